From an optimization exercise on the open Yosys and OpenROAD flow, aimed at small area, a short achievable clock period and few clock cycles; shortcuts taken in it are not production practice.
At most, simulation tests tie the RTL to the original design; equivalence was not proved.
Order is by start time. A run may have started before the one above it ended, and the first run may already hold edits.
Some runs may be left out. An edit can pass the tests and still lose a function that they never use.
Function not checked in run 1: the RTL went through the layout flow alone.

==> flow/design.v <==
`default_nettype none
module div #(parameter WIDTH=32) (   
    input                  i_rst,    
    input                  i_clk,    
    input                  i_start,  
    output reg             o_busy,   
    output reg             o_done,   
    output reg             o_valid,  
    output reg             o_dbz,    
    input      [WIDTH-1:0] i_a,      
    input      [WIDTH-1:0] i_b,      
    output reg [WIDTH-1:0] o_val,    
    output reg [WIDTH-1:0] o_rem     
);
    reg [WIDTH-1:0] b1;              
    reg [WIDTH-1:0] quo, quo_next;   
    reg [WIDTH:0] acc, acc_next;     
    reg [$clog2(WIDTH)-1:0] i;       
    always @(*) begin
        if (acc >= {1'b0, b1}) begin
            acc_next = acc - b1;
            {acc_next, quo_next} = {acc_next[WIDTH-1:0], quo, 1'b1};
        end else begin
            {acc_next, quo_next} = {acc, quo} << 1;
        end
    end
    always @(posedge i_clk) begin
        o_done <= 0;
        if (i_start) begin
            o_valid <= 0;
            i <= 0;
            if (i_b == 0) begin   
                o_busy <= 0;
                o_done <= 1;
                o_dbz <= 1;
            end else begin
                o_busy <= 1;
                o_dbz <= 0;
                b1 <= i_b;
                {acc, quo} <= {{WIDTH{1'b0}}, i_a, 1'b0};   
            end
        end else if (o_busy) begin
            if (i == {$clog2(WIDTH){1'b1}}) begin   
                o_busy <= 0;
                o_done <= 1;
                o_valid <= 1;
                o_val <= quo_next;
                o_rem <= acc_next[WIDTH:1];   
            end else begin   
                i <= i + 1;
                acc <= acc_next;
                quo <= quo_next;
            end
        end
        if (i_rst) begin
            o_busy <= 0;
            o_done <= 0;
            o_valid <= 0;
            o_dbz <= 0;
            o_val <= 0;
            o_rem <= 0;
        end
    end
endmodule
`default_nettype none
module or32(
    input               i_rst,
    input               i_clk,
    output reg [31:0]   o_addr,
    output reg [31:0]   o_dat_w,
    output reg [3:0]    o_we,
    input      [31:0]   i_dat_r,
	output reg          o_stb,
	input               i_ack
);
    localparam FETCH      = 4'd0;
    localparam FETCH_WAIT = 4'd1;
    localparam EXECUTE    = 4'd2;
    localparam LOAD       = 4'd3;
    localparam LOAD_WAIT  = 4'd4;
    localparam STORE      = 4'd5;
    localparam STORE_WAIT = 4'd6;
    localparam DIV_WAIT   = 4'd7;
    reg [31:0] regs[16];
    reg [3:0] state;
    reg [31:0] instr;
    wire [7:0] opcode = instr[7:0];
    wire [7:0] arg1 = instr[15:8];
    wire [7:0] arg2 = instr[23:16];
    wire [7:0] arg3 = instr[31:24];
    wire [31:0] arg1_val = (arg1[7:4] == 4'h8) ? regs[arg1[3:0]] : (arg1[7:4] < 4'h8) ? {24'h0, arg1} : {24'hFFFFFF, arg1}; 
    wire [31:0] arg2_val = (arg2[7:4] == 4'h8) ? regs[arg2[3:0]] : (arg2[7:4] < 4'h8) ? {24'h0, arg2} : {24'hFFFFFF, arg2}; 
    wire [31:0] arg3_val = (arg3[7:4] == 4'h8) ? regs[arg3[3:0]] : (arg3[7:4] < 4'h8) ? {24'h0, arg3} : {24'hFFFFFF, arg3}; 
    wire [31:0] next_ip = regs[4'hF] + 32'h4;
    wire [31:0] addr = arg2_val + arg3_val;
    reg div_start;
    wire div_done;
    reg [31:0] div_a, div_b;
    wire [31:0] div_val;
    div div(
        .i_rst(i_rst),
        .i_clk(i_clk),
        .i_start(div_start),
        .o_busy(),
        .o_done(div_done),
        .o_valid(),
        .o_dbz(),
        .i_a(div_a),
        .i_b(div_b),
        .o_val(div_val),
        .o_rem()
    );
    always @(posedge i_clk) begin
        if (i_rst) begin
            state <= FETCH;
            o_we <= 4'h0;
            o_stb <= 1'b0;
            regs[4'hE] <= 32'h00000000;
            regs[4'hF] <= 32'h00000000;
            div_start <= 1'b0;
        end else begin
            case (state)
                FETCH: begin
                    o_addr <= regs[4'hF];
                    regs[4'hF] <= next_ip;
                    o_stb <= 1'b1;
                    state <= FETCH_WAIT;
                end
                FETCH_WAIT: begin
                    o_stb <= 1'b0;
                    if (i_ack) begin
                        instr <= i_dat_r;
                        state <= EXECUTE;
                    end
                end
                EXECUTE: begin
                    state <= FETCH;
                    if (opcode[7:4] == 4'h7) begin
                        case (opcode[3:0])
                            4'h0:
                                regs[arg1[3:0]] <= arg2_val + arg3_val;
                            4'h1:
                                regs[arg1[3:0]] <= arg2_val - arg3_val;
                            4'h2:
                                regs[arg1[3:0]] <= arg2_val * arg3_val;
                            4'h3: begin
                                div_a <= arg2_val;
                                div_b <= arg3_val;
                                div_start <= 1'b1;
                                state <= DIV_WAIT;
                            end
                            4'h4:
                                regs[arg1[3:0]] <= arg2_val & arg3_val;
                            4'h5:
                                regs[arg1[3:0]] <= arg2_val | arg3_val;
                            4'h6:
                                regs[arg1[3:0]] <= arg2_val << arg3_val;
                            4'h7:
                                regs[arg1[3:0]] <= arg2_val >> arg3_val;
                            4'h8:
                                state <= LOAD;
                            4'hA:
                                state <= LOAD;
                            4'h9:
                                state <= STORE;
                            4'hB:
                                state <= STORE;
                            4'hC:
                                regs[arg1[3:0]] <= {regs[arg1[3:0]][15:0], arg3, arg2}; 
                            4'hD:
                                regs[arg1[3:0]] <= arg2_val < arg3_val ? 32'd1 : 32'd0;
                            4'hE:
                                if (arg1_val == 32'd0)
                                    regs[4'hF] <= regs[4'hF] + {{{14{arg3[7]}}, arg3, arg2}, 2'b00};
                            4'hF: begin
                            end
                        endcase
                    end
                end
                LOAD: begin
                    o_addr <= {addr[31:2], 2'b0};
                    o_stb <= 1'b1;
                    state <= LOAD_WAIT;
                end
                LOAD_WAIT: begin
                    o_stb <= 1'b0;
                    if (i_ack) begin
                        if (opcode[3:0] == 4'hA) begin
                            case (addr[1:0])
                                2'b00: regs[arg1[3:0]] <= {24'd0, i_dat_r[7:0]};
                                2'b01: regs[arg1[3:0]] <= {24'd0, i_dat_r[15:8]};
                                2'b10: regs[arg1[3:0]] <= {24'd0, i_dat_r[23:16]};
                                2'b11: regs[arg1[3:0]] <= {24'd0, i_dat_r[31:24]};
                            endcase
                        end else begin
                            regs[arg1[3:0]] <= i_dat_r;
                        end
                        state <= FETCH;
                    end
                end
                STORE: begin
                    o_addr <= {addr[31:2], 2'b0};
                    if (opcode[3:0] == 4'hB) begin
                        case (addr[1:0])
                            2'b00: begin
                                o_dat_w <= {24'd0, arg1_val[7:0]};
                                o_we <= 4'b0001;
                            end
                            2'b01: begin
                                o_dat_w <= {16'd0, arg1_val[7:0], 8'd0};
                                o_we <= 4'b0010;
                            end
                            2'b10: begin
                                o_dat_w <= {8'd0, arg1_val[7:0], 16'd0};
                                o_we <= 4'b0100;
                            end
                            2'b11: begin
                                o_dat_w <= {arg1_val[7:0], 24'd0};
                                o_we <= 4'b1000;
                            end
                        endcase
                    end else begin
                        o_dat_w <= arg1_val;
                        o_we <= 4'b1111;
                    end
                    o_stb <= 1'b1;
                    state <= STORE_WAIT;
                end
                STORE_WAIT: begin
                    o_stb <= 1'b0;
                    if (i_ack) begin
                        o_we <= 4'h0;
                        state <= FETCH;
                    end
                end
                DIV_WAIT: begin
                    div_start <= 1'b0;
                    if (div_done) begin
                        regs[arg1[3:0]] <= div_val;
                        state <= FETCH;
                    end
                end
                default: begin
                    state <= FETCH;
                end
            endcase
        end
    end
endmodule
==> flow/run.sh <==
#!/bin/bash
# synth_recipe.tcl (not shown) runs the flow's synth.tcl, then flattens the netlist and writes it again
# the make line also repeats each setting of config.mk as NAME=value (left out here)
make -C /OpenROAD-flow-scripts/flow DESIGN_CONFIG=/design/flow/config.mk WORK_HOME=/design/flow/orfs CLKGATE_MAP_FILE= SYNTH_SCRIPT=/design/flow/synth_recipe.tcl finish
==> flow/config.mk <==
export PLATFORM = sky130hd
export DESIGN_NAME = or32
export DESIGN_NICKNAME = or32
export VERILOG_FILES = /design/flow/design.v
export SDC_FILE = /design/flow/constraint.sdc
export NUM_CORES = 4
export LEC_CHECK = 0
export CAP_MARGIN = 20
export CORE_MARGIN = 2
export CORE_UTILIZATION = 40
export SLEW_MARGIN = 20
==> flow/constraint.sdc <==
create_clock -name core_clock -period 13.0 [get_ports {i_clk}]
set_input_delay 2.6000 -clock core_clock [delete_from_list [all_inputs] [get_ports {i_clk}]]
set_output_delay 2.6000 -clock core_clock [all_outputs]
set_load 0.01 [all_outputs]
==> metrics.yaml, run 1 <==
cts_hold_buf: 0
hold_viol: 0
final_common_cell: "edfxtp_1"
min_path_type: "reg2reg"
cts_tree: "done"
avgSynthCellArea_sq_um: 10.9
whs_endpoint: "div.b1[30]$_DFFE_PP_"
startpoint_type: "flop"
post-route-period-util_pct: 92.6
multi_input_area_sq_um: 41400
synth_fa_ha_area_share_pct: 16.9
start_util_pct: 40.2
outcome: "finished clean"
syn_inst: 6423
reg2regPathDepth: 32
critPathKind: "reg2reg"
finClkSkew_ns: 0.0598
synthSimpleGateAreaFrac_pct: 11.4
fillers: 16300
synth_xor_area_share_pct: 2.69
required_ns: 13.52
rsz0062_at_grt: "no"
syn_area_sq_um: 69700
worstHoldStart: "div_b[30]$_DFFE_PP_"
numCtsBuffers: 93
cts_resized: 0
grt_pass1_vias: 56900
finalSetupViolCount: 0
dp_hpwl_um: 239000
track_usage_pct: 35.6
drc: 0
ys_seq_area_share_pct: 34.8
cts_max_level: 3
rrSetupSlack_ns: 0.96
syn_to_final_growth_pct: 10.9
antenna_found_initial: 37
dieArea_sq_um: 178000
vias_per_cell: 6.56
clkLatencyLatePin_ns: 0.79
timing.max_cap.violations: 0
grt.overflow.total: 0
ys_types: 117
crit_slowest_cell: "dfxtp_4"
clock-root-buffer: "clkbuf_16"
ant_nets: 0
whs_ns: 0.441
gp_congestion: 1.11
endpoint_kind: "flop"
async_flop_share_pct: 0
relSlewSlack_pct: 13.5
syn_nets: 7153
die_width_um: 421
worstHoldPathCells: 0
layout.nets: 7196
cts_buffer_depth: 3
port_buffers: 103
grt_max_degree: 91
arrival_ns: 12.56
min_period_ns: 12.04
synth_compound_area_share_pct: 11.4
synth_edf_count: 769
coreArea_sq_um: 173000
cp_common_cell: "fa_1"
maxSlewViolCount: 0
wl_um: 321000
max_freq_mhz: 83.0
cts_num_sinks: 829
rr_endpoint: "regs[15][23]$_DFFE_PP_"
synth_top_family_by_area: "adder cells"
drt_iter0_drc: 8801
post-cts-setup-buffer-count: 0
cp_max_fo: 37
setup_tns_ns: 0
synth-main-ff-cell: "edfxtp_1"
wl_per_cell_um: 36.1
io_pins: 104
rows: 153
clkTransAtPathRegs_ns: 0.06
num_vias: 58400
drtPass1Iterations: 7
worst_path_largest_cell_delay_ns: 0.72
worstMarginPinSlew_ns: 1.29
fin_area_sq_um: 77300
synth_warnings: 2
synth_mux_area_share_pct: 16.6
die_h_um: 421
regArea_sq_um: 24300
dpl_cell_area_sq_um: 74000
drive_gt1_share_pct: 15.2
layout_common_cells: "769 x edfxtp_1, 671 x nand2_1, 616 x inv_1, 598 x nor2_1, 412 x fa_1"
synth-seq-cells: 829
grt_pass1_wl_um: 445000
sequential cells by signal, indices dropped and copies added (netlist names), 3 cells and up, named ones only:
register   count
o_addr        32
o_dat_w       32
regs         512
div.quo       32
o_we           4
div_b         32
div.i          5
state          3
div_a         32
instr         32
div.o_val     32
div.acc       33
div.b1        32
cells by family after synthesis:
logic type	Yosys count
buffers and inverters	1052
adder cells (fa/ha/maj)	695
XOR/XNOR	206
flip-flops	829
AND/OR/NAND/NOR	1801
AO/OA/AOI/OAI	1205
multiplexers	635
metal layers:
metal	routed length [um]	track usage, %	share of wire, %
met5	165	0	0.051
met2	138000	52.6	43
met1	112000	43.1	35
met3	42100	12.8	13
met4	28400	25.5	8.9
area by class of cell:
| class | instances | area share [%] |
|---|---|---|
| diodes | 28 | 0.0907 |
| inverters | 650 | 3.17 |
| flip-flops and latches | 829 | 31.5 |
| well taps | 2325 | 3.76 |
| multi-input cells | 4542 | 53.5 |
| clock buffers | 114 | 3.22 |
| clock inverters | 61 | 0.950 |
| repair buffers | 350 | 3.80 |
how the worst max path moves through the flow:
stage | slack, ns | to | cells after the start | startpoint
4_1_cts | 1.40 | regs[15][23]$_DFFE_PP_ | 34 | flop
3_5_place_dp | 1.40 | regs[15][23]$_DFFE_PP_ | 34 | flop
3_3_place_gp | 1.16 | regs[15][22]$_DFFE_PP_ | 31 | flop
2_1_floorplan | 2.40 | regs[15][30]$_DFFE_PP_ | 41 | flop
6_report | 0.96 | regs[15][23]$_DFFE_PP_ | 32 | flop
5_1_grt | 0.96 | regs[2][29]$_DFFE_PP_ | 36 | flop
per-stage QoR:
step / std cells / util (%) / worst slack, ns
final: 8899 / 44.6 / 0.959
after global routing: 8872 / 44.5 / 0.957
after CTS: 8871 / 44.5 / 1.40
after detailed placement: 8696 / 42.7 / 1.40
after global placement: 8695 / 42.7 / 1.16
after floorplan: 6423 / - / 2.40
critical path: cells and delay by family (launching register included):
kind,cells,cell delay [ns]
AO/OA/AOI/OAI,13,3.88
flip-flops,1,0.72
buffers and inverters,8,1.89
adder cells (fa/ha/maj),9,4.42
XOR/XNOR,1,0.34
multiplexers,1,0.40
cell usage after synthesis, types with 39 or more instances:
master / n / share of area [%]
fa_1: 412 / 12
dfxtp_1: 60 / 1.7
a31oi_1: 47 / 0.42
buf_2: 61 / 0.44
nand3_1: 99 / 0.71
clkbuf_1: 224 / 1.2
a22oi_1: 39 / 0.42
buf_1: 71 / 0.38
nor2b_1: 39 / 0.35
a21o_1: 64 / 0.69
nor3_1: 106 / 0.76
o211ai_1: 53 / 0.57
inv_1: 619 / 3.3
and3_1: 44 / 0.39
xor2_1: 51 / 0.64
a211oi_1: 67 / 0.72
o22ai_1: 50 / 0.45
a21oi_1: 325 / 2.3
ha_1: 283 / 5.1
xnor2_1: 150 / 1.9
mux2i_1: 165 / 2.4
mux4_2: 406 / 13
o21ai_0: 236 / 1.7
edfxtp_1: 769 / 33
nand2_1: 674 / 3.6
mux2_2: 60 / 0.97
nor2_1: 619 / 3.3
Power of run 1 is not shown: the default activity estimate is doubtful for this run.
==> run 2: changes to the inputs <==
==> flow/design.v (replaced) <==
`default_nettype none
module or32_lzc (
    input  wire [31:0] i_v,
    output wire [5:0]  o_n     
);
    wire        z16 = ~|i_v[31:16];
    wire [15:0] v16 = z16 ? i_v[15:0] : i_v[31:16];
    wire        z8  = ~|v16[15:8];
    wire [7:0]  v8  = z8 ? v16[7:0] : v16[15:8];
    wire        z4  = ~|v8[7:4];
    wire [3:0]  v4  = z4 ? v8[3:0] : v8[7:4];
    wire        z2  = ~|v4[3:2];
    wire [1:0]  v2  = z2 ? v4[1:0] : v4[3:2];
    wire        z1  = ~v2[1];
    wire        zz  = ~|i_v;
    assign o_n = zz ? 6'd32 : {1'b0, z16, z8, z4, z2, z1};
endmodule
`default_nettype none
module or32(
    input               i_rst,
    input               i_clk,
    output reg [31:0]   o_addr,
    output reg [31:0]   o_dat_w,
    output reg [3:0]    o_we,
    input      [31:0]   i_dat_r,
    output reg          o_stb,
    input               i_ack
);
    reg         rst;                 
    reg [31:0]  r [0:14];            
    reg [31:0]  fpc;                 
    reg         bus_wait;            
    reg [1:0]   bk;                  
    reg         fkill;               
    reg         mem_pend;            
    reg         mem_ld;              
    reg         st_chk;              
    localparam BK_F = 2'd0, BK_L = 2'd1, BK_S = 2'd2;
    reg [31:0]  ir, fb;
    reg         ir_v, fb_v;
    reg [3:0]   q_r1a;               
    reg         q_p1r;               
    reg         q_use1, q_use2;      
    reg         q_wr;                
    reg         q_x;                 
    reg         q_jz, q_ims, q_shift, q_mul, q_div, q_ld, q_st;
    reg         q_stdat;             
    reg [11:0]  q_xo;                
    reg         q_inv;
    reg         x_v;
    reg [11:0]  xo;
    reg         x_inv;               
    reg         x_lb;                
    reg         x_w15;               
    reg         x_fin;               
    reg [3:0]   x_d;
    reg [7:0]   x_a1;
    reg [31:0]  x_a, x_b;
    reg [31:0]  acc;                 
    reg [31:0]  q;                   
    reg [4:0]   cnt;
    reg [1:0]   dph;                 
    reg         pb;                  
    reg         mfirst;              
    localparam XO_SUM = 0, XO_MUL = 1, XO_DIV = 2, XO_AND = 3, XO_OR = 4, XO_SHL = 5,
               XO_SHR = 6, XO_LD = 7, XO_ST = 8, XO_IMS = 9, XO_LTU = 10, XO_JZ = 11;
    reg         ld_pend;             
    reg         ld_wb;               
    reg [3:0]   ld_d;
    reg         ld_15;
    reg         ld_b;
    reg [1:0]   ld_sel;
    reg [31:0]  ld_data;
    wire [31:0] ir_in = fb_v ? fb : i_dat_r;
    wire [7:0]  n_op = ir_in[7:0];
    wire [7:0]  n_a1 = ir_in[15:8];
    wire [7:0]  n_a2 = ir_in[23:16];
    wire [7:0]  n_a3 = ir_in[31:24];
    wire        n_is7 = (n_op[7:4] == 4'h7);
    wire [3:0]  n_opc = n_op[3:0];
    wire [15:0] n_oh = n_is7 ? (16'd1 << n_opc) : 16'd0;
    wire n_alu  = n_oh[0] | n_oh[1] | n_oh[4] | n_oh[5] | n_oh[6] | n_oh[7] | n_oh[13];
    wire n_mul  = n_oh[2];
    wire n_div  = n_oh[3];
    wire n_ld   = n_oh[8] | n_oh[10];
    wire n_st   = n_oh[9] | n_oh[11];
    wire n_ims  = n_oh[12];
    wire n_jz   = n_oh[14];
    wire n_a1r  = (n_a1[7:4] == 4'h8);
    wire n_a2r  = (n_a2[7:4] == 4'h8);
    wire n_a3r  = (n_a3[7:4] == 4'h8);
    wire n_two  = n_alu | n_mul | n_div | n_ld | n_st;
    wire [7:0] a1 = ir[15:8];
    wire [7:0] a2 = ir[23:16];
    wire [7:0] a3 = ir[31:24];
    wire [3:0] dd = a1[3:0];
    wire [31:0] rv [0:15];
    genvar gi;
    generate
        for (gi = 0; gi < 15; gi = gi + 1) begin : g_rv
            assign rv[gi] = r[gi];
        end
    endgenerate
    assign rv[15] = fpc;
    wire        x_st = xo[XO_ST];
    wire        x_sthold = x_v & x_st;
    wire [3:0]  p1a = x_sthold ? x_a1[3:0] : q_r1a;
    wire [31:0] p1 = rv[p1a];
    wire [31:0] p2 = rv[a3[3:0]];
    wire [7:0]  pimm = q_jz ? a1 : a2;
    wire [31:0] Ap1 = q_p1r ? p1 : {{24{pimm[7]}}, pimm};
    wire [31:0] A3  = (a3[7:4] == 4'h8) ? p2 : {{24{a3[7]}}, a3};
    wire [31:0] ims_v = {p1[15:0], a3, a2};
    wire [31:0] jz_tgt = fpc + {{14{a3[7]}}, a3, a2, 2'b00};
    wire [31:0] xa_in = q_ims ? ims_v : (q_shift ? A3 : Ap1);
    wire [31:0] xb_in = q_jz ? jz_tgt : (q_shift ? Ap1 : A3);
    wire        x_mul = xo[XO_MUL];
    wire        x_div = xo[XO_DIV];
    wire        x_ld  = xo[XO_LD];
    wire        x_jz  = xo[XO_JZ];
    wire        x_wr  = ~x_ld & ~x_st & ~x_jz;
    wire [32:0] sum33 = {1'b0, x_a} + {1'b0, x_inv ? ~x_b : x_b} + {32'd0, x_inv};
    wire [31:0] sum = sum33[31:0];
    wire        cout = sum33[32];
    wire [4:0]  sh_amt = x_div ? cnt : x_a[4:0];
    wire        sh_big = ~x_div & (|x_a[31:5]);
    wire [31:0] shl_r = sh_big ? 32'd0 : (x_b << sh_amt);
    wire [31:0] shr_r = sh_big ? 32'd0 : (x_b >> sh_amt);
    wire [2:0] bd0 = {x_b[1], x_b[0], pb};
    wire [2:0] bd1 = {x_b[3], x_b[2], x_b[1]};
    wire b0_one = bd0[0] ^ bd0[1];
    wire b0_two = (bd0 == 3'b011) | (bd0 == 3'b100);
    wire b0_neg = bd0[2] & ~(bd0[1] & bd0[0]);
    wire b1_one = bd1[0] ^ bd1[1];
    wire b1_two = (bd1 == 3'b011) | (bd1 == 3'b100);
    wire b1_neg = bd1[2] & ~(bd1[1] & bd1[0]);
    wire [31:0] m0 = b0_one ? x_a : (b0_two ? {x_a[30:0], 1'b0} : 32'd0);
    wire [31:0] m1 = b1_one ? {x_a[29:0], 2'b0} : (b1_two ? {x_a[28:0], 3'b0} : 32'd0);
    wire [31:0] row0 = b0_neg ? ~m0 : m0;
    wire [31:0] row1 = b1_neg ? ~m1 : m1;
    wire [31:0] cs_s = acc ^ row0 ^ row1;
    wire [31:0] cs_c = {(acc[30:0] & row0[30:0]) | (acc[30:0] & row1[30:0]) |
                        (row0[30:0] & row1[30:0]), b0_neg};
    wire [32:0] acc_n33 = {cs_s, 1'b1} + {cs_c, b1_neg};
    wire [31:0] acc_n = acc_n33[32:1];
    wire        m_last = (&x_b[31:3]) | ~(|x_b[31:3]);
    wire        sm_a = (&x_a[31:7]) | ~(|x_a[31:7]);
    wire        sm_b = (&x_b[31:7]) | ~(|x_b[31:7]);
    wire        m_swap = mfirst & ~sm_b & sm_a;
    wire [5:0] lz_a, lz_b;
    or32_lzc u_lza (.i_v(x_a), .o_n(lz_a));
    or32_lzc u_lzb (.i_v(x_b), .o_n(lz_b));
    wire       dv_dz  = lz_b[5];
    wire       dv_neg = (lz_a > lz_b);
    wire [4:0] dv_s   = lz_b[4:0] - lz_a[4:0];
    wire [31:0] q_n   = {q[30:0], cout};
    wire x_done = x_v & x_fin & ~(x_ld ? (mem_pend | ld_pend) :
                                  x_st ? mem_pend :
                                  x_jz ? 1'b0 : ld_wb);
    wire [31:0] x_res = ({32{xo[XO_SUM]}} & sum) |
                        ({32{xo[XO_MUL]}} & acc) |
                        ({32{xo[XO_DIV]}} & (dph[0] ? q : q_n)) |
                        ({32{xo[XO_AND]}} & (x_a & x_b)) |
                        ({32{xo[XO_OR]}}  & (x_a | x_b)) |
                        ({32{xo[XO_SHL]}} & shl_r) |
                        ({32{xo[XO_SHR]}} & shr_r) |
                        ({32{xo[XO_IMS]}} & x_a) |
                        {31'd0, xo[XO_LTU] & ~cout};
    wire [31:0] maddr = {sum[31:2], 2'b00};
    wire        x_a1r = (x_a1[7:4] == 4'h8);
    wire [31:0] fpcm4 = {fpc[31:2] - 30'd1, fpc[1:0]};
    wire [31:0] st_rip = ir_v ? fpcm4 : fpc;
    wire [31:0] st_d  = ~x_a1r ? {{24{x_a1[7]}}, x_a1} :
                        (x_a1[3:0] == 4'hF) ? st_rip : p1;
    reg  [3:0]  st_we;
    always @(*) begin
        case (sum[1:0])
            2'd0: st_we = 4'b0001;
            2'd1: st_we = 4'b0010;
            2'd2: st_we = 4'b0100;
            default: st_we = 4'b1000;
        endcase
        if (~x_lb) st_we = 4'b1111;
    end
    wire [31:0] st_dw = x_lb ? {4{st_d[7:0]}} : st_d;
    wire hz_x  = x_v & (x_wr | x_ld) & ((q_use1 & (q_r1a == x_d)) | (q_use2 & (a3[3:0] == x_d)) |
                                        (x_ld & q_wr & (dd == x_d)) |
                                        (x_ld & q_stdat & (dd == x_d)));
    wire hz_ld = ld_pend & ((q_use1 & (q_r1a == ld_d)) | (q_use2 & (a3[3:0] == ld_d)) |
                            ((q_wr | q_stdat) & (dd == ld_d)));
    wire x_blk   = x_v & (x_st | x_jz | x_w15);      
    wire r_stall = hz_x | hz_ld | x_blk | st_chk;
    wire x_free  = ~x_v | x_done;
    wire r_go    = ir_v & ~r_stall & (~q_x | x_free);
    wire r_free  = ~ir_v | r_go;
    wire jzt      = x_v & x_jz & ~(|x_a);
    wire hold     = (x_v & x_w15) | (ld_pend & ld_15);
    wire smc      = st_chk & ((ir_v & (o_addr[31:2] == fpcm4[31:2])) |
                              (o_addr[31:2] == fpc[31:2]));
    wire flush    = jzt | hold | smc;
    wire mem_go   = x_done & (x_ld | x_st);
    wire xj       = x_done & x_w15 & x_wr;
    wire [31:0] ld_val = ~ld_b ? ld_data :
                         {24'd0, (ld_sel == 2'd0) ? ld_data[7:0] :
                                 (ld_sel == 2'd1) ? ld_data[15:8] :
                                 (ld_sel == 2'd2) ? ld_data[23:16] : ld_data[31:24]};
    wire lj       = ld_wb & ld_15;
    wire arr      = i_ack & bus_wait & (bk == BK_F) & ~fkill;
    wire ir_load  = ~flush & r_free & (fb_v | arr);
    wire ir_v_nx  = ~flush & (r_free ? (fb_v | arr) : ir_v);
    wire fb_v_nx  = ~flush & ~r_free & (fb_v | arr);
    wire [31:0] fpc_base = jzt ? x_b : ((smc & ir_v) ? fpcm4 : fpc);
    wire [31:0] fpc_seq  = ir_load ? fpc + 32'd4 : fpc_base;
    wire can_issue = ~o_stb & (~bus_wait | i_ack);
    wire f_go = can_issue & ~mem_go & ~mem_pend & ~hold & ~fb_v & ~(ir_v & arr);
    wire        rf_we = (ld_wb & ~ld_15) | (x_done & x_wr & ~x_w15);
    wire [3:0]  rf_wa = ld_wb ? ld_d : x_d;
    wire [31:0] rf_wd = ld_wb ? ld_val : x_res;
    integer k;
    always @(posedge i_clk) begin
        rst <= i_rst;
        for (k = 0; k < 15; k = k + 1)
            if (rf_we && rf_wa == k) r[k] <= rf_wd;
        if (xj)
            fpc <= x_res;
        else if (lj)
            fpc <= ld_val;
        else
            fpc <= fpc_seq;
        if (r_free) begin
            ir      <= ir_in;
            q_r1a   <= (n_ims | n_jz) ? n_a1[3:0] : n_a2[3:0];
            q_p1r   <= n_jz ? n_a1r : n_a2r;
            q_use1  <= (n_two & n_a2r) | n_ims | (n_jz & n_a1r);
            q_use2  <= n_two & n_a3r;
            q_wr    <= n_alu | n_ims | n_mul | n_div | n_ld;
            q_x     <= n_two | n_ims | n_jz;
            q_jz    <= n_jz;
            q_ims   <= n_ims;
            q_shift <= n_oh[6] | n_oh[7];
            q_mul   <= n_mul;
            q_div   <= n_div;
            q_ld    <= n_ld;
            q_st    <= n_st;
            q_stdat <= n_st & n_a1r;
            q_xo    <= 12'd0;
            q_xo[XO_SUM] <= n_oh[0] | n_oh[1];
            q_xo[XO_MUL] <= n_mul;
            q_xo[XO_DIV] <= n_div;
            q_xo[XO_AND] <= n_oh[4];
            q_xo[XO_OR]  <= n_oh[5];
            q_xo[XO_SHL] <= n_oh[6];
            q_xo[XO_SHR] <= n_oh[7];
            q_xo[XO_LD]  <= n_ld;
            q_xo[XO_ST]  <= n_st;
            q_xo[XO_IMS] <= n_ims;
            q_xo[XO_LTU] <= n_oh[13];
            q_xo[XO_JZ]  <= n_jz;
            q_inv   <= n_oh[1] | n_oh[3] | n_oh[13];
        end
        if (~r_free & ~fb_v) fb <= i_dat_r;
        ir_v <= ir_v_nx;
        fb_v <= fb_v_nx;
        o_stb <= ~i_rst & can_issue & (mem_go | mem_pend | f_go);
        bus_wait <= o_stb | (bus_wait & ~i_ack);
        if (can_issue)
            bk <= (mem_go | mem_pend) ? ((mem_go ? x_ld : mem_ld) ? BK_L : BK_S) : BK_F;
        mem_pend <= (mem_go | mem_pend) & ~can_issue;
        if (mem_go) mem_ld <= x_ld;
        st_chk <= mem_go & x_st;
        if (can_issue & f_go) fkill <= 1'b0;
        else if (flush) fkill <= 1'b1;
        if (mem_go) begin
            o_addr  <= maddr;
            o_we    <= x_st ? st_we : 4'b0000;
            o_dat_w <= st_dw;
        end else if (~mem_pend) begin
            o_addr  <= fpc_seq;
            o_we    <= 4'b0000;
        end
        if (r_go & q_x) begin
            xo     <= q_xo;
            x_inv  <= q_inv;
            x_lb   <= ir[1];
            x_w15  <= q_wr & (dd == 4'hF);
            x_d    <= dd;
            x_a1   <= a1;
            x_a    <= xa_in;
            x_b    <= xb_in;
            acc    <= 32'd0;
            pb     <= 1'b0;
            dph    <= 2'd0;
            mfirst <= 1'b1;
            x_fin  <= ~(q_mul | q_div);
        end else if (x_v & x_mul & ~x_fin) begin
            mfirst <= 1'b0;
            if (m_swap) begin
                x_a   <= x_b;
                x_b   <= x_a;
            end else begin
                x_a   <= {x_a[27:0], 4'd0};
                x_b   <= {{4{x_b[31]}}, x_b[31:4]};
                pb    <= x_b[3];
                acc   <= acc_n;
                x_fin <= m_last;      
            end
        end else if (x_v & x_div) begin
            case (dph)
                2'd0: begin
                    if (dv_dz | dv_neg) begin
                        dph   <= 2'd3;       
                        x_fin <= 1'b1;
                    end else begin
                        cnt <= dv_s;
                        dph <= 2'd1;
                    end
                end
                2'd1: begin
                    x_b   <= shl_r;
                    dph   <= 2'd2;
                    x_fin <= (cnt == 5'd0);
                end
                2'd2: begin
                    if (~(x_fin & ld_wb)) begin
                        if (cout) x_a <= sum;
                        x_b   <= {1'b0, x_b[31:1]};
                        cnt   <= cnt - 5'd1;
                        x_fin <= (cnt == 5'd1);
                    end
                end
                default: ;
            endcase
        end
        if (x_v & x_div) begin
            if (dph == 2'd0) begin
                if (~dv_dz) q <= 32'd0;
            end else if (dph == 2'd2) begin
                if (~(x_fin & ld_wb)) q <= q_n;
            end
        end
        x_v <= (r_go & q_x) | (x_v & ~x_done);
        if (bus_wait & (bk == BK_L)) ld_data <= i_dat_r;
        ld_wb <= i_ack & bus_wait & (bk == BK_L);
        if (mem_go & x_ld) begin
            ld_pend <= 1'b1;
            ld_d    <= x_d;
            ld_15   <= x_w15;
            ld_b    <= x_lb;
            ld_sel  <= sum[1:0];
        end else if (ld_wb)
            ld_pend <= 1'b0;
        if (rst) begin
            o_stb      <= ~i_rst;        
            o_addr     <= 32'd0;
            o_we       <= 4'b0000;
            bk         <= BK_F;
            bus_wait   <= 1'b0;
            fkill      <= 1'b0;
            mem_pend   <= 1'b0;
            st_chk     <= 1'b0;
            fpc        <= 32'd0;
            r[14]      <= 32'd0;
            ir_v       <= 1'b0;
            fb_v       <= 1'b0;
            x_v        <= 1'b0;
            q          <= 32'd0;
            ld_pend    <= 1'b0;
            ld_wb      <= 1'b0;
        end
    end
endmodule
==> flow/flow/run.sh (new file) <==
#!/bin/bash
set -euo pipefail
bash standard.sh SETUP_SLACK_MARGIN=9 finish > standard.log 2>&1
==> flow/standard.sh (new file) <==
#!/bin/bash
# synth_recipe.tcl (not shown) runs the flow's synth.tcl, then flattens the netlist and writes it again
# the make line also repeats each setting of config.mk as NAME=value (left out here)
make -C /OpenROAD-flow-scripts/flow DESIGN_CONFIG=/design/flow/config.mk WORK_HOME=/design/flow/orfs CLKGATE_MAP_FILE= SYNTH_SCRIPT=/design/flow/synth_recipe.tcl "${@:-finish}"
--- a/flow/config.mk
+++ b/flow/config.mk
@@ -5,7 +5,9 @@
 export SDC_FILE = /design/flow/constraint.sdc
 export NUM_CORES = 4
 export LEC_CHECK = 0
+export ABC_CLOCK_PERIOD_IN_PS = 4000
 export CAP_MARGIN = 20
 export CORE_MARGIN = 2
 export CORE_UTILIZATION = 40
 export SLEW_MARGIN = 20
+export TNS_END_PERCENT = 5
removed: flow/run.sh
==> metrics.yaml, run 2 <==
outcome: "finished clean"
syn_area_sq_um: 56100  # -20%
gp_congestion: 1.07  # -3.3%
synth_edf_count: 694  # -9.8%
dpl_cell_area_sq_um: 59900  # -19%
clkLatencyLatePin_ns: 0.74  # -0.05 ns
coreArea_sq_um: 139000  # -20%
clock-root-buffer: "clkbuf_16"
dp.cells: 7432  # -15%
synth_top_area_share_pct: 37.1  # +4.0 points
min_path_type: "reg2reg"
max_freq_mhz: 208  # +150%
grt_pass1_wl_um: 394000  # -11%
numCtsBuffers: 97  # +4.3%
num_vias: 55900  # -4.3%
critical_path_buf_inv_count: 2  # -6
arrival_ns: 5.39  # -7.17 ns
start_util_pct: 40.3  # +0.068 points
critical-path-top-delay-family: "compound AO/OA/AOI/OAI gates"
rr_endpoint: "x_b[15]$_DFFE_PP_"
endpoint_kind: "flop"
hold_viol: 0  # unchanged
synth-main-ff-cell: "edfxtp_1"
synth_warnings: 2  # unchanged
startpoint_type: "flop"
rrSetupSlack_ns: 8.19  # +7.23 ns
async_flop_share_pct: 0  # unchanged
critPathLaunch: "x_a1[3]$_DFFE_PP_"
cp_cell_sequence: "nand2_1 -> mux2_2 -> nor2_2 -> buf_4 -> a222oi_1 -> and3_1 -> a31oi_1 -> buf_4 -> a21oi_1 -> a211oi_1 -> a21oi_1 -> a21oi_1"
drc: 0  # unchanged
cts_hold_buf: 0  # unchanged
syn_nets: 5898  # -18%
yosys-top-cells-count: "694 x edfxtp_1, 473 x a22oi_1, 462 x nor2_1, 415 x clkbuf_1, 414 x nand2_1"
finClkSkew_ns: 0.0422  # -0.0176 ns
io_pins: 104  # unchanged
worst_path_largest_cell_delay_ns: 0.77  # +0.05 ns
post-route-period-util_pct: 37.0  # -56 points
drive_gt1_share_pct: 17.4  # +2.2 points
cts_num_sinks: 876  # +5.7%
synth-seq-cells: 876  # +5.7%
relSlewSlack_pct: 22.0  # +8.5 points
grt_pass1_vias: 50800  # -11%
maxSlewViolCount: 0  # unchanged
fin_area_sq_um: 66700  # -14%
syn_to_final_growth_pct: 18.8
syn_inst: 5715  # -11%
cts_tree: "done"
cp_common_cell: "a21oi_1"
ant_nets: 0  # unchanged
regMostFlops: "r"
cts_buffer_depth: 3  # unchanged
timing.max_cap.violations: 0  # unchanged
whs_ns: 0.402  # -0.0390 ns
reg2regPathDepth: 12  # -63%
track_usage_pct: 38.8  # +3.3 points
die_width_um: 379  # -10%
drt_iter0_drc: 11100  # +26%
grt_max_degree: 60  # -34%
setup_tns_ns: 0  # unchanged
rows: 137  # -10%
port_buffers: 103  # unchanged
synth_area_leaders: "edfxtp_1 37%, dfxtp_1 6.5%, a22oi_1 6.3%"
whs_endpoint: "xo[4]$_DFFE_PP_"
vias_per_cell: 7.16  # +9.0%
grt.overflow.total: 0  # unchanged
cp_max_fo: 16  # -57%
die_h_um: 379  # -10%
worstHoldStart: "q_xo[4]$_DFFE_PN_"
final_cell_count_no_fill: 7810  # -12%
final_common_cell: "edfxtp_1"
avgSynthCellArea_sq_um: 9.82  # -9.5%
ys_types: 93  # -21%
synth.most_common_cell: "edfxtp_1"
rsz0062_at_grt: "yes"
wl_per_cell_um: 36.8  # +2.1%
r2r_start: "x_a1[3]$_DFFE_PP_"
crit_slowest_cell: "a211oi_1"
cts_max_level: 3  # unchanged
dp_hpwl_um: 189000  # -21%
finalSetupViolCount: 0  # unchanged
min_period_ns: 4.81  # -7.23 ns
worstMarginPinSlew_ns: 1.16  # -0.132 ns
clkTransAtPathRegs_ns: 0.08  # +0.02 ns
largest_reg_flops: 480  # -6.3%
worstHoldPathCells: 0  # unchanged
synth_top_cell_by_area: "edfxtp_1"
critical_path_depth: 12  # -63%
critPathKind: "reg2reg"
wl_um: 287000  # -10%
drtPass1Iterations: 10  # +3
layout_common_cells: "694 x edfxtp_1, 454 x a22oi_1, 407 x nand2_1, 405 x nor2_1, 346 x buf_4"
required_ns: 13.58  # +0.06 ns
ys_seq_area_share_pct: 43.6  # +8.8 points
layout.nets: 6029  # -16%
antenna_found_initial: 28  # -24%
dieArea_sq_um: 143000  # -19%
[run 2: cells by family (layout without fill, tap and decap cells)]
| family | after synthesis | count (layout) | synth area share [%] |
|---|---|---|---|
| compound gates | 1887 | 1887 | 23.6 |
| xor+xnor | 304 | 304 | 4.74 |
| fa+ha+maj | 148 | 148 | 3.75 |
| buf+inv | 591 | 799 | 4.02 |
| flops | 876 | 876 | 43.6 |
| mux | 358 | 358 | 7.07 |
| other cells | 0 | 7 | 0 |
| simple gates | 1551 | 1555 | 13.2 |
[run 2: repair_timing]
action                                  4_1_cts  5_1_grt
setup buffers                               128       52
endpoints found under the hold margin         0        0
pin swaps                                    77       63
gates cloned                                  8        3
resized for setup                           291       96
endpoints found under the setup margin      837      816
[run 2: per-stage QoR]
step | setup slack [ns] | util [%]
after floorplan | 8.53 | -
after global placement | 6.97 | 43.0
after detailed placement | 6.90 | 43.0
after CTS | 8.47 | 47.1
after global routing | 8.30 | 47.8
final | 8.19 | 47.9
[run 2: worst max-delay path by stage]
stage                                 to  slack (ns)
floorplan             fpc[28]$_SDFF_PP0_        8.53
global placement    acc[30]$_SDFFE_PP0P_        6.97
detailed placement  acc[30]$_SDFFE_PP0P_        6.90
CTS                   r[3][29]$_DFFE_PP_        8.47
global route        acc[30]$_SDFFE_PP0P_        8.30
finish                 x_b[15]$_DFFE_PP_        8.19
[run 2: routing by layer]
layer | part of all wire (%) | global-route usage (%)
met1 | 36 | 51.0
met2 | 40 | 53.3
met3 | 16 | 14.4
met4 | 8.3 | 24.9
met5 | 0.072 | 0
[run 2: area by class of cell]
class	instances	area (sq um)
Antenna cell	7	17.5
Clock buffer	127	2650
Clock inverter	53	627
Fill cell	12700	72700
Inverter	101	418
Multi-Input combinational cell	4252	31300
Sequential cell	876	24500
Tap cell	1876	2350
Timing Repair Buffer	517	4790
Timing Repair inverter	1	7.51
Testbench counts for the RTL of run 2, summed over its fixed seeds: cycles 176,329.
Power of run 2 is not shown: the default activity estimate is doubtful for this run.
==> run 3: changes to the inputs <==
--- a/flow/design.v
+++ b/flow/design.v
@@ -39,17 +39,21 @@
     reg [31:0]  ir, fb;
     reg         ir_v, fb_v;
     reg [3:0]   q_r1a;               
-    reg         q_p1r;               
+    reg [3:0]   q_r2a;               
+    reg         q_p2r;               
     reg         q_use1, q_use2;      
     reg         q_wr;                
     reg         q_x;                 
     reg         q_jz, q_ims, q_shift, q_mul, q_div, q_ld, q_st;
+    reg         q_rj;                
     reg         q_stdat;             
     reg [11:0]  q_xo;                
     reg         q_inv;
+    reg [15:0]  sel1, sel2;          
     reg         x_v;
     reg [11:0]  xo;
     reg         x_inv;               
+    reg         x_as;                
     reg         x_lb;                
     reg         x_w15;               
     reg         x_fin;               
@@ -60,17 +64,22 @@
     reg [31:0]  q;                   
     reg [4:0]   cnt;
     reg [1:0]   dph;                 
-    reg         pb;                  
     reg         mfirst;              
+    reg         dvz, dneg;           
+    reg [2:0]   bc0, bc1;            
     localparam XO_SUM = 0, XO_MUL = 1, XO_DIV = 2, XO_AND = 3, XO_OR = 4, XO_SHL = 5,
                XO_SHR = 6, XO_LD = 7, XO_ST = 8, XO_IMS = 9, XO_LTU = 10, XO_JZ = 11;
     reg         ld_pend;             
-    reg         ld_wb;               
+    reg         ld_rdy;              
     reg [3:0]   ld_d;
     reg         ld_15;
     reg         ld_b;
     reg [1:0]   ld_sel;
     reg [31:0]  ld_data;
+    reg         w_v;
+    reg [3:0]   w_d;
+    reg         w_15;
+    reg [31:0]  w_data;
     wire [31:0] ir_in = fb_v ? fb : i_dat_r;
     wire [7:0]  n_op = ir_in[7:0];
     wire [7:0]  n_a1 = ir_in[15:8];
@@ -90,6 +99,14 @@
     wire n_a2r  = (n_a2[7:4] == 4'h8);
     wire n_a3r  = (n_a3[7:4] == 4'h8);
     wire n_two  = n_alu | n_mul | n_div | n_ld | n_st;
+    wire n_jz0   = n_jz & (n_a1 == 8'h00);
+    wire n_addpc = n_oh[0] & (n_a1[3:0] == 4'hF) & (n_a2 == 8'h8F) & ~n_a3r;
+    wire n_rj    = n_jz0 | n_addpc;
+    wire [7:0] d_a1 = i_dat_r[15:8];
+    wire [7:0] d_a2 = i_dat_r[23:16];
+    wire       d_rj = (i_dat_r[7:0] == 8'h7E & d_a1 == 8'h00) |
+                      (i_dat_r[7:0] == 8'h70 & d_a1[3:0] == 4'hF & d_a2 == 8'h8F &
+                       i_dat_r[31:28] != 4'h8);
     wire [7:0] a1 = ir[15:8];
     wire [7:0] a2 = ir[23:16];
     wire [7:0] a3 = ir[31:24];
@@ -105,35 +122,46 @@
     wire        x_st = xo[XO_ST];
     wire        x_sthold = x_v & x_st;
     wire [3:0]  p1a = x_sthold ? x_a1[3:0] : q_r1a;
-    wire [31:0] p1 = rv[p1a];
-    wire [31:0] p2 = rv[a3[3:0]];
-    wire [7:0]  pimm = q_jz ? a1 : a2;
-    wire [31:0] Ap1 = q_p1r ? p1 : {{24{pimm[7]}}, pimm};
-    wire [31:0] A3  = (a3[7:4] == 4'h8) ? p2 : {{24{a3[7]}}, a3};
-    wire [31:0] ims_v = {p1[15:0], a3, a2};
-    wire [31:0] jz_tgt = fpc + {{14{a3[7]}}, a3, a2, 2'b00};
-    wire [31:0] xa_in = q_ims ? ims_v : (q_shift ? A3 : Ap1);
-    wire [31:0] xb_in = q_jz ? jz_tgt : (q_shift ? Ap1 : A3);
+    reg  [31:0] p1r, p2r;
+    integer j;
+    always @(*) begin
+        p1r = 32'd0;
+        p2r = 32'd0;
+        for (j = 0; j < 16; j = j + 1) begin
+            p1r = p1r | ({32{sel1[j]}} & rv[j]);
+            p2r = p2r | ({32{sel2[j]}} & rv[j]);
+        end
+    end
+    wire [31:0] p1 = (w_v & ~w_15 & (w_d == p1a)) ? w_data : p1r;
+    wire [31:0] p2 = (w_v & ~w_15 & (w_d == q_r2a)) ? w_data : p2r;
+    wire [7:0]  pimm = q_jz ? a1 : a3;
+    wire [31:0] A2  = (a2[7:4] == 4'h8) ? p1 : {{24{a2[7]}}, a2};
+    wire [31:0] B2  = q_p2r ? p2 : {{24{pimm[7]}}, pimm};      
+    wire [31:0] ims_v = {p2[15:0], a3, a2};
+    wire [31:0] jz_tgt = fpc + (q_jz ? {{14{a3[7]}}, a3, a2, 2'b00} : {{24{a3[7]}}, a3});
+    wire [31:0] xa_in = q_ims ? ims_v : ((q_jz | q_shift) ? B2 : A2);
+    wire [31:0] xb_in = q_jz ? jz_tgt : (q_shift ? A2 : B2);
+    function [2:0] booth(input [2:0] b);     
+        booth = {b[2] & ~(b[1] & b[0]), (b == 3'b011) | (b == 3'b100), b[1] ^ b[0]};
+    endfunction
     wire        x_mul = xo[XO_MUL];
     wire        x_div = xo[XO_DIV];
     wire        x_ld  = xo[XO_LD];
     wire        x_jz  = xo[XO_JZ];
     wire        x_wr  = ~x_ld & ~x_st & ~x_jz;
-    wire [32:0] sum33 = {1'b0, x_a} + {1'b0, x_inv ? ~x_b : x_b} + {32'd0, x_inv};
+    wire        inv = x_div ? ~x_as : x_inv;
+    wire [32:0] sum33 = {x_as, x_a} + (inv ? ~{1'b0, x_b} : {1'b0, x_b}) + {32'd0, inv};
     wire [31:0] sum = sum33[31:0];
-    wire        cout = sum33[32];
     wire [4:0]  sh_amt = x_div ? cnt : x_a[4:0];
     wire        sh_big = ~x_div & (|x_a[31:5]);
     wire [31:0] shl_r = sh_big ? 32'd0 : (x_b << sh_amt);
     wire [31:0] shr_r = sh_big ? 32'd0 : (x_b >> sh_amt);
-    wire [2:0] bd0 = {x_b[1], x_b[0], pb};
-    wire [2:0] bd1 = {x_b[3], x_b[2], x_b[1]};
-    wire b0_one = bd0[0] ^ bd0[1];
-    wire b0_two = (bd0 == 3'b011) | (bd0 == 3'b100);
-    wire b0_neg = bd0[2] & ~(bd0[1] & bd0[0]);
-    wire b1_one = bd1[0] ^ bd1[1];
-    wire b1_two = (bd1 == 3'b011) | (bd1 == 3'b100);
-    wire b1_neg = bd1[2] & ~(bd1[1] & bd1[0]);
+    wire b0_one = bc0[0];
+    wire b0_two = bc0[1];
+    wire b0_neg = bc0[2];
+    wire b1_one = bc1[0];
+    wire b1_two = bc1[1];
+    wire b1_neg = bc1[2];
     wire [31:0] m0 = b0_one ? x_a : (b0_two ? {x_a[30:0], 1'b0} : 32'd0);
     wire [31:0] m1 = b1_one ? {x_a[29:0], 2'b0} : (b1_two ? {x_a[28:0], 3'b0} : 32'd0);
     wire [31:0] row0 = b0_neg ? ~m0 : m0;
@@ -150,13 +178,9 @@
     wire [5:0] lz_a, lz_b;
     or32_lzc u_lza (.i_v(x_a), .o_n(lz_a));
     or32_lzc u_lzb (.i_v(x_b), .o_n(lz_b));
-    wire       dv_dz  = lz_b[5];
-    wire       dv_neg = (lz_a > lz_b);
-    wire [4:0] dv_s   = lz_b[4:0] - lz_a[4:0];
-    wire [31:0] q_n   = {q[30:0], cout};
+    wire [31:0] q_n   = {q[30:0], ~sum33[32]};
     wire x_done = x_v & x_fin & ~(x_ld ? (mem_pend | ld_pend) :
-                                  x_st ? mem_pend :
-                                  x_jz ? 1'b0 : ld_wb);
+                                  x_st & mem_pend);
     wire [31:0] x_res = ({32{xo[XO_SUM]}} & sum) |
                         ({32{xo[XO_MUL]}} & acc) |
                         ({32{xo[XO_DIV]}} & (dph[0] ? q : q_n)) |
@@ -165,7 +189,7 @@
                         ({32{xo[XO_SHL]}} & shl_r) |
                         ({32{xo[XO_SHR]}} & shr_r) |
                         ({32{xo[XO_IMS]}} & x_a) |
-                        {31'd0, xo[XO_LTU] & ~cout};
+                        {31'd0, xo[XO_LTU] & sum33[32]};    
     wire [31:0] maddr = {sum[31:2], 2'b00};
     wire        x_a1r = (x_a1[7:4] == 4'h8);
     wire [31:0] fpcm4 = {fpc[31:2] - 30'd1, fpc[1:0]};
@@ -183,10 +207,10 @@
         if (~x_lb) st_we = 4'b1111;
     end
     wire [31:0] st_dw = x_lb ? {4{st_d[7:0]}} : st_d;
-    wire hz_x  = x_v & (x_wr | x_ld) & ((q_use1 & (q_r1a == x_d)) | (q_use2 & (a3[3:0] == x_d)) |
+    wire hz_x  = x_v & (x_wr | x_ld) & ((q_use1 & (q_r1a == x_d)) | (q_use2 & (q_r2a == x_d)) |
                                         (x_ld & q_wr & (dd == x_d)) |
                                         (x_ld & q_stdat & (dd == x_d)));
-    wire hz_ld = ld_pend & ((q_use1 & (q_r1a == ld_d)) | (q_use2 & (a3[3:0] == ld_d)) |
+    wire hz_ld = ld_pend & ((q_use1 & (q_r1a == ld_d)) | (q_use2 & (q_r2a == ld_d)) |
                             ((q_wr | q_stdat) & (dd == ld_d)));
     wire x_blk   = x_v & (x_st | x_jz | x_w15);      
     wire r_stall = hz_x | hz_ld | x_blk | st_chk;
@@ -194,47 +218,49 @@
     wire r_go    = ir_v & ~r_stall & (~q_x | x_free);
     wire r_free  = ~ir_v | r_go;
     wire jzt      = x_v & x_jz & ~(|x_a);
-    wire hold     = (x_v & x_w15) | (ld_pend & ld_15);
+    wire hold     = (x_v & x_w15) | (w_v & w_15) | (ld_pend & ld_15);
     wire smc      = st_chk & ((ir_v & (o_addr[31:2] == fpcm4[31:2])) |
                               (o_addr[31:2] == fpc[31:2]));
-    wire flush    = jzt | hold | smc;
+    wire rj       = r_go & q_rj;
+    wire flush    = jzt | hold | smc | rj;
     wire mem_go   = x_done & (x_ld | x_st);
-    wire xj       = x_done & x_w15 & x_wr;
     wire [31:0] ld_val = ~ld_b ? ld_data :
                          {24'd0, (ld_sel == 2'd0) ? ld_data[7:0] :
                                  (ld_sel == 2'd1) ? ld_data[15:8] :
                                  (ld_sel == 2'd2) ? ld_data[23:16] : ld_data[31:24]};
-    wire lj       = ld_wb & ld_15;
+    wire ld_wr    = ld_rdy & ~w_v;         
     wire arr      = i_ack & bus_wait & (bk == BK_F) & ~fkill;
     wire ir_load  = ~flush & r_free & (fb_v | arr);
     wire ir_v_nx  = ~flush & (r_free ? (fb_v | arr) : ir_v);
     wire fb_v_nx  = ~flush & ~r_free & (fb_v | arr);
-    wire [31:0] fpc_base = jzt ? x_b : ((smc & ir_v) ? fpcm4 : fpc);
+    wire [31:0] fpc_base = rj ? jz_tgt : jzt ? x_b : ((smc & ir_v) ? fpcm4 : fpc);
     wire [31:0] fpc_seq  = ir_load ? fpc + 32'd4 : fpc_base;
     wire can_issue = ~o_stb & (~bus_wait | i_ack);
-    wire f_go = can_issue & ~mem_go & ~mem_pend & ~hold & ~fb_v & ~(ir_v & arr);
-    wire        rf_we = (ld_wb & ~ld_15) | (x_done & x_wr & ~x_w15);
-    wire [3:0]  rf_wa = ld_wb ? ld_d : x_d;
-    wire [31:0] rf_wd = ld_wb ? ld_val : x_res;
+    wire f_go = can_issue & ~mem_go & ~mem_pend & ~hold & ~fb_v & ~(ir_v & arr) & ~(arr & d_rj);
+    wire        rf_we = w_v ? ~w_15 : (ld_wr & ~ld_15);
+    wire [3:0]  rf_wa = w_v ? w_d : ld_d;
+    wire [31:0] rf_wd = w_v ? w_data : ld_val;
     integer k;
     always @(posedge i_clk) begin
         rst <= i_rst;
         for (k = 0; k < 15; k = k + 1)
             if (rf_we && rf_wa == k) r[k] <= rf_wd;
-        if (xj)
-            fpc <= x_res;
-        else if (lj)
+        if (w_v & w_15)
+            fpc <= w_data;
+        else if (ld_wr & ld_15)
             fpc <= ld_val;
         else
             fpc <= fpc_seq;
         if (r_free) begin
             ir      <= ir_in;
-            q_r1a   <= (n_ims | n_jz) ? n_a1[3:0] : n_a2[3:0];
-            q_p1r   <= n_jz ? n_a1r : n_a2r;
-            q_use1  <= (n_two & n_a2r) | n_ims | (n_jz & n_a1r);
-            q_use2  <= n_two & n_a3r;
-            q_wr    <= n_alu | n_ims | n_mul | n_div | n_ld;
-            q_x     <= n_two | n_ims | n_jz;
+            q_r1a   <= n_a2[3:0];
+            q_r2a   <= (n_ims | n_jz) ? n_a1[3:0] : n_a3[3:0];
+            q_p2r   <= n_jz ? n_a1r : n_a3r;
+            q_use1  <= n_two & n_a2r & ~n_rj;
+            q_use2  <= ((n_two & n_a3r) | n_ims | (n_jz & n_a1r)) & ~n_rj;
+            q_wr    <= (n_alu | n_ims | n_mul | n_div | n_ld) & ~n_rj;
+            q_x     <= (n_two | n_ims | n_jz) & ~n_rj;
+            q_rj    <= n_rj;
             q_jz    <= n_jz;
             q_ims   <= n_ims;
             q_shift <= n_oh[6] | n_oh[7];
@@ -259,6 +285,14 @@
             q_inv   <= n_oh[1] | n_oh[3] | n_oh[13];
         end
         if (~r_free & ~fb_v) fb <= i_dat_r;
+        if (r_go & q_st)
+            sel1 <= 16'd1 << dd;                 
+        else if (r_free)
+            sel1 <= 16'd1 << n_a2[3:0];
+        else if (x_sthold & x_done)
+            sel1 <= 16'd1 << q_r1a;
+        if (r_free)
+            sel2 <= (n_ims | n_jz) ? (16'd1 << n_a1[3:0]) : (16'd1 << n_a3[3:0]);
         ir_v <= ir_v_nx;
         fb_v <= fb_v_nx;
         o_stb <= ~i_rst & can_issue & (mem_go | mem_pend | f_go);
@@ -281,6 +315,7 @@
         if (r_go & q_x) begin
             xo     <= q_xo;
             x_inv  <= q_inv;
+            x_as   <= 1'b0;
             x_lb   <= ir[1];
             x_w15  <= q_wr & (dd == 4'hF);
             x_d    <= dd;
@@ -288,7 +323,8 @@
             x_a    <= xa_in;
             x_b    <= xb_in;
             acc    <= 32'd0;
-            pb     <= 1'b0;
+            bc0    <= booth({xb_in[1:0], 1'b0});
+            bc1    <= booth(xb_in[3:1]);
             dph    <= 2'd0;
             mfirst <= 1'b1;
             x_fin  <= ~(q_mul | q_div);
@@ -297,58 +333,69 @@
             if (m_swap) begin
                 x_a   <= x_b;
                 x_b   <= x_a;
+                bc0   <= booth({x_a[1:0], 1'b0});
+                bc1   <= booth(x_a[3:1]);
             end else begin
                 x_a   <= {x_a[27:0], 4'd0};
                 x_b   <= {{4{x_b[31]}}, x_b[31:4]};
-                pb    <= x_b[3];
+                bc0   <= booth(x_b[5:3]);
+                bc1   <= booth(x_b[7:5]);
                 acc   <= acc_n;
                 x_fin <= m_last;      
             end
         end else if (x_v & x_div) begin
             case (dph)
                 2'd0: begin
-                    if (dv_dz | dv_neg) begin
+                    cnt   <= lz_b[4:0] - lz_a[4:0];
+                    dvz   <= lz_b[5];
+                    dneg  <= (lz_a > lz_b);
+                    dph   <= 2'd1;
+                    x_fin <= ~(|x_b);        
+                end
+                2'd1: begin
+                    if (dvz | dneg) begin
                         dph   <= 2'd3;       
                         x_fin <= 1'b1;
                     end else begin
-                        cnt <= dv_s;
-                        dph <= 2'd1;
+                        x_b   <= shl_r;
+                        dph   <= 2'd2;
+                        x_fin <= (cnt == 5'd0);
                     end
                 end
-                2'd1: begin
-                    x_b   <= shl_r;
-                    dph   <= 2'd2;
-                    x_fin <= (cnt == 5'd0);
-                end
                 2'd2: begin
-                    if (~(x_fin & ld_wb)) begin
-                        if (cout) x_a <= sum;
-                        x_b   <= {1'b0, x_b[31:1]};
-                        cnt   <= cnt - 5'd1;
-                        x_fin <= (cnt == 5'd1);
-                    end
+                    x_a   <= sum;
+                    x_as  <= sum33[32];
+                    x_b   <= {1'b0, x_b[31:1]};
+                    cnt   <= cnt - 5'd1;
+                    x_fin <= (cnt == 5'd1);
                 end
                 default: ;
             endcase
         end
         if (x_v & x_div) begin
-            if (dph == 2'd0) begin
-                if (~dv_dz) q <= 32'd0;
+            if (dph == 2'd1) begin
+                if (~dvz) q <= 32'd0;
             end else if (dph == 2'd2) begin
-                if (~(x_fin & ld_wb)) q <= q_n;
+                q <= q_n;
             end
         end
         x_v <= (r_go & q_x) | (x_v & ~x_done);
         if (bus_wait & (bk == BK_L)) ld_data <= i_dat_r;
-        ld_wb <= i_ack & bus_wait & (bk == BK_L);
+        ld_rdy <= (ld_rdy & ~ld_wr) | (i_ack & bus_wait & (bk == BK_L));
         if (mem_go & x_ld) begin
             ld_pend <= 1'b1;
             ld_d    <= x_d;
             ld_15   <= x_w15;
             ld_b    <= x_lb;
             ld_sel  <= sum[1:0];
-        end else if (ld_wb)
+        end else if (ld_wr)
             ld_pend <= 1'b0;
+        w_v <= x_done & x_wr;
+        if (x_done) begin
+            w_d    <= x_d;
+            w_15   <= x_w15;
+            w_data <= x_res;
+        end
         if (rst) begin
             o_stb      <= ~i_rst;        
             o_addr     <= 32'd0;
@@ -365,7 +412,8 @@
             x_v        <= 1'b0;
             q          <= 32'd0;
             ld_pend    <= 1'b0;
-            ld_wb      <= 1'b0;
+            ld_rdy     <= 1'b0;
+            w_v        <= 1'b0;
         end
     end
 endmodule
==> flow/flow/run.sh (replaced) <==
#!/bin/bash
set -euo pipefail
bash standard.sh SETUP_SLACK_MARGIN=9 "BUFFER_PORTS_ARGS=-buffer_cell sky130_fd_sc_hd__buf_4" finish > standard.log 2>&1
==> metrics.yaml, run 3 <==
outcome: "finished clean"
grt.overflow.total: 0  # unchanged
ys_types: 92  # -1.1%
cts_max_level: 3  # unchanged
drtPass1Iterations: 8  # -2
start_util_pct: 40.3  # +0.075 points
syn_to_final_growth_pct: 17.1
synth-main-ff-cell: "edfxtp_1"
die_width_um: 390  # +3.1%
startpoint_type: "flop"
post-route-period-util_pct: 34.8  # -2.2 points
wl_per_cell_um: 37.3  # +1.3%
num_vias: 57500  # +3.0%
drc: 0  # unchanged
synth.most_common_cell: "edfxtp_1"
max_freq_mhz: 221  # +6.3%
track_usage_pct: 39.1  # +0.24 points
setup_tns_ns: 0  # unchanged
yosys-top-cells-count: "772 x edfxtp_1, 538 x nand2_1, 523 x nor2_1, 434 x clkbuf_1, 385 x a21oi_1"
synth_warnings: 2  # unchanged
rows: 141  # +2.9%
ant_nets: 0  # unchanged
reg2regPathDepth: 17  # +5
r2r_start: "x_b[10]$_DFFE_PP_"
hold_viol: 0  # unchanged
critPathLaunch: "x_b[10]$_DFFE_PP_"
largest_reg_flops: 480  # unchanged
dieArea_sq_um: 152000  # +6.3%
maxSlewViolCount: 0  # unchanged
die_h_um: 390  # +3.1%
synth_area_leaders: "edfxtp_1 39%, dfxtp_1 6.1%, a22oi_1 4.5%"
avgSynthCellArea_sq_um: 9.71  # -1.1%
grt_pass1_vias: 52900  # +4.1%
endpoint_kind: "flop"
synth-seq-cells: 955  # +9.0%
rsz0062_at_grt: "yes"
arrival_ns: 5.00  # -0.39 ns
critPathKind: "reg2reg"
clkLatencyLatePin_ns: 0.84  # +0.10 ns
regMostFlops: "r"
clock-root-buffer: "clkbuf_16"
gp_congestion: 1.07  # -0.16%
timing.max_cap.violations: 0  # unchanged
dp_hpwl_um: 206000  # +9.1%
crit_slowest_cell: "edfxtp_1"
relSlewSlack_pct: 12.3  # -9.7 points
syn_area_sq_um: 59700  # +6.4%
synth_edf_count: 772  # +11%
clkTransAtPathRegs_ns: 0.07  # about the same
min_period_ns: 4.53  # -0.286 ns
syn_inst: 6148  # +7.6%
finalSetupViolCount: 0  # unchanged
crit_end: "dneg$_DFFE_PP_"
final_common_cell: "edfxtp_1"
worst_path_largest_cell_delay_ns: 0.76  # about the same
finClkSkew_ns: 0.0991  # +0.0569 ns
port_buffers: 103  # unchanged
cp_cell_sequence: "nor4_1 -> nand2_1 -> nor2_1 -> nand3_1 -> nor3_1 -> inv_1 -> and2_1 -> o21ai_0 -> inv_1 -> ha_1 -> nor2b_1 -> o21a_1 -> o21a_1 -> o21ai_1 -> nand2b_1 -> a21oi_2 -> a31oi_2"
io_pins: 104  # unchanged
grt_pass1_wl_um: 422000  # +7.0%
antenna_found_initial: 12  # -57%
ys_seq_area_share_pct: 45.0  # +1.3 points
cp_max_fo: 14  # -2
drt_iter0_drc: 10300  # -7.2%
coreArea_sq_um: 148000  # +6.2%
synth_top_area_share_pct: 38.8  # +1.7 points
async_flop_share_pct: 0  # unchanged
layout_common_cells: "772 x edfxtp_1, 529 x nand2_1, 488 x nor2_1, 425 x buf_4, 362 x a21oi_1"
wl_um: 308000  # +7.0%
fin_util_pct: 47.3  # -0.60 points
cts_hold_buf: 0  # unchanged
vias_per_cell: 6.97  # -2.5%
rrSetupSlack_ns: 8.47  # +0.29 ns
rr_endpoint: "dneg$_DFFE_PP_"
numCtsBuffers: 106  # +9.3%
worstMarginPinSlew_ns: 1.31  # +0.149 ns
required_ns: 13.47  # -0.11 ns
drive_gt1_share_pct: 16.4  # -1.1 points
grt_max_degree: 68  # +13%
cts_buffer_depth: 3  # unchanged
layout.nets: 6415  # +6.4%
min_path_type: "reg2reg"
cts_num_sinks: 955  # +9.0%
syn_nets: 6339  # +7.5%
cts_tree: "done"
synth_top_cell_by_area: "edfxtp_1"
-- run 3: cell families after synthesis --
group	Yosys count	synth area share (%)
buffers and inverters	648	4.14
adders and majority gates	156	3.70
muxes	338	5.85
AOI/OAI and AO/OA	1994	23.1
and+or+nand+nor	1741	13.6
xor gates and xnor gates	316	4.63
DFF	955	45.0
-- run 3: metal layers --
layer	GRT usage, %	vias up	part of all wire, %
li1	-	23600	-
met1	50.0	28100	37
met2	56.3	4757	41
met3	14.2	1073	14
met4	23.3	16	7.8
met5	0.383	-	0.056
-- run 3: repair_timing --
item	CTS	global route
endpoints found under the hold margin	0	0
pin swaps	95	29
endpoints found under the setup margin	400	369
cloned	19	1
buffers inserted	139	18
resized for setup	268	91
-- run 3: final cells by class --
cell class	instances	area, sq um
Antenna cell	4	10.0
Clock buffer	131	2870
Clock inverter	70	850
Fill cell	13800	78100
Inverter	121	488
Multi-Input combinational cell	4546	31900
Sequential cell	955	26900
Tap cell	1930	2410
Timing Repair Buffer	494	4510
-- run 3: worst min-delay path by stage --
stage | endpoint | depth (start not counted) | from
after floorplan | x_inv$_DFFE_PP_ | 0 | q_inv$_DFFE_PN_
after global placement | xo[10]$_DFFE_PP_ | 0 | q_xo[10]$_DFFE_PN_
after detailed placement | xo[7]$_DFFE_PP_ | 0 | q_xo[7]$_DFFE_PN_
after CTS | xo[5]$_DFFE_PP_ | 0 | q_xo[5]$_DFFE_PN_
after global routing | xo[5]$_DFFE_PP_ | 0 | q_xo[5]$_DFFE_PN_
final | xo[3]$_DFFE_PP_ | 0 | q_xo[3]$_DFFE_PN_
-- run 3: critical path: cells and delay by family (launching register included) --
kind            cells  cell delay [ns]
fa+ha+maj           1             0.34
simple gates        8             2.01
buf+inv             2             0.31
flops               1             0.76
compound gates      6             0.81
-- run 3: stage by stage --
| stage | setup slack [ns] | instance area, sq um | std cells | hold slack [ns] |
|---|---|---|---|---|
| after floorplan | 8.29 | 59700 | 6148 | 0.400 |
| after global placement | 7.38 | 62800 | 7869 | 0.401 |
| after detailed placement | 7.31 | 62800 | 7869 | 0.405 |
| after CTS | 8.56 | 69300 | 8228 | 0.418 |
| after global routing | 8.34 | 69900 | 8247 | 0.419 |
| final | 8.47 | 69900 | 8251 | 0.417 |
Testbench counts for the RTL of run 3, summed over its fixed seeds: cycles 173,888.
Power of run 3 is not shown: the default activity estimate is doubtful for this run.
==> run 4: changes to the inputs <==
--- a/flow/design.v
+++ b/flow/design.v
@@ -29,15 +29,16 @@
     reg         rst;                 
     reg [31:0]  r [0:14];            
     reg [31:0]  fpc;                 
-    reg         bus_wait;            
+    reg         pend;                
     reg [1:0]   bk;                  
     reg         fkill;               
     reg         mem_pend;            
     reg         mem_ld;              
     reg         st_chk;              
+    reg [13:2]  st_lo;               
     localparam BK_F = 2'd0, BK_L = 2'd1, BK_S = 2'd2;
-    reg [31:0]  ir, fb;
-    reg         ir_v, fb_v;
+    reg [31:0]  ir;
+    reg         ir_v;
     reg [3:0]   q_r1a;               
     reg [3:0]   q_r2a;               
     reg         q_p2r;               
@@ -80,7 +81,7 @@
     reg [3:0]   w_d;
     reg         w_15;
     reg [31:0]  w_data;
-    wire [31:0] ir_in = fb_v ? fb : i_dat_r;
+    wire [31:0] ir_in = i_dat_r;
     wire [7:0]  n_op = ir_in[7:0];
     wire [7:0]  n_a1 = ir_in[15:8];
     wire [7:0]  n_a2 = ir_in[23:16];
@@ -219,8 +220,7 @@
     wire r_free  = ~ir_v | r_go;
     wire jzt      = x_v & x_jz & ~(|x_a);
     wire hold     = (x_v & x_w15) | (w_v & w_15) | (ld_pend & ld_15);
-    wire smc      = st_chk & ((ir_v & (o_addr[31:2] == fpcm4[31:2])) |
-                              (o_addr[31:2] == fpc[31:2]));
+    wire smc      = st_chk & ((ir_v & (st_lo == fpcm4[13:2])) | (st_lo == fpc[13:2]));
     wire rj       = r_go & q_rj;
     wire flush    = jzt | hold | smc | rj;
     wire mem_go   = x_done & (x_ld | x_st);
@@ -229,14 +229,14 @@
                                  (ld_sel == 2'd1) ? ld_data[15:8] :
                                  (ld_sel == 2'd2) ? ld_data[23:16] : ld_data[31:24]};
     wire ld_wr    = ld_rdy & ~w_v;         
-    wire arr      = i_ack & bus_wait & (bk == BK_F) & ~fkill;
-    wire ir_load  = ~flush & r_free & (fb_v | arr);
-    wire ir_v_nx  = ~flush & (r_free ? (fb_v | arr) : ir_v);
-    wire fb_v_nx  = ~flush & ~r_free & (fb_v | arr);
+    wire arr      = i_ack & pend & (bk == BK_F) & ~fkill;
+    wire ir_load  = ~flush & r_free & arr;
+    wire ir_v_nx  = ~flush & (r_free ? arr : ir_v);
     wire [31:0] fpc_base = rj ? jz_tgt : jzt ? x_b : ((smc & ir_v) ? fpcm4 : fpc);
     wire [31:0] fpc_seq  = ir_load ? fpc + 32'd4 : fpc_base;
-    wire can_issue = ~o_stb & (~bus_wait | i_ack);
-    wire f_go = can_issue & ~mem_go & ~mem_pend & ~hold & ~fb_v & ~(ir_v & arr) & ~(arr & d_rj);
+    wire can_issue = ~pend | i_ack;
+    wire issue     = ~i_rst & can_issue & (mem_go | mem_pend | f_go);
+    wire f_go = can_issue & ~mem_go & ~mem_pend & ~hold & ~(ir_v & arr) & ~(arr & d_rj);
     wire        rf_we = w_v ? ~w_15 : (ld_wr & ~ld_15);
     wire [3:0]  rf_wa = w_v ? w_d : ld_d;
     wire [31:0] rf_wd = w_v ? w_data : ld_val;
@@ -284,7 +284,6 @@
             q_xo[XO_JZ]  <= n_jz;
             q_inv   <= n_oh[1] | n_oh[3] | n_oh[13];
         end
-        if (~r_free & ~fb_v) fb <= i_dat_r;
         if (r_go & q_st)
             sel1 <= 16'd1 << dd;                 
         else if (r_free)
@@ -294,9 +293,8 @@
         if (r_free)
             sel2 <= (n_ims | n_jz) ? (16'd1 << n_a1[3:0]) : (16'd1 << n_a3[3:0]);
         ir_v <= ir_v_nx;
-        fb_v <= fb_v_nx;
-        o_stb <= ~i_rst & can_issue & (mem_go | mem_pend | f_go);
-        bus_wait <= o_stb | (bus_wait & ~i_ack);
+        o_stb <= issue;
+        pend  <= issue | (pend & ~i_ack);
         if (can_issue)
             bk <= (mem_go | mem_pend) ? ((mem_go ? x_ld : mem_ld) ? BK_L : BK_S) : BK_F;
         mem_pend <= (mem_go | mem_pend) & ~can_issue;
@@ -305,6 +303,7 @@
         if (can_issue & f_go) fkill <= 1'b0;
         else if (flush) fkill <= 1'b1;
         if (mem_go) begin
+            st_lo   <= maddr[13:2];
             o_addr  <= maddr;
             o_we    <= x_st ? st_we : 4'b0000;
             o_dat_w <= st_dw;
@@ -380,8 +379,8 @@
             end
         end
         x_v <= (r_go & q_x) | (x_v & ~x_done);
-        if (bus_wait & (bk == BK_L)) ld_data <= i_dat_r;
-        ld_rdy <= (ld_rdy & ~ld_wr) | (i_ack & bus_wait & (bk == BK_L));
+        if (pend & (bk == BK_L)) ld_data <= i_dat_r;
+        ld_rdy <= (ld_rdy & ~ld_wr) | (i_ack & pend & (bk == BK_L));
         if (mem_go & x_ld) begin
             ld_pend <= 1'b1;
             ld_d    <= x_d;
@@ -401,14 +400,13 @@
             o_addr     <= 32'd0;
             o_we       <= 4'b0000;
             bk         <= BK_F;
-            bus_wait   <= 1'b0;
+            pend       <= ~i_rst;
             fkill      <= 1'b0;
             mem_pend   <= 1'b0;
             st_chk     <= 1'b0;
             fpc        <= 32'd0;
             r[14]      <= 32'd0;
             ir_v       <= 1'b0;
-            fb_v       <= 1'b0;
             x_v        <= 1'b0;
             q          <= 32'd0;
             ld_pend    <= 1'b0;
--- a/flow/config.mk
+++ b/flow/config.mk
@@ -5,7 +5,7 @@
 export SDC_FILE = /design/flow/constraint.sdc
 export NUM_CORES = 4
 export LEC_CHECK = 0
-export ABC_CLOCK_PERIOD_IN_PS = 4000
+export ABC_AREA = 1
 export CAP_MARGIN = 20
 export CORE_MARGIN = 2
 export CORE_UTILIZATION = 40
==> metrics.yaml, run 4 <==
arrival_ns: 4.80  # -0.20 ns
setup_tns_ns: 0  # unchanged
gp_congestion: 1.11  # +3.5%
track_usage_pct: 42.9  # +3.8 points
antenna_found_initial: 32  # +20
cts_buffer_depth: 3  # unchanged
worstMarginPinSlew_ns: 1.36  # +0.0474 ns
dieArea_sq_um: 153000  # +0.73%
ys_types: 71  # -23%
synth-main-ff-cell: "edfxtp_1"
rsz0062_at_grt: "yes"
layout.nets: 7933  # +24%
grt_max_degree: 79  # +16%
drtPass1Iterations: 10  # +2
min_period_ns: 4.37  # -0.160 ns
critPathKind: "reg2reg"
grt_pass1_wl_um: 460000  # +8.8%
yosys-top-cells-count: "2144 x nand2_1, 752 x edfxtp_1, 706 x o21ai_0, 598 x a21oi_1, 538 x inv_1"
largest_reg_flops: 480  # unchanged
final_common_cell: "nand2_1"
outcome: "finished clean"
startpoint_type: "flop"
drc: 0  # unchanged
syn_area_sq_um: 60200  # +0.74%
crit_slowest_cell: "edfxtp_1"
endpoint_kind: "flop"
r2r_start: "x_a[15]$_DFFE_PP_"
syn_to_final_growth_pct: 14.5
layout_common_cells: "2129 x nand2_1, 752 x edfxtp_1, 668 x o21ai_0, 582 x a21oi_1, 507 x inv_1"
crit_end: "w_data[24]$_DFFE_PP_"
die_h_um: 392  # +0.36%
synth.most_common_cell: "nand2_1"
ant_nets: 0  # unchanged
synth_top_area_share_pct: 37.5  # -1.3 points
wl_um: 340000  # +10%
post-route-period-util_pct: 33.6  # -1.2 points
async_flop_share_pct: 0  # unchanged
num_vias: 64200  # +12%
cts_hold_buf: 0  # unchanged
required_ns: 13.43  # -0.04 ns
timing.max_cap.violations: 0  # unchanged
clock-root-buffer: "clkbuf_16"
critPathLaunch: "x_a[15]$_DFFE_PP_"
synth_area_leaders: "edfxtp_1 38%, nand2_1 13%, dfxtp_1 6.1%"
syn_inst: 7664  # +25%
final_cell_count_no_fill: 9876  # +20%
io_pins: 104  # unchanged
reg2regPathDepth: 15  # -2
coreArea_sq_um: 150000  # +1.1%
rows: 142  # +0.71%
synth_warnings: 2  # unchanged
synth_top_cell_by_area: "edfxtp_1"
wl_per_cell_um: 34.4  # -7.7%
dp_hpwl_um: 242000  # +18%
cp_max_fo: 13  # -1
ys_seq_area_share_pct: 43.6  # -1.4 points
cts_tree: "done"
die_width_um: 392  # +0.36%
hold_viol: 0  # unchanged
clkLatencyLatePin_ns: 0.82  # -0.02 ns
grt.overflow.total: 0  # unchanged
clkTransAtPathRegs_ns: 0.06  # about the same
numCtsBuffers: 104  # -1.9%
maxSlewViolCount: 0  # unchanged
regMostFlops: "r"
worstHoldPathCells: 0  # unchanged
syn_nets: 7855  # +24%
synth_edf_count: 752  # -2.6%
start_util_pct: 40.2  # -0.13 points
cp_cell_sequence: "inv_1 -> nand2_1 -> nor3_1 -> nand2_1 -> nor2_1 -> inv_1 -> nor2_1 -> nor2_1 -> nor2_1 -> nand2_1 -> inv_1 -> nand2_1 -> o2111ai_1 -> a21oi_1 -> o21ai_0"
port_buffers: 103  # unchanged
drt_iter0_drc: 10900  # +5.5%
cts_max_level: 3  # unchanged
relSlewSlack_pct: 9.11  # -3.2 points
avgSynthCellArea_sq_um: 7.85  # -19%
vias_per_cell: 6.50  # -6.7%
synth-seq-cells: 934  # -2.2%
rr_endpoint: "w_data[24]$_DFFE_PP_"
min_path_type: "reg2reg"
finClkSkew_ns: 0.101  # +0.00163 ns
worst_path_largest_cell_delay_ns: 0.87  # +0.11 ns
drive_gt1_share_pct: 10.9  # -5.5 points
cts_num_sinks: 934  # -2.2%
max_freq_mhz: 229  # +3.7%
dp.cells: 9540  # +21%
rrSetupSlack_ns: 8.63  # +0.16 ns
finalSetupViolCount: 0  # unchanged
grt_pass1_vias: 57300  # +8.3%
run 4: cell count changes in the layout (fill, tap and decap cells not counted), moves of 58 or more:
cell	delta
nor2b_1	-58
o21ai_0	+356
mux2_2	-76
o22ai_1	+76
a22oi_1	-349
nand2_1	+1600
inv_1	+397
a21oi_1	+220
a22o_1	-102
xnor2_1	-157
mux2i_1	-224
nor2_1	-83
nand4_1	+59
nand3_1	+238
run 4: kinds of logic (layout without fill, tap and decap cells):
kind of cell	count (synthesis)	count (layout)	synth area share [%]
AND/OR/NAND/NOR	3310	3310	22.9
AO/OA/AOI/OAI	1985	1985	19.4
buffers and inverters	1040	1210	6.86
flip-flops	934	934	43.6
XOR/XNOR	212	212	3.09
adder cells (fa/ha/maj)	156	156	3.67
multiplexers	27	27	0.449
other	0	26	0
run 4: how the worst min path moves through the flow:
stage,slack (ns),endpoint,startpoint
floorplan,0.40,x_inv$_DFFE_PP_,q_inv$_DFFE_PN_
global placement,0.40,xo[10]$_DFFE_PP_,q_xo[10]$_DFFE_PN_
detailed placement,0.41,x_inv$_DFFE_PP_,q_inv$_DFFE_PN_
CTS,0.41,x_inv$_DFFE_PP_,q_inv$_DFFE_PN_
global route,0.43,x_inv$_DFFE_PP_,q_inv$_DFFE_PN_
finish,0.41,x_inv$_DFFE_PP_,q_inv$_DFFE_PN_
run 4: layout make-up:
type                    instances  area [sq um]
diodes                         26          65.1
clock inverters                49           646
well taps                    2016          2520
multi-input cells            5690         30700
repair buffers                412          3270
clock buffers                 149          2960
fillers                     14900         80700
flip-flops and latches        934         26200
inverters                     597          2410
repair inverters                3          21.3
run 4: metrics by stage:
stage	setup slack, ns	util (%)	hold slack [ns]	instance area, sq um
after floorplan	8.97	-	0.400	60200
after global routing	8.77	46.0	0.434	68800
after CTS	8.87	45.4	0.412	67900
after global placement	7.72	42.3	0.403	63300
after detailed placement	7.56	42.4	0.406	63400
final	8.63	46.0	0.412	68900
run 4: critical path: cells and delay by family (launching register included):
kind                   cells  cell delay (ns)
AND/OR/NAND/NOR            9             1.54
AO/OA/AOI/OAI              3             0.89
flip-flops                 1             0.87
buffers and inverters      3             0.67
run 4: metal layers:
metal  share of wire [%]  track usage [%]
met1                  36             53.3
met2                  41             61.3
met3                  15             17.6
met4                 7.9             27.0
met5                0.17            0.478
run 4: what timing repair did:
action,4_1_cts,5_1_grt
buffers inserted,54,53
cloned,3,1
endpoints found under the setup margin,311,238
pin swaps,8,14
gates resized for setup,97,147
Testbench counts for the RTL of run 4, summed over its fixed seeds: cycles 174,885.
Power of run 4 is not shown: the default activity estimate is doubtful for this run.
==> run 5: changes to the inputs <==
==> flow/design.v: back to that of run 3 <==
==> metrics.yaml, run 5 <==
syn_inst: 7641  # -0.30%
final_common_cell: "nand2_1"
track_usage_pct: 42.9  # about the same
wl_per_cell_um: 35.1  # +1.9%
die_h_um: 396  # +0.99%
layout_common_cells: "1809 x nand2_1, 772 x edfxtp_1, 702 x o21ai_0, 573 x a21oi_1, 562 x inv_1"
required_ns: 13.66  # +0.23 ns
port_buffers: 103  # unchanged
grt_max_degree: 84  # +6.3%
synth_top_cell_by_area: "edfxtp_1"
clkTransAtPathRegs_ns: 0.06  # about the same
clock-root-buffer: "clkbuf_16"
syn_to_final_growth_pct: 17.1
worstMarginPinSlew_ns: 1.33  # -0.0221 ns
critPathKind: "reg2reg"
whs_ns: 0.414  # +0.00221 ns
cts_max_level: 3  # unchanged
synth-main-ff-cell: "edfxtp_1"
wl_um: 349000  # +2.8%
multi_input_area_sq_um: 31900  # +3.8%
grt_pass1_wl_um: 472000  # +2.8%
async_flop_share_pct: 0  # unchanged
cp_max_fo: 54  # +41
fillers: 14900  # -0.027%
synth.most_common_cell: "nand2_1"
max_freq_mhz: 230  # +0.25%
drc: 0  # unchanged
clkLatencyLatePin_ns: 0.83  # about the same
drt_iter0_drc: 10500  # -3.0%
ys_types: 71  # unchanged
regArea_sq_um: 26900  # +2.4%
io_pins: 104  # unchanged
cts_tree: "done"
synth_edf_count: 772  # +2.7%
drive_gt1_share_pct: 13.9  # +3.0 points
num_vias: 65100  # +1.3%
avgSynthCellArea_sq_um: 8.03  # +2.3%
drtPass1Iterations: 9  # -1
endpoint_kind: "flop"
fin_util_pct: 47.2  # +1.2 points
coreArea_sq_um: 152000  # +1.7%
hold_viol: 0  # unchanged
rsz0062_at_grt: "yes"
syn_nets: 7832  # -0.29%
dieArea_sq_um: 157000  # +2.0%
maxSlewViolCount: 0  # unchanged
antenna_found_initial: 17  # -47%
relSlewSlack_pct: 10.7  # +1.6 points
cts_num_sinks: 955  # +2.2%
cts_buffer_depth: 3  # unchanged
largest_reg_flops: 480  # unchanged
yosys-top-cells-count: "1833 x nand2_1, 778 x o21ai_0, 772 x edfxtp_1, 603 x inv_1, 602 x a21oi_1"
grt_pass1_vias: 58800  # +2.7%
syn_area_sq_um: 61400  # +2.0%
start_util_pct: 40.3  # +0.14 points
cts_hold_buf: 0  # unchanged
setup_tns_ns: 0  # unchanged
finClkSkew_ns: 0.0959  # -0.00482 ns
finalSetupViolCount: 0  # unchanged
min_path_type: "reg2reg"
arrival_ns: 5.02  # +0.22 ns
rows: 143  # +0.70%
timing.max_cap.violations: 0  # unchanged
numCtsBuffers: 110  # +5.8%
min_period_ns: 4.36  # -0.0109 ns
die_width_um: 396  # +0.99%
ant_nets: 0  # unchanged
post-route-period-util_pct: 33.5  # -0.084 points
synth_top_area_share_pct: 37.8  # +0.24 points
ys_seq_area_share_pct: 43.8  # +0.16 points
outcome: "finished clean"
startpoint_type: "flop"
synth-seq-cells: 955  # +2.2%
regMostFlops: "r"
layout.nets: 8000  # +0.84%
synth_warnings: 2  # unchanged
vias_per_cell: 6.54  # +0.53%
gp_congestion: 1.13  # +2.4%
grt.overflow.total: 0  # unchanged
dp_hpwl_um: 247000  # +2.0%
synth_area_leaders: "edfxtp_1 38%, nand2_1 11%, o21ai_0 6.3%"
==> run 5: per-layer routing <==
layer	part of all wire, %	GRT usage, %	up-vias	routed length (um)
li1	-	-	27300	-
met1	35	52.0	31100	124000
met2	41	62.2	5243	144000
met3	14	15.3	1448	47500
met4	9.8	32.0	14	34300
met5	0.11	1.45	-	370
==> run 5: cell families (layout without fill, tap and decap cells) <==
| family | Yosys count | in the layout | share of synthesized area [%] |
|---|---|---|---|
| simple gates | 3050 | 3051 | 21.3 |
| mux | 40 | 40 | 0.653 |
| xor+xnor | 252 | 252 | 3.60 |
| compound gates | 2100 | 2100 | 20.3 |
| other cells | 0 | 21 | 0 |
| buf+inv | 1088 | 1351 | 6.85 |
| fa+ha+maj | 156 | 156 | 3.60 |
| flops | 955 | 955 | 43.8 |
==> run 5: what timing repair did <==
action | 4_1_cts | 5_1_grt
endpoints found under the setup margin | 338 | 297
resized for setup | 216 | 233
gates cloned | 4 | 3
pin swaps | 18 | 48
setup buffers | 91 | 89
==> run 5: area by class of cell <==
class	instances	area share (%)
antenna	21	0.0731
clock buffer	136	4.04
clock inverter	72	1.15
inverter	652	3.64
multi-input combinational	5599	44.4
sequential	955	37.4
tap	2030	3.54
timing repair buffer	490	5.74
timing repair inverter	1	0.0104
==> run 5: through the flow <==
stage	setup WS (ns)	instance area [sq um]	cells
after floorplan	8.80	61400	7641
after global placement	7.68	64700	9539
after detailed placement	7.66	64700	9539
after CTS	8.84	70000	9842
after global routing	8.77	71800	9935
final	8.64	71800	9956
==> run 5: worst paths after layout <==
kind / start / to / slack, ns / cells past startpoint
max: x_v$_SDFF_PP0_ / x_a[27]$_DFFE_PP_ / 8.64 / 13
min: q_xo[3]$_DFFE_PN_ / xo[3]$_DFFE_PP_ / 0.41 / 0
max reg2reg: x_v$_SDFF_PP0_ / x_a[27]$_DFFE_PP_ / 8.64 / 13
min reg2reg: q_xo[3]$_DFFE_PN_ / xo[3]$_DFFE_PP_ / 0.41 / 0
==> run 5: worst max-delay path, stage by stage, from the launching register on <==
cell     delay [ns]
dfxtp_2        0.51
nand2_1        0.30
o21ai_0        0.35
nor2_1         0.07
nor3_1         0.24
nand3_2        0.28
buf_12         0.31
a31oi_1        0.41
inv_1          0.16
o21ai_0        0.55
o21ai_0        0.19
a21oi_1        0.22
o21ai_0        0.45
nand2_1        0.18
Testbench counts for the RTL of run 5, summed over its fixed seeds: cycles 173,888.
Power of run 5 is not shown: the default activity estimate is doubtful for this run.
==> run 6: changes to the inputs <==
==> flow/design.v: back to that of run 4 <==
--- a/flow/config.mk
+++ b/flow/config.mk
@@ -10,4 +10,4 @@
 export CORE_MARGIN = 2
 export CORE_UTILIZATION = 40
 export SLEW_MARGIN = 20
-export TNS_END_PERCENT = 5
+export TNS_END_PERCENT = 100
==> metrics.yaml, run 6 <==
drtPass1Iterations: 12  # +3
cts_hold_buf: 0  # unchanged
setup_tns_ns: 0  # unchanged
place_ws_ns: 7.68  # +0.0260 ns
syn_nets: 7855  # +0.29%
relSlewSlack_pct: 13.8  # +3.1 points
synth_top_cell_by_area: "edfxtp_1"
async_flop_share_pct: 0  # unchanged
port_buffers: 103  # unchanged
wl_um: 349000  # about the same
ys_seq_area_share_pct: 43.6  # -0.16 points
ant_nets: 0  # unchanged
synth_edf_count: 752  # -2.6%
endpoint_kind: "flop"
numCtsBuffers: 108  # -1.8%
synth_area_leaders: "edfxtp_1 38%, nand2_1 13%, dfxtp_1 6.1%"
outcome: "finished clean"
critical_path_buf_inv_count: 3  # +1
num_vias: 64300  # -1.1%
regArea_sq_um: 26300  # -2.3%
ys_types: 71  # unchanged
final_common_cell: "nand2_1"
required_ns: 13.45  # -0.21 ns
finalSetupViolCount: 0  # unchanged
timing.max_cap.violations: 0  # unchanged
synth_top_area_share_pct: 37.5  # -0.24 points
maxSlewViolCount: 0  # unchanged
io_pins: 104  # unchanged
multi_input_area_sq_um: 30900  # -3.1%
syn_to_final_growth_pct: 15.7
die_width_um: 392  # -0.98%
cts_num_sinks: 934  # -2.2%
wl_met2_um: 141000  # -1.9%
min_period_ns: 4.08  # -0.272 ns
max_freq_mhz: 245  # +6.7%
yosys-top-cells-count: "2144 x nand2_1, 752 x edfxtp_1, 706 x o21ai_0, 598 x a21oi_1, 538 x inv_1"
critical-path-top-delay-family: "buffers and inverters"
dieArea_sq_um: 153000  # -1.9%
antenna_found_initial: 38  # +21
syn_inst: 7664  # +0.30%
rows: 142  # -0.70%
cp_common_cell: "inv_1"
cts_buffer_depth: 3  # unchanged
clock-root-buffer: "clkbuf_16"
clkTransAtPathRegs_ns: 0.06  # about the same
hold_viol: 0  # unchanged
vias_per_cell: 6.49  # -0.78%
drt_iter0_drc: 11500  # +9.6%
cts_max_level: 3  # unchanged
wirelength_met1_um: 126000  # +1.8%
wl_per_cell_um: 35.2  # +0.28%
dr.max_layer_used: "met5"
fin_util_pct: 46.5  # -0.72 points
rsz0062_at_grt: "yes"
grt.overflow.total: 0  # unchanged
layout.nets: 7979  # -0.26%
grt_max_degree: 79  # -6.0%
met3_wirelength_um: 51800  # +9.0%
syn_area_sq_um: 60200  # -2.0%
synth-seq-cells: 934  # -2.2%
finClkSkew_ns: 0.0886  # -0.00732 ns
critPathKind: "reg2reg"
layout_setup_ws_ns: 8.92  # +0.272 ns
layout_common_cells: "2129 x nand2_1, 752 x edfxtp_1, 658 x o21ai_0, 571 x a21oi_1, 501 x inv_1"
coreArea_sq_um: 150000  # -1.6%
die_h_um: 392  # -0.98%
drive_gt1_share_pct: 12.2  # -1.7 points
avgSynthCellArea_sq_um: 7.85  # -2.3%
synth.most_common_cell: "nand2_1"
start_util_pct: 40.2  # -0.14 points
cts_tree: "done"
min_path_type: "reg2reg"
startpoint_type: "flop"
crit_slowest_cell: "inv_1"
grt_pass1_vias: 57600  # -2.0%
cp_max_fo: 48  # -11%
worst_path_largest_cell_delay_ns: 0.60  # +0.05 ns
dp_hpwl_um: 247000  # +0.13%
worstMarginPinSlew_ns: 1.28  # -0.0537 ns
synth-main-ff-cell: "edfxtp_1"
post-route-period-util_pct: 31.4  # -2.1 points
clkLatencyLatePin_ns: 0.82  # about the same
gp_congestion: 1.11  # -1.8%
drc: 0  # unchanged
largest_reg_flops: 480  # unchanged
cp_cell_sequence: "inv_1 -> nor4_2 -> buf_4 -> inv_1 -> nor2_2 -> o22ai_1 -> nand2_1 -> o21ai_0"
track_usage_pct: 44.0  # +1.1 points
synth_warnings: 2  # unchanged
arrival_ns: 4.53  # -0.49 ns
regMostFlops: "r"
fillers: 15000  # +0.56%
grt_pass1_wl_um: 469000  # -0.80%
-- run 6: cell types whose count changed after synthesis, moves of 19 or more --
cell	before	now
nand2_1	1833	2144
o21ai_0	778	706
inv_1	603	538
nor2_1	492	438
nand3_1	341	394
clkbuf_1	342	298
o211ai_1	87	129
buf_2	42	79
o22ai_1	141	108
o21ai_1	23	51
xnor2_1	66	43
edfxtp_1	772	752
a211oi_1	56	37
or2_2	35	16
-- run 6: per-stage QoR --
step	hold slack, ns	std cells	instance area [sq um]
4_1_cts	0.420	9817	68300
2_1_floorplan	0.400	7664	60200
3_3_place_gp	0.404	9538	63300
6_report	0.418	9920	69600
3_5_place_dp	0.405	9540	63400
5_1_grt	0.426	9902	69600
-- run 6: path summary, 6_finish.rpt --
| path | start | end | slack, ns | cells past startpoint |
|---|---|---|---|---|
| worst max-delay path | x_a1[0]$_DFFE_PP_ | o_dat_w[19]$_DFFE_PP_ | 8.92 | 8 |
| worst max register to register | x_a1[0]$_DFFE_PP_ | o_dat_w[19]$_DFFE_PP_ | 8.92 | 8 |
| worst min-delay path | q_xo[10]$_DFFE_PN_ | xo[10]$_DFFE_PP_ | 0.42 | 0 |
| worst min register to register | q_xo[10]$_DFFE_PN_ | xo[10]$_DFFE_PP_ | 0.42 | 0 |
-- run 6: routing by layer --
layer	vias to the layer above	global-route usage, %
met5	-	0
met4	30	29.9
met3	1319	17.6
met2	5281	62.4
met1	30700	54.6
li1	27100	-
-- run 6: layout make-up --
| type | count | area share [%] |
|---|---|---|
| inverter | 597 | 3.52 |
| multi-input combinational | 5691 | 44.4 |
| antenna | 23 | 0.0827 |
| timing repair buffer | 454 | 5.28 |
| clock buffer | 133 | 4.13 |
| sequential | 934 | 37.7 |
| tap | 2016 | 3.62 |
| clock inverter | 70 | 1.17 |
| timing repair inverter | 2 | 0.0216 |
-- run 6: cell families after synthesis --
logic type | after synthesis | share of synthesized area, %
multiplexers | 27 | 0.449
XOR/XNOR | 212 | 3.09
AND/OR/NAND/NOR | 3310 | 22.9
AO/OA/AOI/OAI | 1985 | 19.4
buffers and inverters | 1040 | 6.86
flip-flops | 934 | 43.6
adder cells (fa/ha/maj) | 156 | 3.67
-- run 6: worst register-to-register path: stages (launching register included) --
cell and delay (ns):
edfxtp_1 0.56, inv_1 0.18, nor4_2 0.28, buf_4 0.52, inv_1 0.64, nor2_2 0.58, o22ai_1 0.54, nand2_1 0.29
o21ai_0 0.18
-- run 6: repair_timing --
item,CTS,global route
hold endpoints to repair,0,0
gates cloned,3,3
pin swaps,11,25
gates resized for setup,177,150
buffers inserted,71,77
setup endpoints to repair,303,265
Testbench counts for the RTL of run 6, summed over its fixed seeds: cycles 174,885.
Power of run 6 is not shown: the default activity estimate is doubtful for this run.
==> run 7: changes to the inputs <==
==> flow/flow/run.sh (replaced) <==
#!/bin/bash
set -euo pipefail
bash standard.sh SETUP_SLACK_MARGIN=9.6 "BUFFER_PORTS_ARGS=-buffer_cell sky130_fd_sc_hd__buf_4" finish > standard.log 2>&1
--- a/flow/config.mk
+++ b/flow/config.mk
@@ -10,4 +10,4 @@
 export CORE_MARGIN = 2
 export CORE_UTILIZATION = 40
 export SLEW_MARGIN = 20
-export TNS_END_PERCENT = 100
+export TNS_END_PERCENT = 30
==> metrics.yaml, run 7 <==
post-route-period-util_pct: 32.0  # +0.54 points
fin_util_pct: 50.1  # +3.6 points
drive_gt1_share_pct: 19.9  # +7.7 points
start_util_pct: 40.2  # unchanged
syn_inst: 7664  # unchanged
regMostFlops: "r"
syn_to_final_growth_pct: 24.5
wl_per_cell_um: 35.0  # -0.56%
ys_seq_area_share_pct: 43.6  # unchanged
ys_types: 71  # unchanged
async_flop_share_pct: 0  # unchanged
synth_top_cell_by_area: "edfxtp_1"
die_width_um: 392  # unchanged
synth-main-ff-cell: "edfxtp_1"
outcome: "finished clean"
multi_input_area_sq_um: 33800  # +9.3%
reg2regPathDepth: 14  # +6
antenna_found_initial: 25  # -34%
rr_endpoint: "fpc[22]$_SDFF_PP0_"
synth_edf_count: 752  # unchanged
cts_hold_buf: 0  # unchanged
numCtsBuffers: 107  # -0.93%
rows: 142  # unchanged
min_period_ns: 4.15  # +0.0706 ns
clkLatencyLatePin_ns: 0.84  # +0.02 ns
synth_area_leaders: "edfxtp_1 38%, nand2_1 13%, dfxtp_1 6.1%"
r2r_start: "fpc[5]$_SDFF_PP0_"
clock-root-buffer: "clkbuf_16"
num_vias: 66200  # +2.9%
syn_nets: 7855  # unchanged
largest_reg_flops: 480  # unchanged
cts_num_sinks: 934  # unchanged
layout_setup_ws_ns: 8.85  # -0.0706 ns
cp_cell_sequence: "nand3_1 -> nor2_1 -> inv_1 -> nor2_1 -> nand3_1 -> nor2_1 -> nand2_1 -> nor2_1 -> nand4_1 -> o21ai_0 -> nand3_1 -> nand3_2 -> nand2_1 -> a21oi_2"
grt_pass1_wl_um: 474000  # +1.2%
crit_slowest_cell: "dfxtp_1"
hold_viol: 0  # unchanged
finClkSkew_ns: 0.0835  # -0.00508 ns
setup_tns_ns: 0  # unchanged
drc: 0  # unchanged
worst_path_largest_cell_delay_ns: 0.83  # +0.23 ns
vias_per_cell: 6.56  # +1.2%
dieArea_sq_um: 153000  # unchanged
wl_um: 353000  # +1.1%
cp_common_cell: "nor2_1"
max_freq_mhz: 241  # -1.7%
synth.most_common_cell: "nand2_1"
layout_common_cells: "1998 x nand2_1, 752 x edfxtp_1, 614 x o21ai_0, 504 x a21oi_1, 465 x buf_4"
grt_max_degree: 79  # unchanged
grt.overflow.total: 0  # unchanged
timing.max_cap.violations: 0  # unchanged
required_ns: 13.72  # +0.27 ns
die_h_um: 392  # unchanged
place_ws_ns: 7.68  # -0.00445 ns
synth-seq-cells: 934  # unchanged
port_buffers: 103  # unchanged
critPathLaunch: "fpc[5]$_SDFF_PP0_"
io_pins: 104  # unchanged
grt_pass1_vias: 60100  # +4.3%
relSlewSlack_pct: 5.90  # -7.9 points
dp_hpwl_um: 240000  # -3.1%
endpoint_kind: "flop"
synth_top_area_share_pct: 37.5  # unchanged
coreArea_sq_um: 150000  # unchanged
cts_buffer_depth: 3  # unchanged
cts_tree: "done"
fillers: 14400  # -4.2%
drt_iter0_drc: 11400  # -0.98%
min_path_type: "reg2reg"
regArea_sq_um: 26300  # +0.17%
rrSetupSlack_ns: 8.85  # -0.07 ns
gp_congestion: 1.13  # +1.6%
cp_max_fo: 8  # -83%
layout.nets: 8150  # +2.1%
clkTransAtPathRegs_ns: 0.07  # about the same
synth_warnings: 2  # unchanged
ant_nets: 0  # unchanged
syn_area_sq_um: 60200  # unchanged
track_usage_pct: 44.2  # +0.22 points
crit_end: "fpc[22]$_SDFF_PP0_"
cts_max_level: 3  # unchanged
drtPass1Iterations: 13  # +1
rsz0062_at_grt: "yes"
maxSlewViolCount: 0  # unchanged
critPathKind: "reg2reg"
yosys-top-cells-count: "2144 x nand2_1, 752 x edfxtp_1, 706 x o21ai_0, 598 x a21oi_1, 538 x inv_1"
final_common_cell: "nand2_1"
finalSetupViolCount: 0  # unchanged
startpoint_type: "flop"
avgSynthCellArea_sq_um: 7.85  # unchanged
worstMarginPinSlew_ns: 1.40  # +0.117 ns
arrival_ns: 4.87  # +0.34 ns
run 7: layout make-up:
| type | count | share of cell area, % |
|---|---|---|
| clock inverters | 74 | 1.15 |
| repair inverters | 7 | 0.112 |
| well taps | 2016 | 3.37 |
| clock buffers | 130 | 3.81 |
| flip-flops and latches | 934 | 35.1 |
| multi-input cells | 5692 | 45.1 |
| repair buffers | 620 | 7.82 |
| diodes | 18 | 0.0601 |
| inverters | 597 | 3.45 |
run 7: worst min-delay path by stage:
stage | startpoint | endpoint | slack, ns | depth (start not counted)
2_1_floorplan | q_inv$_DFFE_PN_ | x_inv$_DFFE_PP_ | 0.40 | 0
3_3_place_gp | q_xo[7]$_DFFE_PN_ | xo[7]$_DFFE_PP_ | 0.40 | 0
3_5_place_dp | q_xo[7]$_DFFE_PN_ | xo[7]$_DFFE_PP_ | 0.41 | 0
4_1_cts | q_xo[7]$_DFFE_PN_ | xo[7]$_DFFE_PP_ | 0.42 | 0
5_1_grt | q_xo[7]$_DFFE_PN_ | xo[7]$_DFFE_PP_ | 0.44 | 0
6_report | q_xo[7]$_DFFE_PN_ | xo[7]$_DFFE_PP_ | 0.42 | 0
run 7: cells by family after synthesis:
kind of cell,Yosys count,synth area share [%]
AO/OA/AOI/OAI,1985,19.4
buffers and inverters,1040,6.86
adder cells (fa/ha/maj),156,3.67
multiplexers,27,0.449
XOR/XNOR,212,3.09
AND/OR/NAND/NOR,3310,22.9
flip-flops,934,43.6
run 7: metal layers:
| layer | global-route usage [%] | part of all wire (%) |
|---|---|---|
| met4 | 32.3 | 9.8 |
| met3 | 21.0 | 16 |
| met2 | 62.0 | 40 |
| met5 | 0.447 | 0.13 |
| met1 | 52.4 | 35 |
run 7: critical path, delay by kind of cell, from the launching register on:
kind	cells	cell delay (ns)
AND/OR/NAND/NOR	11	2.22
AO/OA/AOI/OAI	2	0.86
flip-flops	1	0.83
buffers and inverters	1	0.12
run 7: per-stage QoR:
stage / instances / hold WS (ns) / instance area [sq um]
detailed placement: 9536 / 0.407 / 63400
finish: 10100 / 0.420 / 74900
CTS: 9982 / 0.421 / 72400
global placement: 9534 / 0.401 / 63300
global route: 10100 / 0.435 / 74900
floorplan: 7664 / 0.400 / 60300
run 7: repair_timing:
action                     CTS  global route
setup endpoints to repair  534           398
resized for setup          767           414
buffers inserted           224            80
pin swaps                  196           129
cloned                      18             8
Power of run 7 is not shown: the default activity estimate is doubtful for this run.
==> run 8: changes to the inputs <==
==> flow/flow/run.sh (replaced) <==
#!/bin/bash
set -euo pipefail
bash standard.sh SETUP_SLACK_MARGIN=8.8 "BUFFER_PORTS_ARGS=-buffer_cell sky130_fd_sc_hd__buf_4" finish > standard.log 2>&1
--- a/flow/config.mk
+++ b/flow/config.mk
@@ -10,4 +10,4 @@
 export CORE_MARGIN = 2
 export CORE_UTILIZATION = 40
 export SLEW_MARGIN = 20
-export TNS_END_PERCENT = 30
+export TNS_END_PERCENT = 100
==> metrics.yaml, run 8 <==
outcome: "finished clean"
io_pins: 104  # unchanged
synth_edf_count: 752  # unchanged
coreArea_sq_um: 150000  # unchanged
wl_met2_um: 141000  # +0.52%
ys_types: 71  # unchanged
finClkSkew_ns: 0.0903  # +0.00678 ns
dr.max_layer_used: "met5"
cts_tree: "done"
track_usage_pct: 44.1  # -0.13 points
rr_endpoint: "w_data[15]$_DFFE_PP_"
timing.max_cap.violations: 0  # unchanged
drc: 0  # unchanged
rows: 142  # unchanged
synth-main-ff-cell: "edfxtp_1"
relSlewSlack_pct: 11.5  # +5.6 points
synth_top_cell_by_area: "edfxtp_1"
cp_max_fo: 8  # unchanged
drive_gt1_share_pct: 10.3  # -9.6 points
numCtsBuffers: 108  # +0.93%
dieArea_sq_um: 153000  # unchanged
setup_tns_ns: 0  # unchanged
fin_util_pct: 45.9  # -4.2 points
worstHoldStart: "q_xo[10]$_DFFE_PN_"
die_h_um: 392  # unchanged
synth_area_leaders: "edfxtp_1 38%, nand2_1 13%, dfxtp_1 6.1%"
drtPass1Iterations: 6  # -7
startpoint_type: "flop"
avgSynthCellArea_sq_um: 7.85  # unchanged
port_buffers: 103  # unchanged
ys_seq_area_share_pct: 43.6  # unchanged
die_width_um: 392  # unchanged
dp_hpwl_um: 251000  # +4.8%
syn_to_final_growth_pct: 14.2
start_util_pct: 40.2  # unchanged
cts_num_sinks: 934  # unchanged
min_path_type: "reg2reg"
vias_per_cell: 6.49  # -1.0%
whs_endpoint: "xo[10]$_DFFE_PP_"
r2r_start: "x_b[6]$_DFFE_PP_"
grt_max_degree: 79  # unchanged
wl_um: 349000  # -1.2%
grt_pass1_vias: 57300  # -4.6%
wirelength_met1_um: 129000  # +6.2%
drt_iter0_drc: 11100  # -3.0%
max_freq_mhz: 224  # -6.8%
grt_pass1_wl_um: 470000  # -0.96%
hold_viol: 0  # unchanged
async_flop_share_pct: 0  # unchanged
critPathKind: "reg2reg"
clock-root-buffer: "clkbuf_16"
cts_buffer_depth: 3  # unchanged
grt.overflow.total: 0  # unchanged
arrival_ns: 4.89  # +0.02 ns
reg2regPathDepth: 13  # -1
wl_per_cell_um: 35.3  # +1.0%
gp_congestion: 1.12  # -0.44%
post-route-period-util_pct: 34.3  # +2.3 points
maxSlewViolCount: 0  # unchanged
final_common_cell: "nand2_1"
min_period_ns: 4.46  # +0.304 ns
worstMarginPinSlew_ns: 1.31  # -0.0826 ns
layout.nets: 7923  # -2.8%
synth_top_area_share_pct: 37.5  # unchanged
endpoint_kind: "flop"
syn_area_sq_um: 60200  # unchanged
required_ns: 13.43  # -0.29 ns
syn_inst: 7664  # unchanged
worstHoldPathCells: 0  # unchanged
fin_area_sq_um: 68700  # -8.3%
met3_wirelength_um: 51000  # -8.9%
layout_common_cells: "2137 x nand2_1, 752 x edfxtp_1, 672 x o21ai_0, 587 x a21oi_1, 512 x inv_1"
antenna_found_initial: 41  # +64%
ant_nets: 0  # unchanged
rsz0062_at_grt: "yes"
yosys-top-cells-count: "2144 x nand2_1, 752 x edfxtp_1, 706 x o21ai_0, 598 x a21oi_1, 538 x inv_1"
synth.most_common_cell: "nand2_1"
regMostFlops: "r"
clkLatencyLatePin_ns: 0.83  # about the same
synth-seq-cells: 934  # unchanged
dpl_cell_area_sq_um: 63400  # about the same
cts_max_level: 3  # unchanged
whs_ns: 0.418  # -0.00232 ns
largest_reg_flops: 480  # unchanged
finalSetupViolCount: 0  # unchanged
num_vias: 64100  # -3.2%
synth_warnings: 2  # unchanged
syn_nets: 7855  # unchanged
rrSetupSlack_ns: 8.54  # -0.30 ns
clkTransAtPathRegs_ns: 0.07  # about the same
==> run 8: layout make-up <==
type / count / area (sq um)
Clock buffer: 143 / 2950
Antenna cell: 22 / 55.1
Timing Repair inverter: 1 / 5.00
Sequential cell: 934 / 26200
Inverter: 597 / 2380
Fill cell: 15100 / 80900
Clock inverter: 63 / 811
Timing Repair Buffer: 400 / 3160
Tap cell: 2016 / 2520
Multi-Input combinational cell: 5690 / 30600
==> run 8: how the worst max path moves through the flow <==
| stage | startpoint | end | slack, ns | cells past startpoint |
|---|---|---|---|---|
| 5_1_grt | x_a[24]$_DFFE_PP_ | cnt[4]$_DFFE_PP_ | 8.70 | 26 |
| 3_5_place_dp | i_ack | fpc[12]$_SDFF_PP0_ | 7.85 | 12 |
| 3_3_place_gp | i_ack | fpc[12]$_SDFF_PP0_ | 7.78 | 12 |
| 4_1_cts | x_a[0]$_DFFE_PP_ | acc[30]$_SDFFE_PP0P_ | 8.72 | 17 |
| 2_1_floorplan | i_dat_r[6] | sel2[12]$_SDFFCE_PN0N_ | 8.83 | 12 |
| 6_report | x_b[6]$_DFFE_PP_ | w_data[15]$_DFFE_PP_ | 8.54 | 13 |
==> run 8: worst max-delay path, cell delays in order (launching register included) <==
cell and delay, ns:
edfxtp_1 0.33, buf_4 0.29, clkinvlp_4 0.44, xor2_1 0.28, ha_1 0.34, a21oi_1 0.27
o21ai_0 0.14, a21oi_1 0.18, nand2_1 0.15, nand2_1 0.09, nand2_1 0.08, xor2_1 0.29
a221oi_1 0.75, o21ai_0 0.49
==> run 8: kinds of logic (layout without fill, tap and decap cells) <==
group	after synthesis	after routing	share of synthesized area [%]
DFF	934	934	43.6
muxes	27	27	0.449
and+or+nand+nor	3310	3310	22.9
AOI/OAI and AO/OA	1985	1985	19.4
buffers and inverters	1040	1204	6.86
other	0	22	0
xor gates and xnor gates	212	212	3.09
adders and majority gates	156	156	3.67
==> run 8: metrics by stage <==
stage	cells	setup slack [ns]
final	9866	8.54
after global routing	9844	8.70
after CTS	9785	8.72
after detailed placement	9548	7.85
after global placement	9547	7.78
after floorplan	7664	8.83
==> run 8: layer usage <==
layer / track usage (%) / up-vias
met3: 16.8 / 1275
met2: 62.3 / 5137
met5: 0 / -
met4: 27.3 / 30
met1: 56.4 / 30700
li1: - / 26900
==> run 8: repair_timing <==
action,in CTS,in global routing
gates cloned,1,1
pin swaps,1,8
buffers inserted,30,58
resized for setup,76,122
setup endpoints to repair,275,170
hold buffers,0,0
Power of run 8 is not shown: the default activity estimate is doubtful for this run.
==> run 9: changes to the inputs <==
==> flow/flow/run.sh (replaced) <==
#!/bin/bash
set -euo pipefail
bash standard.sh SETUP_SLACK_MARGIN=9.3 "BUFFER_PORTS_ARGS=-buffer_cell sky130_fd_sc_hd__buf_4" finish > standard.log 2>&1
==> metrics.yaml, run 9 <==
drt_iter0_drc: 12000  # +7.9%
critPathLaunch: "w_v$_SDFF_PP0_"
gp_congestion: 1.15  # +2.6%
rows: 142  # unchanged
setup_tns_ns: 0  # unchanged
clkTransAtPathRegs_ns: 0.06  # about the same
critical_path_buf_inv_count: 3  # +1
grt_max_degree: 79  # unchanged
post-route-period-util_pct: 30.5  # -3.8 points
critical-path-top-delay-family: "compound AO/OA/AOI/OAI gates"
rsz0062_at_grt: "yes"
wl_um: 346000  # -0.90%
drc: 0  # unchanged
hold_viol: 0  # unchanged
cts_buffer_depth: 3  # unchanged
rrSetupSlack_ns: 9.03  # +0.49 ns
syn_inst: 7664  # unchanged
cts_max_level: 3  # unchanged
ys_seq_area_share_pct: 43.6  # unchanged
critPathKind: "reg2reg"
drive_gt1_share_pct: 16.5  # +6.2 points
layout.nets: 8050  # +1.6%
met3_wirelength_um: 56800  # +11%
port_buffers: 103  # unchanged
crit_slowest_cell: "o21ai_0"
io_pins: 104  # unchanged
wl_met2_um: 136000  # -2.9%
numCtsBuffers: 107  # -0.93%
cts_num_sinks: 934  # unchanged
outcome: "finished clean"
start_util_pct: 40.2  # unchanged
die_h_um: 392  # unchanged
dieArea_sq_um: 153000  # unchanged
clock-root-buffer: "clkbuf_16"
cp_common_cell: "o21ai_0"
synth_top_cell_by_area: "edfxtp_1"
coreArea_sq_um: 150000  # unchanged
synth-main-ff-cell: "edfxtp_1"
startpoint_type: "flop"
vias_per_cell: 6.60  # +1.6%
synth-seq-cells: 934  # unchanged
critical_path_depth: 13  # unchanged
endpoint_kind: "flop"
track_usage_pct: 43.3  # -0.76 points
max_freq_mhz: 252  # +12%
grt.overflow.total: 0  # unchanged
ys_types: 71  # unchanged
cp_cell_sequence: "buf_12 -> inv_2 -> or2_1 -> nor3_2 -> nand3_2 -> clkbuf_8 -> nand4_1 -> o21ai_2 -> o21ai_0 -> o21ai_0 -> a21oi_1 -> o21ai_0 -> nand2_1"
syn_area_sq_um: 60200  # unchanged
wl_per_cell_um: 34.6  # -2.2%
wirelength_met1_um: 122000  # -5.4%
grt_pass1_wl_um: 464000  # -1.2%
finClkSkew_ns: 0.105  # +0.0146 ns
ant_nets: 0  # unchanged
synth_edf_count: 752  # unchanged
maxSlewViolCount: 0  # unchanged
worstMarginPinSlew_ns: 1.34  # +0.0249 ns
drtPass1Iterations: 10  # +4
synth_top_area_share_pct: 37.5  # unchanged
reg2regPathDepth: 13  # unchanged
dp_hpwl_um: 237000  # -5.5%
dr.max_layer_used: "met5"
arrival_ns: 4.59  # -0.30 ns
avgSynthCellArea_sq_um: 7.85  # unchanged
min_period_ns: 3.97  # -0.492 ns
timing.max_cap.violations: 0  # unchanged
min_path_type: "reg2reg"
rr_endpoint: "x_a[24]$_DFFE_PP_"
cts_hold_buf: 0  # unchanged
final_common_cell: "nand2_1"
crit_end: "x_a[24]$_DFFE_PP_"
largest_reg_flops: 480  # unchanged
synth_area_leaders: "edfxtp_1 38%, nand2_1 13%, dfxtp_1 6.1%"
finalSetupViolCount: 0  # unchanged
clkLatencyLatePin_ns: 0.83  # about the same
synth.most_common_cell: "nand2_1"
required_ns: 13.62  # +0.19 ns
relSlewSlack_pct: 10.1  # -1.4 points
regMostFlops: "r"
fin_util_pct: 48.2  # +2.3 points
cts_tree: "done"
syn_to_final_growth_pct: 19.9
async_flop_share_pct: 0  # unchanged
num_vias: 65900  # +2.9%
grt_pass1_vias: 58200  # +1.5%
cp_max_fo: 28  # +20
antenna_found_initial: 48  # +17%
yosys-top-cells-count: "2144 x nand2_1, 752 x edfxtp_1, 706 x o21ai_0, 598 x a21oi_1, 538 x inv_1"
worst_path_largest_cell_delay_ns: 0.50  # -0.25 ns
layout_common_cells: "2074 x nand2_1, 752 x edfxtp_1, 619 x o21ai_0, 530 x a21oi_1, 478 x inv_1"
synth_warnings: 2  # unchanged
r2r_start: "w_v$_SDFF_PP0_"
die_width_um: 392  # unchanged
syn_nets: 7855  # unchanged
## run 9: changes by cell type in the layout (fill, tap and decap cells not counted), moves of 25 or more
cell | before | now
o21ai_0 | 672 | 619
o21ai_1 | 68 | 93
nand3_1 | 391 | 363
dfxtp_1 | 175 | 135
nand2_1 | 2137 | 2074
nand2_2 | 9 | 67
inv_1 | 512 | 478
buf_4 | 382 | 408
a21oi_2 | 10 | 56
a21oi_1 | 587 | 530
buf_6 | 8 | 84
nand3_2 | 7 | 32
## run 9: repair_timing
item | CTS | global route
buffers inserted | 126 | 81
cloned | 11 | 4
endpoints found under the setup margin | 458 | 333
hold endpoints to repair | 0 | 0
resized for setup | 383 | 388
pin swaps | 32 | 86
## run 9: cell families after synthesis
kind of cell | count (synthesis) | share of synthesized area (%)
buffers and inverters | 1040 | 6.86
DFF | 934 | 43.6
and+or+nand+nor | 3310 | 22.9
adders and majority gates | 156 | 3.67
xor gates and xnor gates | 212 | 3.09
AOI/OAI and AO/OA | 1985 | 19.4
muxes | 27 | 0.449
## run 9: how the worst min path moves through the flow
| stage | cells after the start | startpoint | end |
|---|---|---|---|
| 6_report | 0 | q_inv$_DFFE_PN_ | x_inv$_DFFE_PP_ |
| 5_1_grt | 0 | q_inv$_DFFE_PN_ | x_inv$_DFFE_PP_ |
| 4_1_cts | 0 | q_inv$_DFFE_PN_ | x_inv$_DFFE_PP_ |
| 3_5_place_dp | 0 | q_inv$_DFFE_PN_ | x_inv$_DFFE_PP_ |
| 3_3_place_gp | 0 | q_xo[0]$_DFFE_PN_ | xo[0]$_DFFE_PP_ |
| 2_1_floorplan | 0 | q_inv$_DFFE_PN_ | x_inv$_DFFE_PP_ |
## run 9: per-stage QoR
step	hold slack [ns]	cell area (sq um)	std cells	worst slack, ns
finish	0.417	72100	9998	9.03
CTS	0.419	69800	9884	9.02
global placement	0.403	63500	9543	7.36
global route	0.426	72100	9974	8.97
detailed placement	0.405	63500	9543	7.30
floorplan	0.400	60300	7664	9.02
## run 9: routing by layer
metal  global-route usage (%)  vias to the layer above
met4                     27.6                       32
li1                         -                    27200
met5                    0.893                        -
met3                     20.0                     1641
met1                     53.8                    31200
met2                     60.1                     5888
## run 9: layout make-up
type / count / area [sq um]
repair buffers: 521 / 4620
well taps: 2016 / 2520
multi-input cells: 5695 / 32200
fillers: 14600 / 77500
diodes: 28 / 70.1
clock inverters: 60 / 826
inverters: 597 / 2470
flip-flops and latches: 934 / 26300
repair inverters: 3 / 23.8
clock buffers: 144 / 3040
Power of run 9 is not shown: the default activity estimate is doubtful for this run.

-- port drivers added, routing unchanged --
Ports are ideal in the flow. The routed layouts listed here were re-timed in OpenROAD.
Step 1, drivers: a clkbuf_16 drives i_clk and a buf_2 each remaining input, both assumed.
Step 2 times the ports against the registers' clock, not the clock port: input delays grow and output delays shrink by t, the midpoint of the rising clock arrivals with the driver on.
Three values: ideal ports, drivers, drivers and shift; two values: the first two.
| run | t (ns) | setup WS [ns] | latest minus earliest clock arrival (ns) | worst slew at a driven data input, ns |
|---|---|---|---|---|
| run 1 | 0.842 | 0.959 / 0.959 / 0.959 | 0.063 / 0.062 | 0.06 |
| run 2 | 0.806 | 8.188 / 8.188 / 7.750 | 0.044 / 0.045 | 0.05 |
| run 3 | 0.861 | 8.474 / 8.474 / 7.707 | 0.105 / 0.105 | 0.08 |
| run 4 | 0.853 | 8.634 / 8.634 / 7.927 | 0.107 / 0.106 | 0.13 |
| run 5 | 0.863 | 8.645 / 8.645 / 8.141 | 0.099 / 0.099 | 0.04 |
| run 6 | 0.856 | 8.917 / 8.917 / 8.178 | 0.096 / 0.096 | 0.13 |
| run 7 | 0.879 | 8.846 / 8.846 / 8.198 | 0.085 / 0.085 | 0.15 |
| run 8 | 0.873 | 8.542 / 8.542 / 8.118 | 0.093 / 0.093 | 0.04 |
| run 9 | 0.865 | 9.035 / 8.970 / 8.312 | 0.106 / 0.106 | 0.16 |
After both steps setup and hold are still met in every run listed. For run 3, which loses most, drivers alone change the setup slack by 0.000 ns; drivers and shift together by -0.767 ns.
